Context: an optimization exercise on an open-source flow, tuned for a short achievable clock period and few clock cycles. The choices shown serve that exercise and are no tape-out recipe.
In this exercise RTL edits were held to simulation tests only and were not proved equivalent to the original.
Order is by start time. A run may have started before the one above it ended, and the first run may already hold edits.
Not every run is shown, and edits may drop behaviour that the tests do not exercise.
Power and IR drop assume default switching activity.

==> flow/design.v <==
module ffd #( parameter WIDTH = 32)
            ( input                  CLK, 
              input                  RESET,
              input                  EN,
              input      [WIDTH-1:0] D,
              output reg [WIDTH-1:0] Q );
always_ff @(posedge CLK)
  if (RESET)  Q <= 0;
  else if(EN) Q <= D;
endmodule
module mux2 #(parameter WIDTH = 32)
             ( input             S,
               input [WIDTH-1:0] D0,
               input [WIDTH-1:0] D1,
               output[WIDTH-1:0] Y);
assign Y = S ? D1 : D0;
endmodule
module mux4 #(parameter WIDTH = 32)
             ( input [1:0] S,
               input [WIDTH-1:0] D0, D1, D2, D3,
               output[WIDTH-1:0] Y);
assign Y = S[1] ? (S[0] ? D3 : D2)
                : (S[0] ? D1 : D0);
endmodule
module mux8 #(parameter WIDTH = 32)
             ( input [2:0]       S,
               input [WIDTH-1:0] D0, D1, D2, D3, D4, D5, D6, D7,
               output[WIDTH-1:0] Y);
assign Y = S[2] ? (S[1] ? (S[0] ? D7 : D6) :
                          (S[0] ? D5 : D4)):
                  (S[1] ? (S[0] ? D3 : D2) :
                          (S[0] ? D1 : D0));
endmodule
module signext( input  [15:0] a,
                output [31:0] y );
assign y = {{16{a[15]}}, a};
endmodule
module immed_extend( input      [1:0] sel,
                     input      [15:0] immed,
                     output reg [31:0] immed_extend );
always@(*)
  case(sel)
  2'b00:   immed_extend = {{16{immed[15]}}, immed};  
  2'b01:   immed_extend = {16'd0, immed};        
  2'b10:   immed_extend = 32'd0;                 
  default: immed_extend = {immed, 16'd0};        
  endcase
endmodule
module sl2 (input  [31:0] a,
            output [31:0] y );
assign y = {a[29:00], 2'b00};
endmodule
module sync (  input  CLK,
               input  IN,
               output OUT );
reg [1:0] v;
always_ff @(posedge CLK)
  v <= {v[0], IN};
assign OUT = v[1];
endmodule
module edetect (  input  CLK,
                  input  IN,
                  output POS,
                  output NEG );
reg [1:0] v;
always@(posedge CLK)
  v <= {v[0], IN};
assign POS = v[0] & (~v[1]); 
assign NEG = v[1] & (~v[0]); 
endmodule
module hystheresis (  input  CLK,
                      input  RESET,
                      input  IN,
                      output OUT );
reg [3:0] sr;
reg       val;
always_ff @(posedge CLK)
  if(RESET)
    begin
    sr <= 4'd0;
    val <= 1'b0;
    end
  else
    begin
    sr <= {sr[2:0], IN};
    if     (sr == '1)       val <= 1'b1;
    else if(sr == '0)       val <= 1'b0;
    else                    val <= val;
    end
assign OUT = val;
endmodule
module counter #(parameter SIZE = 8) (  input             CLK,
                                        input             RESET,
                                        input             EN,
                                        output [SIZE-1:0] OUT );
logic [SIZE-1:0] cnt;
always_ff@ (posedge CLK)
  if(RESET)
    cnt <= '0;
  else if(EN) cnt <= cnt + 1'b1;
assign OUT = cnt;
endmodule
module shift_reg_lf #(parameter SIZE = 8) ( input             CLK,
                                            input             RESET,
                                            input             IN,
                                            input             EN,
                                            output [SIZE-1:0] OUT );
logic [SIZE-1:0] sreg;
always_ff@ (posedge CLK)
  if(RESET)   sreg <= '0;
  else if(EN) sreg <= {IN, sreg[SIZE-1:1]}; 
assign OUT = sreg;
endmodule
module alu( input   [7:0] ctrl,
            input  [31:0] A, 
            input  [31:0] B,
            input   [4:0] SH,
            output [31:0] Y );
wire AE_bit = ctrl[7] ? A[31] : 1'b0;
wire BE_bit = ctrl[7] ? B[31] : 1'b0;
wire [32:0] op_A = {AE_bit, A};
wire [32:0] op_B = {BE_bit, B};
wire Cin = ctrl[3];  
wire [32:0] op_BN = Cin ? ~op_B : op_B;  
wire [32:0] Sum = op_A + op_BN + Cin;
wire [4:0] shamt; 
mux2 #(5) shift_in_mux( .S (ctrl[6]),
                        .D0(SH),
                        .D1(A[4:0]),
                        .Y (shamt));
wire[31:0] sh_out;
shifter shifter_unit( .S(ctrl[5:4]),
                      .N(  shamt  ),
                      .A(    B    ),
                      .Y(  sh_out ) );
wire [31:0] Zero_extend = {31'b0, Sum[32]};
mux8 out_mux( .S (  ctrl[2:0]      ),
              .D0(  A & B          ),
              .D1(  A | B          ),
              .D2(  A ^ B          ),
              .D3(~(A | B)         ),
              .D4(  Sum[31:0]      ),
              .D5(  0              ),  
              .D6(  sh_out         ), 
              .D7(  Zero_extend    ),
              .Y (  Y              ) );
endmodule
module shifter( input         [1:0] S,
                input         [4:0] N,
                input signed [31:0] A,
                output       [31:0] Y );
assign Y = S[1] ? (S[0] ? A >>> N : A <<< N) :
                  (S[0] ?  A >> N : A << N);
endmodule
module controller ( input   [5:0] OPCODE,        
                    input   [5:0] FCODE,         
                    input   [4:0] RS,            
                    input   [4:0] RT,            
                    output        WRITE_REG,     
                    output        WRITE_MEM,     
                    output        MEM_PARTIAL,   
                    output  [1:0] MEM_OPTYPE,    
                    output        ALUORMEM_WR,   
                    output        MULTIPLY,      
                    output        BRANCH_E,      
                    output        BRANCH_NE,     
                    output        BRANCH_LEZ,    
                    output        BRANCH_LTZ,    
                    output        BRANCH_GEZ,    
                    output        BRANCH_GTZ,    
                    output        JUMP,          
                    output        JUMP_R,        
                    output        NOT_IMPLTD,    
                    output        ALU_SRC_B,     
                    output  [7:0] ALU_OP,        
                    output  [1:0] REG_DST,       
                    output  [1:0] IMMED_EXT,
                    output  [1:0] MFCOP_SEL );   
parameter OP_RT    = 6'b000000;  
parameter OP_LW    = 6'b100011;
parameter OP_LH    = 6'b100001;
parameter OP_LHU   = 6'b100101;
parameter OP_LB    = 6'b100000;
parameter OP_LBU   = 6'b100100;
parameter OP_SW    = 6'b101011;
parameter OP_SH    = 6'b101001;
parameter OP_SB    = 6'b101000;
parameter OP_ADDI  = 6'b001000;
parameter OP_ADDIU = 6'b001001;
parameter OP_ANDI  = 6'b001100;
parameter OP_ORI   = 6'b001101;
parameter OP_XORI  = 6'b001110;
parameter OP_LUI   = 6'b001111;
parameter OP_BRT   = 6'b000001;  
parameter OP_BEQ   = 6'b000100;  
parameter OP_BNE   = 6'b000101;  
parameter OP_BLEZ  = 6'b000110;  
parameter OP_BGTZ  = 6'b000111;  
parameter OP_J     = 6'b000010;
parameter OP_JAL   = 6'b000011;
parameter OP_SLTI  = 6'b001010;
parameter OP_SLTIU = 6'b001011;
parameter OP_COP0  = 6'b010000;
logic  [30:0] controls;
assign { WRITE_REG, 
         WRITE_MEM,
         MEM_PARTIAL,
         MEM_OPTYPE,
         ALUORMEM_WR,  
         MULTIPLY,
         REG_DST,      
         MFCOP_SEL,    
         BRANCH_E,
         BRANCH_NE,
         BRANCH_LEZ,
         BRANCH_LTZ,
         BRANCH_GEZ,
         BRANCH_GTZ,
         JUMP,
         JUMP_R,
         NOT_IMPLTD,
         ALU_SRC_B,  
         IMMED_EXT,
         ALU_OP } = controls;
always_comb
  case(OPCODE)              
    OP_RT:
      case(FCODE)              
      6'b100000: controls = 31'b1_0000_00_01_00_000000_000_0_00_10000100;  
      6'b100001: controls = 31'b1_0000_00_01_00_000000_000_0_00_10000100;  
      6'b100010: controls = 31'b1_0000_00_01_00_000000_000_0_00_10001100;  
      6'b100011: controls = 31'b1_0000_00_01_00_000000_000_0_00_10001100;  
      6'b100100: controls = 31'b1_0000_00_01_00_000000_000_0_00_00000000;  
      6'b100101: controls = 31'b1_0000_00_01_00_000000_000_0_00_00000001;  
      6'b100110: controls = 31'b1_0000_00_01_00_000000_000_0_00_00000010;  
      6'b100111: controls = 31'b1_0000_00_01_00_000000_000_0_00_00000011;  
      6'b101010: controls = 31'b1_0000_00_01_00_000000_000_0_00_10001111;  
      6'b101011: controls = 31'b1_0000_00_01_00_000000_000_0_00_00001111;  
      6'b000000: controls = 31'b1_0000_00_01_00_000000_000_0_00_00000110;  
      6'b000010: controls = 31'b1_0000_00_01_00_000000_000_0_00_00010110;  
      6'b000011: controls = 31'b1_0000_00_01_00_000000_000_0_00_00110110;  
      6'b000100: controls = 31'b1_0000_00_01_00_000000_000_0_00_01000110;  
      6'b000110: controls = 31'b1_0000_00_01_00_000000_000_0_00_01010110;  
      6'b000111: controls = 31'b1_0000_00_01_00_000000_000_0_00_01110110;  
      6'b001000: controls = 31'b0_0000_00_01_00_000000_010_0_00_00000100;  
      6'b001001: controls = 31'b1_0000_00_01_00_000000_010_0_00_00000100;  
      6'b010000: controls = 31'b1_0000_00_01_01_000000_000_0_00_00000000;  
      6'b010010: controls = 31'b1_0000_00_01_10_000000_000_0_00_00000000;  
      6'b011000: controls = 31'b0_0000_01_01_00_000000_000_0_00_10000000;  
      6'b011001: controls = 31'b0_0000_01_01_00_000000_000_0_00_00000000;  
      default:   controls = 31'b0_0000_00_00_00_000000_001_0_00_00000000;  
      endcase
    OP_LW:    controls = 31'b1_0000_10_00_00_000000_000_1_00_00000100;
    OP_LH:    controls = 31'b1_0111_10_00_00_000000_000_1_00_00000100; 
    OP_LHU:   controls = 31'b1_0101_10_00_00_000000_000_1_00_00000100; 
    OP_LB:    controls = 31'b1_0110_10_00_00_000000_000_1_00_00000100; 
    OP_LBU:   controls = 31'b1_0100_10_00_00_000000_000_1_00_00000100; 
    OP_SW:    controls = 31'b0_1000_00_00_00_000000_000_1_00_00000100;
    OP_SH:    controls = 31'b0_1101_00_00_00_000000_000_1_00_00000100;
    OP_SB:    controls = 31'b0_1100_00_00_00_000000_000_1_00_00000100;
    OP_ADDI:  controls = 31'b1_0000_00_00_00_000000_000_1_00_10000100;
    OP_ADDIU: controls = 31'b1_0000_00_00_00_000000_000_1_00_00000100;
    OP_ANDI:  controls = 31'b1_0000_00_00_00_000000_000_1_01_00000000;
    OP_ORI:   controls = 31'b1_0000_00_00_00_000000_000_1_01_00000001;
    OP_XORI:  controls = 31'b1_0000_00_00_00_000000_000_1_01_00000010;
    OP_SLTI:  controls = 31'b1_0000_00_00_00_000000_000_1_00_10001111;
    OP_SLTIU: controls = 31'b1_0000_00_00_00_000000_000_1_01_00001111;
    OP_LUI:   controls = 31'b1_0000_00_00_00_000000_000_1_11_00000100; 
    OP_BEQ:   controls = 31'b0_0000_00_00_00_100000_000_0_00_00001100; 
    OP_BNE:   controls = 31'b0_0000_00_00_00_010000_000_0_00_00001100;
    OP_BLEZ:  controls = 31'b0_0000_00_00_00_001000_000_0_00_00000100;  
    OP_BGTZ:  controls = 31'b0_0000_00_00_00_000001_000_0_00_00000100;
    OP_BRT:
      case(RT)                
      5'b00000: controls = 31'b0_0000_00_11_00_000100_000_0_00_00000100; 
      5'b10000: controls = 31'b1_0000_00_11_00_000100_000_0_00_00000100; 
      5'b00001: controls = 31'b0_0000_00_11_00_000010_000_0_00_00000100; 
      5'b10001: controls = 31'b1_0000_00_11_00_000010_000_0_00_00000100; 
      default:  controls = 31'b0_0000_00_00_00_000000_001_0_00_00000000; 
      endcase
    OP_COP0:
      case(RS)                
      5'b00000: controls = 31'b1_0000_00_00_11_000000_000_0_00_00000000; 
      default:  controls = 31'b0_0000_00_00_00_000000_001_0_00_00000000; 
      endcase
    OP_J:     controls = 31'b0_0000_00_11_00_000000_100_0_00_00000100;
    OP_JAL:   controls = 31'b1_0000_00_11_00_000000_100_0_00_00000100;
    default:  controls = 31'b0_0000_00_00_00_000000_001_0_00_00000000;  
  endcase
endmodule
module coprocessor0 ( input         CLK,
                      input         RESET,
                      input  [31:0] DEC_STAGE_ADDR,
                      input         DEC_STAGE_EXCP,
                      input         DELAY_SLOT,
                      input  [31:0] EXE_STAGE_ADDR,
                      input         EXE_STAGE_EXCP,
                      input  [31:0] MEM_STAGE_ADDR,
                      input         MEM_STAGE_EXCP,
                      input   [4:0] CP0_REG_SELECT, 
                      output [31:0] CP0_REG_OUT,
                      output [31:0] EXCP_VECTOR );
wire exception_occured = DEC_STAGE_EXCP | EXE_STAGE_EXCP | MEM_STAGE_EXCP;
wire [31:0] excp_epc  = MEM_STAGE_EXCP ? MEM_STAGE_ADDR :
                        EXE_STAGE_EXCP ? EXE_STAGE_ADDR :
                        DEC_STAGE_EXCP ? DEC_STAGE_ADDR : 32'h00000000;                  
wire [31:0] excp_cause = {DELAY_SLOT, 28'd0, MEM_STAGE_EXCP, EXE_STAGE_EXCP, DEC_STAGE_EXCP};
wire [31:0] cause_q, epc_q;
ffd #(32) cause_reg(CLK, RESET, exception_occured, excp_cause, cause_q); 
ffd #(32) epc_reg  (CLK, RESET, exception_occured, excp_epc,   epc_q);
assign CP0_REG_OUT = (CP0_REG_SELECT == 5'd13) ? cause_q :
                     (CP0_REG_SELECT == 5'd14) ? epc_q   : 32'hECECECEC;  
assign EXCP_VECTOR = 32'h0000DEAD;  
endmodule
module store_reorder( input  [ 1:0] LO_ADDR,
                      input  [31:0] DATA_IN,
                      input         PARTIAL,
                      input  [ 1:0] OP_TYPE,
                      output [ 3:0] BYTE_EN,
                      output [31:0] DATA_OUT );
logic [35:0] out;
always_comb
  if(PARTIAL)
    begin
    if(OP_TYPE[0])  
      begin
      if(LO_ADDR[1])  out = {4'b0011, 16'd0, DATA_IN[15:0]};  
      else            out = {4'b1100, DATA_IN[15:0], 16'd0};
      end
    else            
      begin
      case(LO_ADDR)
        2'd0:  out = {4'b1000, DATA_IN[7:0], 24'd0};
        2'd1:  out = {4'b0100, 8'd0,  DATA_IN[7:0], 16'd0};
        2'd2:  out = {4'b0010, 16'd0, DATA_IN[7:0], 8'd0};
      default: out = {4'b0001, 24'd0, DATA_IN[7:0]};
      endcase
      end
    end
  else out = {4'b1111, DATA_IN};
assign BYTE_EN  = out[35:32];
assign DATA_OUT = out[31:0];
endmodule
module load_reorder(  input  [ 1:0] LO_ADDR,
                      input  [31:0] DATA_IN,
                      input         PARTIAL,
                      input  [ 1:0] OP_TYPE,
                      output [31:0] DATA_OUT );
logic [31:0] out;
always_comb
  if(PARTIAL)
    case(OP_TYPE)
    2'b01:    begin  
                if(LO_ADDR[1])  out = {16'd0, DATA_IN[15:00]};  
                else            out = {16'd0, DATA_IN[31:16]};
              end
    2'b00:    begin  
                case(LO_ADDR)
                2'd0:           out = {24'd0, DATA_IN[31:24]};
                2'd1:           out = {24'd0, DATA_IN[23:16]};
                2'd2:           out = {24'd0, DATA_IN[15:08]};
                default:        out = {24'd0, DATA_IN[07:00]};
                endcase
              end
    2'b11:    begin  
                if(LO_ADDR[1])  out = {{16{DATA_IN[15]}}, DATA_IN[15:00]};  
                else            out = {{16{DATA_IN[31]}}, DATA_IN[31:16]};
              end
    default:  begin  
                case(LO_ADDR)
                2'd0:           out = {{24{DATA_IN[31]}}, DATA_IN[31:24]};
                2'd1:           out = {{24{DATA_IN[23]}}, DATA_IN[23:16]};
                2'd2:           out = {{24{DATA_IN[15]}}, DATA_IN[15:08]};
                default:        out = {{24{DATA_IN[07]}}, DATA_IN[07:00]};
                endcase
              end
    endcase
  else out = DATA_IN;
assign DATA_OUT = out;
endmodule
module regfile(   input           CLK,
                  input   [4:0]   RD_ADDR_1, 
                  input   [4:0]   RD_ADDR_2, 
                  input   [4:0]   WR_ADDR_3,
                  input   [31:0]  W_DATA,
                  input           WE,
                  output  [31:0]  R_DATA_1,
                  output  [31:0]  R_DATA_2);
logic [31:0] rf[31:0];
logic [31:0] rd1, rd2, rd_reg1, rd_reg2;
always_ff@ (posedge CLK)
   begin
   if(WE) rf[WR_ADDR_3] <= W_DATA;
   end
assign rd_reg1 = rf[RD_ADDR_1];
assign rd_reg2 = rf[RD_ADDR_2];
always_comb
  begin
  if(WE)
    begin
      if      (RD_ADDR_1 == 0)          rd1 = 0;
      else if (RD_ADDR_1 == WR_ADDR_3)  rd1 = W_DATA;
      else                              rd1 = rd_reg1;
    end
  else
    begin
      if      (RD_ADDR_1 == 0)          rd1 = 0;
      else                              rd1 = rd_reg1;
    end
  end
always_comb
  begin
  if(WE)
    begin
      if      (RD_ADDR_2 == 0)          rd2 = 0;
      else if (RD_ADDR_2 == WR_ADDR_3)  rd2 = W_DATA;
      else                              rd2 = rd_reg2;
    end
  else
    begin
      if      (RD_ADDR_2 == 0)          rd2 = 0;
      else                              rd2 = rd_reg2;
    end
  end
assign R_DATA_1 = rd1;
assign R_DATA_2 = rd2;
endmodule
module datapath ( input CLK,
                  input RESET,
                  input        WRITE_REG,     
                  input        WRITE_MEM,     
                  input        ALUORMEM_WR,   
                  input        MEM_PARTIAL,   
                  input  [1:0] MEM_OPTYPE,    
                  input        MULTIPLY,      
                  input        BRANCH_E,      
                  input        BRANCH_NE,     
                  input        BRANCH_LEZ,    
                  input        BRANCH_LTZ,    
                  input        BRANCH_GEZ,    
                  input        BRANCH_GTZ,    
                  input        JUMP,          
                  input        JUMP_R,        
                  input        NOT_IMPLTD,    
                  input        ALU_SRC_B,     
                  input  [7:0] ALU_OP,        
                  input  [1:0] REG_DST,       
                  input  [1:0] IMMED_EXT,     
                  input  [1:0] MFCOP_SEL,     
                  output [5:0] OPCODE,        
                  output [5:0] FCODE,         
                  output [4:0] RS,            
                  output [4:0] RT,            
                  output [31:0] DEC_STAGE_ADDR,
                  output        DEC_STAGE_EXCP,
                  output        DELAY_SLOT,   
                  output [31:0] EXE_STAGE_ADDR,
                  output        EXE_STAGE_EXCP,
                  output [31:0] MEM_STAGE_ADDR,
                  output        MEM_STAGE_EXCP,
                  output  [4:0] CP0_REG_SELECT, 
                  input  [31:0] CP0_REG_OUT,
                  input  [31:0] EXCP_VECTOR,
                  output [29:0] inst_mem_addr,
                  input  [31:0] inst_mem_data,
                  output        data_mem_we,
                  output [ 3:0] data_mem_be,
                  output [29:0] data_mem_addr,
                  output [31:0] data_mem_wdata,
                  input  [31:0] data_mem_rdata );
wire [31:0] branch_target, jump_target, jumpr_target, next_pc_reg, pc, pc_plus_4;
wire [31:0] inst_d, pc_plus_4_d, rd1, rd2, regfile_wdata, immed_extend_d, immed_extend_sl2_d,
            rd1_fwd, rd2_fwd;
wire  [4:0] reg_dst_addr_w, rs_d, rt_d;
wire        link_d, do_branch, stall, lw_stall, br_stall;
wire [31:0] pc_plus_4_e, immed_extend_e, src_a_e, src_b_e, 
            src_a_fwd_e, src_b_fwd_e, src_a, src_b, hi_e,
            lo_e, aluout_e, aluout_mux_e;
wire  [7:0] alu_op_e;
wire  [4:0] reg_dst_addr_e, rs_e, rt_e, rd_e, shamt_e;
wire  [1:0] reg_dst_e, mfcop_sel_e, mem_optype_e;
wire        write_reg_e, write_mem_e, aluormem_e, multiply_e, 
            alu_src_b_e, link_e, mem_partial_e,
            br_inst_e;
wire [31:0] aluout_m, src_b_m, mem_reordered_m;
wire  [4:0] reg_dst_addr_m;
wire  [1:0] mem_optype_m;
wire        write_reg_m, write_mem_m, aluormem_m, mem_partial_m;
wire [31:0] aluout_w, mem_reordered_w;
wire        write_reg_w, aluormem_w;
assign pc_plus_4 = pc + 4;
assign stall = lw_stall | br_stall;
assign inst_mem_addr = pc[31:2];
wire [2:0] next_pc_select = NOT_IMPLTD ? 3'b100 :
                            JUMP       ? 3'b011 :
                            JUMP_R     ? 3'b010 :
                            do_branch  ? 3'b001 :
                                         3'b000 ;
mux8  pc_src_mux( next_pc_select,
                  pc_plus_4,         
                  branch_target,     
                  jumpr_target,      
                  jump_target,       
                  32'h00000100,      
                  32'h00000100,
                  32'h00000100,
                  32'h00000100,
                  next_pc_reg );
ffd   pc_reg(CLK, RESET, ~stall | NOT_IMPLTD, next_pc_reg, pc );
ffd #(64) pipe_reg_D(CLK, RESET | NOT_IMPLTD, ~stall, 
                              {  inst_mem_data, 
                                 pc_plus_4 }, 
                              {  inst_d, 
                                 pc_plus_4_d }); 
assign OPCODE = inst_d[31:26];
assign FCODE  = inst_d [5:0];
assign RS     = inst_d[25:21];
assign RT     = inst_d[20:16];
assign rs_d = RS;
assign rt_d = RT;
assign DEC_STAGE_ADDR = pc_plus_4_d;
assign DEC_STAGE_EXCP = NOT_IMPLTD;
regfile rf_unit(.CLK        (CLK            ), 
                .WE         (write_reg_w    ), 
                .RD_ADDR_1  (rs_d           ),   
                .RD_ADDR_2  (rt_d           ),   
                .WR_ADDR_3  (reg_dst_addr_w ),   
                .W_DATA     (regfile_wdata  ),   
                .R_DATA_1   (rd1            ),   
                .R_DATA_2   (rd2            ));  
immed_extend immed_ext_unit(IMMED_EXT, inst_d[15:0], immed_extend_d);
sl2 shl2_unit(immed_extend_d, immed_extend_sl2_d);
wire fwd_br_a = (rs_d != 0) && (rs_d == reg_dst_addr_m) && write_reg_m;
wire fwd_br_b = (rt_d != 0) && (rt_d == reg_dst_addr_m) && write_reg_m;
mux2 fwd_br_a_mux(fwd_br_a, rd1,             
                            aluout_m,        
                            rd1_fwd );
mux2 fwd_br_b_mux(fwd_br_b, rd2,             
                            aluout_m,        
                            rd2_fwd );
wire br_inst =  BRANCH_E   | BRANCH_NE  | BRANCH_LEZ |
                BRANCH_LTZ | BRANCH_GEZ | BRANCH_GTZ |
                JUMP | JUMP_R;
assign br_stall =  ((rs_d != 0) | (rt_d != 0)) & br_inst &
                  ((write_reg_e & ((reg_dst_addr_e == rs_d)    |    
                                   (reg_dst_addr_e == rt_d) )) |
                   (aluormem_m  & ((reg_dst_addr_m == rs_d)    |     
                                   (reg_dst_addr_m == rt_d) )));
assign branch_target = immed_extend_sl2_d + pc_plus_4_d;
assign jump_target   = {pc_plus_4_d[31:28], inst_d[25:0], 2'b00};
assign jumpr_target  = rd1_fwd; 
wire regs_equal = (rd1_fwd == rd2_fwd);
wire reg_zero   = (rd1_fwd == 0);
assign do_branch = ( (BRANCH_E   &  regs_equal)    |
                     (BRANCH_NE  & ~regs_equal)    |
                     (BRANCH_LEZ & ( rd1_fwd[31]   |  reg_zero)) |   
                     (BRANCH_LTZ &   rd1_fwd[31] ) |   
                     (BRANCH_GEZ &  ~rd1_fwd[31] ) |   
                     (BRANCH_GTZ & (~rd1_fwd[31] & ~reg_zero)) );  
assign link_d = JUMP | JUMP_R | BRANCH_GEZ | BRANCH_LTZ;
ffd #(170) pipe_reg_E(CLK, RESET | stall, 1'b1,
                  {  WRITE_REG,          
                     WRITE_MEM,          
                     MEM_PARTIAL,        
                     MEM_OPTYPE,         
                     ALUORMEM_WR,        
                     MULTIPLY,           
                     link_d,             
                     br_inst,            
                     ALU_SRC_B,          
                     ALU_OP,             
                     REG_DST,            
                     MFCOP_SEL,          
                     rd1,                
                     rd2,                
                     rs_d,               
                     rt_d,               
                     inst_d[15:11],      
                     inst_d[10:06],      
                     immed_extend_d,     
                     pc_plus_4_d  },     
                  {  write_reg_e,        
                     write_mem_e,        
                     mem_partial_e,      
                     mem_optype_e,       
                     aluormem_e,         
                     multiply_e,         
                     link_e,             
                     br_inst_e,          
                     alu_src_b_e,        
                     alu_op_e,           
                     reg_dst_e,          
                     mfcop_sel_e,        
                     src_a_e,
                     src_b_e,
                     rs_e,
                     rt_e,
                     rd_e,
                     shamt_e,
                     immed_extend_e, 
                     pc_plus_4_e  }); 
assign EXE_STAGE_ADDR = pc_plus_4_e;
assign EXE_STAGE_EXCP = 1'b0;
assign CP0_REG_SELECT = rd_e;
assign DELAY_SLOT = br_inst_e;
mux4 #(5) regfile_wr_addr_mux( reg_dst_e, 
                               rt_e, 
                               rd_e,
                               5'd31,  
                               5'd31,  
                               reg_dst_addr_e);
wire [1:0] fwd_a = ((rs_e != 0) && (rs_e == reg_dst_addr_m) && write_reg_m) ? 2'b10 :
                   ((rs_e != 0) && (rs_e == reg_dst_addr_w) && write_reg_w) ? 2'b01 :
                                                                              2'b00;
wire [1:0] fwd_b = ((rt_e != 0) && (rt_e == reg_dst_addr_m) && write_reg_m) ? 2'b10 :
                   ((rt_e != 0) && (rt_e == reg_dst_addr_w) && write_reg_w) ? 2'b01 :
                                                                              2'b00;
assign lw_stall = aluormem_e & ((rs_d == rt_e) | 
                                (rt_d == rt_e) );
mux4 fwd_src_a(fwd_a, src_a_e,         
                      regfile_wdata,   
                      aluout_m,        
                      src_a_e,         
                      src_a_fwd_e );
mux4 fwd_src_b(fwd_b, src_b_e,         
                      regfile_wdata,   
                      aluout_m,        
                      src_b_e,         
                      src_b_fwd_e );
mux2 alu_src_a_mux( link_e,
                    src_a_fwd_e,
                    pc_plus_4_e,
                    src_a );
mux4 alu_src_b_mux( {link_e, alu_src_b_e}, 
                    src_b_fwd_e,     
                    immed_extend_e,  
                    32'd4,           
                    32'd4,           
                    src_b );
alu alu(alu_op_e, src_a, src_b, shamt_e, aluout_e);
wire [63:0] product_e = src_a_fwd_e * src_b_fwd_e;
ffd #( 64) hi_lo_reg(CLK, RESET, multiply_e, product_e, {hi_e, lo_e});
mux4 aluout_mux(  mfcop_sel_e,
                  aluout_e,
                  hi_e,            
                  lo_e,            
                  CP0_REG_OUT,     
                  aluout_mux_e ); 
ffd #( 75) pipe_reg_M(CLK, RESET, 1'b1,
                  {  write_reg_e,        
                     write_mem_e,        
                     mem_partial_e,      
                     mem_optype_e,       
                     aluormem_e,         
                     aluout_mux_e,       
                     src_b_fwd_e,        
                     reg_dst_addr_e },   
                  {  write_reg_m,
                     write_mem_m,
                     mem_partial_m,         
                     mem_optype_m,
                     aluormem_m,
                     aluout_m,
                     src_b_m,
                     reg_dst_addr_m });
assign data_mem_we = write_mem_m;
assign data_mem_addr = aluout_m[31:2];
assign MEM_STAGE_ADDR = 32'hEEEE8888;
assign MEM_STAGE_EXCP = 1'b0;
store_reorder st_reorder_unit( .LO_ADDR ( aluout_m[1:0]  ),
                               .DATA_IN ( src_b_m        ),
                               .PARTIAL ( mem_partial_m  ),
                               .OP_TYPE ( mem_optype_m   ),
                               .BYTE_EN ( data_mem_be    ),
                               .DATA_OUT( data_mem_wdata ));
load_reorder ld_reorder_unit( .LO_ADDR ( aluout_m[1:0]  ),
                              .DATA_IN ( data_mem_rdata ),
                              .PARTIAL ( mem_partial_m  ),
                              .OP_TYPE ( mem_optype_m   ),
                              .DATA_OUT( mem_reordered_m)); 
ffd #( 71) pipe_reg_W(CLK, RESET, 1'b1,
                  {  write_reg_m,         
                     aluormem_m,          
                     aluout_m,            
                     mem_reordered_m,     
                     reg_dst_addr_m},     
                  {  write_reg_w,         
                     aluormem_w,          
                     aluout_w,            
                     mem_reordered_w,     
                     reg_dst_addr_w} );   
mux2 regfile_wr_data_mux( aluormem_w, 
                          aluout_w,         
                          mem_reordered_w,  
                          regfile_wdata);
endmodule
module mcpu(  input CLK,
              input RESET,
              output [29:0] INST_ADDR,
              input  [31:0] INST_RD,
              output        DATA_WE,
              output [3:0]  DATA_BE,
              output [29:0] DATA_ADDR,
              output [31:0] DATA_WD,
              input  [31:0] DATA_RD );
wire  WRITE_REG, WRITE_MEM, ALUORMEM_WR, MULTIPLY, 
      ALU_SRC_B, BRANCH_E, BRANCH_NE, JUMP, JUMP_R,
      BRANCH_LEZ, BRANCH_LTZ, BRANCH_GEZ, BRANCH_GTZ,
      MEM_PARTIAL, NOT_IMPLTD, DEC_STAGE_EXCP, 
      EXE_STAGE_EXCP, MEM_STAGE_EXCP, DELAY_SLOT;
wire [1:0] IMMED_EXT, REG_DST, MFCOP_SEL, MEM_OPTYPE;     
wire [7:0] ALU_OP;
wire [5:0] OPCODE;
wire [5:0] FCODE;
wire [4:0] RT, RS, CP0_REG_SELECT;
wire [31:0] DEC_STAGE_ADDR, EXE_STAGE_ADDR, MEM_STAGE_ADDR, 
            CP0_REG_OUT, EXCP_VECTOR;
controller the_controller ( .OPCODE     (OPCODE     ),   
                            .FCODE      (FCODE      ),   
                            .RS         (RS         ),   
                            .RT         (RT         ),   
                            .WRITE_REG  (WRITE_REG  ),   
                            .WRITE_MEM  (WRITE_MEM  ),   
                            .MEM_PARTIAL(MEM_PARTIAL),   
                            .MEM_OPTYPE (MEM_OPTYPE ),   
                            .ALUORMEM_WR(ALUORMEM_WR),   
                            .MULTIPLY   (MULTIPLY   ),   
                            .BRANCH_E   (BRANCH_E   ),   
                            .BRANCH_NE  (BRANCH_NE  ),   
                            .BRANCH_LEZ (BRANCH_LEZ ),   
                            .BRANCH_LTZ (BRANCH_LTZ ),   
                            .BRANCH_GEZ (BRANCH_GEZ ),   
                            .BRANCH_GTZ (BRANCH_GTZ ),   
                            .JUMP       (JUMP       ),   
                            .JUMP_R     (JUMP_R     ),   
                            .NOT_IMPLTD (NOT_IMPLTD ),   
                            .ALU_SRC_B  (ALU_SRC_B  ),   
                            .ALU_OP     (ALU_OP     ),   
                            .REG_DST    (REG_DST    ),   
                            .IMMED_EXT  (IMMED_EXT  ),   
                            .MFCOP_SEL  (MFCOP_SEL  ));  
datapath the_datapath (     .CLK            (CLK        ),
                            .RESET          (RESET      ),
                            .OPCODE         (OPCODE     ),  
                            .FCODE          (FCODE      ),  
                            .RS             (RS         ),  
                            .RT             (RT         ),  
                            .WRITE_REG      (WRITE_REG  ),  
                            .WRITE_MEM      (WRITE_MEM  ),  
                            .MEM_PARTIAL    (MEM_PARTIAL),  
                            .MEM_OPTYPE     (MEM_OPTYPE ),  
                            .ALUORMEM_WR    (ALUORMEM_WR),  
                            .MULTIPLY       (MULTIPLY   ),  
                            .BRANCH_E       (BRANCH_E   ),  
                            .BRANCH_NE      (BRANCH_NE  ),  
                            .BRANCH_LEZ     (BRANCH_LEZ ),  
                            .BRANCH_LTZ     (BRANCH_LTZ ),  
                            .BRANCH_GEZ     (BRANCH_GEZ ),  
                            .BRANCH_GTZ     (BRANCH_GTZ ),  
                            .JUMP           (JUMP       ),  
                            .JUMP_R         (JUMP_R     ),  
                            .NOT_IMPLTD     (NOT_IMPLTD ),   
                            .ALU_SRC_B      (ALU_SRC_B  ),  
                            .ALU_OP         (ALU_OP     ),  
                            .REG_DST        (REG_DST    ),  
                            .IMMED_EXT      (IMMED_EXT  ),  
                            .MFCOP_SEL      (MFCOP_SEL  ),  
                            .DEC_STAGE_ADDR ( DEC_STAGE_ADDR ),
                            .DEC_STAGE_EXCP ( DEC_STAGE_EXCP ),
                            .DELAY_SLOT     ( DELAY_SLOT     ),
                            .EXE_STAGE_ADDR ( EXE_STAGE_ADDR ),
                            .EXE_STAGE_EXCP ( EXE_STAGE_EXCP ),
                            .MEM_STAGE_ADDR ( MEM_STAGE_ADDR ),
                            .MEM_STAGE_EXCP ( MEM_STAGE_EXCP ),
                            .CP0_REG_SELECT ( CP0_REG_SELECT ), 
                            .CP0_REG_OUT    ( CP0_REG_OUT    ),
                            .EXCP_VECTOR    ( EXCP_VECTOR    ),        
                            .inst_mem_addr  (INST_ADDR),
                            .inst_mem_data  (INST_RD  ),
                            .data_mem_we    (DATA_WE  ),
                            .data_mem_be    (DATA_BE  ),
                            .data_mem_addr  (DATA_ADDR),
                            .data_mem_wdata (DATA_WD  ),
                            .data_mem_rdata (DATA_RD  ) );
 coprocessor0 cop0( .CLK            ( CLK            ),
                    .RESET          ( RESET          ),
                    .DEC_STAGE_ADDR ( DEC_STAGE_ADDR ),
                    .DEC_STAGE_EXCP ( DEC_STAGE_EXCP ),
                    .DELAY_SLOT     ( DELAY_SLOT     ),
                    .EXE_STAGE_ADDR ( EXE_STAGE_ADDR ),
                    .EXE_STAGE_EXCP ( EXE_STAGE_EXCP ),
                    .MEM_STAGE_ADDR ( MEM_STAGE_ADDR ),
                    .MEM_STAGE_EXCP ( MEM_STAGE_EXCP ),
                    .CP0_REG_SELECT ( CP0_REG_SELECT ),
                    .CP0_REG_OUT    ( CP0_REG_OUT    ),
                    .EXCP_VECTOR    ( EXCP_VECTOR    ) );           
endmodule
==> flow/run.sh <==
#!/bin/bash
# synth_recipe.tcl (not shown) runs the flow's synth.tcl, then flattens the netlist and writes it again
# the make line also repeats each setting of config.mk as NAME=value (left out here)
make -C /OpenROAD-flow-scripts/flow DESIGN_CONFIG=/design/flow/config.mk WORK_HOME=/design/flow/orfs CLKGATE_MAP_FILE= SYNTH_SCRIPT=/design/flow/synth_recipe.tcl finish
==> flow/config.mk <==
export PLATFORM = sky130hd
export DESIGN_NAME = mcpu
export DESIGN_NICKNAME = mcpu
export VERILOG_FILES = /design/flow/design.v
export SDC_FILE = /design/flow/constraint.sdc
export NUM_CORES = 4
export LEC_CHECK = 0
export CAP_MARGIN = 20
export CORE_MARGIN = 2
export CORE_UTILIZATION = 40
export SLEW_MARGIN = 20
==> flow/constraint.sdc <==
create_clock -name core_clock -period 10.5 [get_ports {CLK}]
set_input_delay 2.1000 -clock core_clock [delete_from_list [all_inputs] [get_ports {CLK}]]
set_output_delay 2.1000 -clock core_clock [all_outputs]
set_load 0.01 [all_outputs]
==> results of run 1 <==
[registers in the layout, indices dropped and copies added (netlist names), named ones only]
register / cells
cop0.cause_reg.Q: 2
cop0.epc_reg.Q: 32
the_datapath.hi_lo_reg.Q: 64
the_datapath.pc_reg.Q: 32
the_datapath.pipe_reg_D.Q: 64
the_datapath.pipe_reg_E.Q: 170
the_datapath.pipe_reg_M.Q: 75
the_datapath.pipe_reg_W.Q: 71
the_datapath.rf_unit.rf: 1024
[per-stage QoR]
step	std cells	worst slack (ns)	power (mW)	hold WS [ns]	setup TNS, ns
3_3_place_gp	14934	-0.181	37.0	0.436	-0.336
6_report	15331	0.209	44.4	0.438	0
2_1_floorplan	11094	0.429	23.6	0.414	0
5_1_grt	15307	-0.0474	46.3	0.450	-0.0720
4_1_cts	15259	0.0289	43.7	0.423	0
3_5_place_dp	14934	-0.167	37.1	0.451	-0.429
[metal layers]
metal  wire (µm)  track usage [%]  vias up  share of wire (%)
met5          71                0        -              0.013
met4       49300             26.6       12                9.3
met3       54600             8.27     1617                 10
met2      231000             54.3     6088                 43
met1      197000             44.0    47828                 37
li1            -                -    39211                  -
[worst reg2reg max path, delay by kind of cell (launching register included)]
| kind | cells | cell delay, ns |
|---|---|---|
| AO/OA/AOI/OAI | 10 | 1.62 |
| buffers and inverters | 7 | 1.31 |
| AND/OR/NAND/NOR | 9 | 2.19 |
| XOR/XNOR | 1 | 0.16 |
| adder cells (fa/ha/maj) | 9 | 4.52 |
| flip-flops | 1 | 0.33 |
[final cells by class]
type	instances	area, µm²	share of cell area (%)
diodes	61	153	0.117
multi-input cells	7684	66600	50.8
flip-flops and latches	1559	41500	31.7
clock buffers	223	4740	3.62
inverters	1023	3840	2.93
repair buffers	924	8240	6.30
well taps	3762	4710	3.60
clock inverters	95	1180	0.905
[kinds of logic (layout without fill, tap and decap cells)]
logic type,count (synthesis),after routing,share of synthesized area (%)
flops,1559,1559,36.0
compound gates,1838,1838,10.8
buf+inv,1852,2265,6.86
fa+ha+maj,1287,1287,19.8
xor+xnor,277,277,2.11
mux,1207,1207,12.5
simple gates,3074,3075,12.0
other cells,0,61,0
[worst paths after layout]
check | endpoint
worst max-delay path | the_datapath.hi_lo_reg.Q[60]
worst min-delay path | the_datapath.pipe_reg_M.Q[73]
worst max register to register | the_datapath.hi_lo_reg.Q[60]
worst min register to register | the_datapath.pipe_reg_M.Q[73]
[cell usage after synthesis (172+ instances only)]
library cell | number | area [µm²]
nand2_1 | 906 | 3400
nand3_1 | 181 | 906
a21oi_1 | 335 | 1680
fa_1 | 898 | 18000
mux4_2 | 172 | 3870
inv_1 | 1015 | 3810
mux2i_1 | 967 | 9680
clkbuf_1 | 462 | 1730
a22oi_1 | 219 | 1640
edfxtp_1 | 1024 | 30700
nor2_1 | 1243 | 4670
o21ai_0 | 318 | 1590
xnor2_1 | 201 | 1760
dfxtp_1 | 535 | 10700
ha_1 | 388 | 4850
o22ai_1 | 187 | 1170
[what timing repair did]
action | 4_1_cts | 5_1_grt
gates cloned | 1 | 0
setup endpoints to repair | 9 | 18
pin swaps | 4 | 18
hold buffers | 0 | 0
buffers inserted | 6 | 7
gates resized for setup | 12 | 58
[power by group through the flow]
stage                     Combinational [mW]  Clock (mW)  Sequential [mW]
after global routing                    31.4        6.70             8.19
final                                   29.7        6.43             8.22
after floorplan                         16.1           0             7.57
after CTS                               29.1        6.46             8.15
after detailed placement                28.9           0             8.27
after global placement                  28.8           0             8.27
==> run_results.csv, run 1 <==
group,metric,value,unit
power,power.density,339,nW/µm²
global_route,antenna_found_initial,41,
clocking,numCtsBuffers,175,
sta,period_share,98.0,%
yosys,synthesis.nets,12446,
drt,initialDrtViolationCount,12945,
critical_path,cp_data_required_time,11.21,ns
critical_path,critical_path_depth,36,
final_layout,fin_util,45.8,%
power,p_int,21.9,mW
power,leakage,52.2,nW
clocking,cts_tree,"done",
final_layout,final_cell_mix,"nor2_1 (1,199), edfxtp_1 (1,024), inv_1 (1,011)",
sta,slew_headroom,8.86,%
die,die_w,541,µm
critical_path,cp-start-kind,"register",
yosys,synthArstFlopShare,0,%
min_path,hold-path-cell-count,1,
global_route,grt_max_degree,129,
place,gp_congestion,1.06,
sta,hold_viol_final,0,
yosys,avgSynthCellArea,10.4,µm²
clocking,clk_pin_slew,0.06,ns
critical_path,r2r_cells,36,
die,die_area,292000,µm²
clocking,h-tree-depth,4,
critical_path,critPathTopFamily,"adder cells",
sta,worst_slew_pin_slew,1.35,ns
global_route,grt_usage,35.6,%
place,placed_cell_area,124000,µm²
drt,drc_errors,0,
power,vdd_ir_drop_max,0.471,mV
power,pwr-share-seq,18.5,%
critical_path,worstSetupStartpoint,"the_datapath.pipe_reg_E.Q[74]",
power,switching_share,50.7,%
yosys,synth-seq-cells,1559,
clocking,clkSinkCount,1559,
drt,postRouteAntennaNets,0,
drt,post_drt_wl_per_cell,34.7,µm
yosys,synth_cell_types,118,
die,start_util,40.3,%
critical_path,end_kind,"register",
drt,dr.pass1.iters,7,
power,power_frac_comb,67.0,%
sta,max_freq,0.0972,GHz
power,p_clk_share,14.5,%
critical_path,timing.rr.start,"the_datapath.pipe_reg_E.Q[74]",
final_layout,fin_nets,12719,
critical_path,cp_data_arrival_time,11.00,ns
power,switchingPower,22.5,mW
die,core_area,286000,µm²
min_path,hold_path_class,"reg2reg",
min_path,hp-start,"the_datapath.pipe_reg_E.Q[168]",
final_layout,nFillCells,26344,
drt,via_count,94756,
final_layout,drive_gt1_share,13.1,%
clocking,root_buffer,"clkbuf_16",
critical_path,crit_path_max_fanout,8,
sta,period_needed,10.29,ns
drt,vias_per_cell,6.18,
sta,maxSlewViolCount,0,
place,port_buffers,162,
critical_path,cpMaxStageDelayCell,"fa_1",
sta,clock-skew-final,0.132,ns
global_route,overflow,0,
run_status,status,"timing/DRC/antenna clean",
clocking,clock_path_buffers,4,
sta,finalSetupViolations,0,
yosys,netlist_instances,11094,
clocking,clock_latency,0.95,ns
job,cap_violations,0,
die,io_pins,163,
yosys,synth_seq_area_share,36.0,%
yosys,synth_flop_cell,"edfxtp_1",
yosys,yosysWarnings,11,
critical_path,critPathBufInv,7,
drt,finalWirelength,532,mm
critical_path,crit_type,"reg2reg",
global_route,grt_pass1_wl,733,mm
yosys,syn_area,115000,µm²
die,die_y,541,µm
place,hpwl,392,mm
critical_path,slowest_delay,0.74,ns
final_layout,final_common_cell,"nor2_1",
global_route,grt_pass1_vias,94032,
critical_path,rrSetupSlack,0.21,ns
final_layout,syn_to_final_growth,13.7,%
yosys,synth-edff-count,1024,
die,rows,196,
final_layout,fin_area,131000,µm²
Testbench counts, summed over its fixed seeds: cycles 274,921.
--- run 2: outline of the changes from run 1 ---
flow/design.v: 797 -> 2711 lines; modules unchanged: 4
  mul_stage1: new, 1755 lines, shown in part
  mul_stage2: new, 461 lines, not shown
  alu: edited, 34 -> 25 lines
  coprocessor0: edited, 24 -> 19 lines
  regfile: edited, 47 -> 14 lines
  datapath: edited, 269 -> 209 lines
  mcpu: edited, 101 -> 19 lines
  removed: ffd, mux2, mux4, mux8, signext, immed_extend, sl2, sync, edetect, hystheresis, counter, shift_reg_lf
==> module mul_stage1 as of run 2, first 29 of 1755 lines <==
module mul_stage1(input [31:0] a, input [31:0] b, output [348:0] rows);
wire s0 = (a[28]&b[0])^(a[27]&b[1]);
wire c0 = (a[28]&b[0])&(a[27]&b[1]);
wire s1 = (a[29]&b[0])^(a[28]&b[1])^(a[27]&b[2]);
wire c1 = ((a[29]&b[0])&(a[28]&b[1]))|((a[29]&b[0])&(a[27]&b[2]))|((a[28]&b[1])&(a[27]&b[2]));
wire s2 = (a[26]&b[3])^(a[25]&b[4]);
wire c2 = (a[26]&b[3])&(a[25]&b[4]);
wire s3 = (a[30]&b[0])^(a[29]&b[1])^(a[28]&b[2]);
wire c3 = ((a[30]&b[0])&(a[29]&b[1]))|((a[30]&b[0])&(a[28]&b[2]))|((a[29]&b[1])&(a[28]&b[2]));
wire s4 = (a[27]&b[3])^(a[26]&b[4])^(a[25]&b[5]);
wire c4 = ((a[27]&b[3])&(a[26]&b[4]))|((a[27]&b[3])&(a[25]&b[5]))|((a[26]&b[4])&(a[25]&b[5]));
wire s5 = (a[24]&b[6])^(a[23]&b[7]);
wire c5 = (a[24]&b[6])&(a[23]&b[7]);
wire s6 = (a[31]&b[0])^(a[30]&b[1])^(a[29]&b[2]);
wire c6 = ((a[31]&b[0])&(a[30]&b[1]))|((a[31]&b[0])&(a[29]&b[2]))|((a[30]&b[1])&(a[29]&b[2]));
wire s7 = (a[28]&b[3])^(a[27]&b[4])^(a[26]&b[5]);
wire c7 = ((a[28]&b[3])&(a[27]&b[4]))|((a[28]&b[3])&(a[26]&b[5]))|((a[27]&b[4])&(a[26]&b[5]));
wire s8 = (a[25]&b[6])^(a[24]&b[7])^(a[23]&b[8]);
wire c8 = ((a[25]&b[6])&(a[24]&b[7]))|((a[25]&b[6])&(a[23]&b[8]))|((a[24]&b[7])&(a[23]&b[8]));
wire s9 = (a[22]&b[9])^(a[21]&b[10]);
wire c9 = (a[22]&b[9])&(a[21]&b[10]);
wire s10 = (a[31]&b[1])^(a[30]&b[2])^(a[29]&b[3]);
wire c10 = ((a[31]&b[1])&(a[30]&b[2]))|((a[31]&b[1])&(a[29]&b[3]))|((a[30]&b[2])&(a[29]&b[3]));
wire s11 = (a[28]&b[4])^(a[27]&b[5])^(a[26]&b[6]);
wire c11 = ((a[28]&b[4])&(a[27]&b[5]))|((a[28]&b[4])&(a[26]&b[6]))|((a[27]&b[5])&(a[26]&b[6]));
wire s12 = (a[25]&b[7])^(a[24]&b[8])^(a[23]&b[9]);
wire c12 = ((a[25]&b[7])&(a[24]&b[8]))|((a[25]&b[7])&(a[23]&b[9]))|((a[24]&b[8])&(a[23]&b[9]));
wire s13 = (a[22]&b[10])^(a[21]&b[11]);
wire c13 = (a[22]&b[10])&(a[21]&b[11]);
==> module alu as of run 2 <==
module alu( input   [3:0] ctrl,      
            input         sh_var,    
            input  [31:0] A,
            input  [31:0] B,
            input   [4:0] SH,
            input   [6:0] sel,       
            output [31:0] Y,
            output  [1:0] SUM_LO );
wire AE_bit = ctrl[3] & A[31];
wire BE_bit = ctrl[3] & B[31];
wire Cin    = ctrl[2];
wire [32:0] op_BN = Cin ? ~{BE_bit, B} : {BE_bit, B};
wire [32:0] Sum   = {AE_bit, A} + op_BN + Cin;
wire [4:0] shamt = sh_var ? A[4:0] : SH;
wire [31:0] sh_out;
shifter shifter_unit( .S(ctrl[1:0]), .N(shamt), .A(B), .Y(sh_out) );
assign Y = ({32{sel[0]}} & (A & B))
         | ({32{sel[1]}} & (A | B))
         | ({32{sel[2]}} & (A ^ B))
         | ({32{sel[3]}} & ~(A | B))
         | ({32{sel[4]}} & Sum[31:0])
         | ({32{sel[5]}} & sh_out)
         | {31'd0, sel[6] & Sum[32]};
assign SUM_LO = Sum[1:0];
endmodule
==> module coprocessor0 as of run 2 <==
module coprocessor0 ( input         CLK,
                      input         RESET,
                      input  [31:0] DEC_STAGE_ADDR,
                      input         DEC_STAGE_EXCP,
                      input         DELAY_SLOT,
                      output [31:0] CAUSE,
                      output [31:0] EPC );
reg [31:0] cause_q, epc_q;
always_ff @(posedge CLK)
  if (RESET) begin
    cause_q <= 32'd0;
    epc_q   <= 32'd0;
  end else if (DEC_STAGE_EXCP) begin
    cause_q <= {DELAY_SLOT, 28'd0, 3'b001};
    epc_q   <= DEC_STAGE_ADDR;
  end
assign CAUSE = cause_q;
assign EPC   = epc_q;
endmodule
==> module regfile as of run 2 <==
module regfile(   input           CLK,
                  input   [4:0]   RD_ADDR_1,
                  input   [4:0]   RD_ADDR_2,
                  input   [4:0]   WR_ADDR_3,
                  input   [31:0]  W_DATA,
                  input           WE,
                  output  [31:0]  R_DATA_1,
                  output  [31:0]  R_DATA_2);
logic [31:0] rf[31:0];
always_ff@ (posedge CLK)
  if(WE) rf[WR_ADDR_3] <= W_DATA;
assign R_DATA_1 = (RD_ADDR_1 == 5'd0) ? 32'd0 : rf[RD_ADDR_1];
assign R_DATA_2 = (RD_ADDR_2 == 5'd0) ? 32'd0 : rf[RD_ADDR_2];
endmodule
==> module datapath as of run 2 <==
module datapath ( input         CLK,
                  input         RESET,
                  output [29:0] inst_mem_addr,
                  input  [31:0] inst_mem_data,
                  output        data_mem_we,
                  output [ 3:0] data_mem_be,
                  output [29:0] data_mem_addr,
                  output [31:0] data_mem_wdata,
                  input  [31:0] data_mem_rdata );
reg  [31:0] pc;
reg  [31:0] inst_d, pc4_d;
reg         wreg_e, load_e, wmem_e, partial_e, mult_e, br_inst_e;
reg   [1:0] optype_e;
reg   [4:0] dst_e;
reg   [3:0] aluctl_e;
reg         shvar_e;
reg   [6:0] alusel_e;        
reg   [5:0] ressel_e;        
reg   [4:0] shamt_e;
reg  [31:0] a_e, b_e, rt_e;
reg         sa_m_e, sa_w_e, sb_m_e, sb_w_e, st_m_e, st_w_e;
reg         wreg_m, load_m, we_m, partial_m;
reg   [1:0] optype_m;
reg   [4:0] dst_m;
reg  [31:0] res_m;
reg   [3:0] be_m;
reg  [31:0] wd_m;
reg         mv_m;
reg         wreg_w;
reg   [4:0] dst_w;
reg  [31:0] res_w;
reg  [31:0] hi, lo;
wire        WRITE_REG, WRITE_MEM, MEM_PARTIAL, ALUORMEM_WR, MULTIPLY,
            BRANCH_E, BRANCH_NE, BRANCH_LEZ, BRANCH_LTZ, BRANCH_GEZ, BRANCH_GTZ,
            JUMP, JUMP_R, NOT_IMPLTD, ALU_SRC_B;
wire  [1:0] MEM_OPTYPE, REG_DST, IMMED_EXT, MFCOP_SEL;
wire  [7:0] ALU_OP;
wire  [5:0] opcode = inst_d[31:26];
wire  [4:0] rs_d   = inst_d[25:21];
wire  [4:0] rt_d   = inst_d[20:16];
wire  [4:0] rd_d   = inst_d[15:11];
controller the_controller ( .OPCODE(opcode), .FCODE(inst_d[5:0]), .RS(rs_d), .RT(rt_d),
                            .WRITE_REG(WRITE_REG), .WRITE_MEM(WRITE_MEM),
                            .MEM_PARTIAL(MEM_PARTIAL), .MEM_OPTYPE(MEM_OPTYPE),
                            .ALUORMEM_WR(ALUORMEM_WR), .MULTIPLY(MULTIPLY),
                            .BRANCH_E(BRANCH_E), .BRANCH_NE(BRANCH_NE),
                            .BRANCH_LEZ(BRANCH_LEZ), .BRANCH_LTZ(BRANCH_LTZ),
                            .BRANCH_GEZ(BRANCH_GEZ), .BRANCH_GTZ(BRANCH_GTZ),
                            .JUMP(JUMP), .JUMP_R(JUMP_R), .NOT_IMPLTD(NOT_IMPLTD),
                            .ALU_SRC_B(ALU_SRC_B), .ALU_OP(ALU_OP), .REG_DST(REG_DST),
                            .IMMED_EXT(IMMED_EXT), .MFCOP_SEL(MFCOP_SEL));
wire  [4:0] dst_d  = REG_DST[1] ? 5'd31 : (REG_DST[0] ? rd_d : rt_d);
wire        wreg_d = WRITE_REG & (dst_d != 5'd0);
wire        link_d = JUMP | JUMP_R | BRANCH_GEZ | BRANCH_LTZ;
wire        br_inst = BRANCH_E | BRANCH_NE | BRANCH_LEZ | BRANCH_LTZ |
                      BRANCH_GEZ | BRANCH_GTZ | JUMP | JUMP_R;
wire        uses_rs = ~(opcode == 6'b000010 || opcode == 6'b000011);
wire        uses_rt = (opcode == 6'b000000) | (opcode == 6'b000100) | (opcode == 6'b000101) |
                      (opcode[5:3] == 3'b101);
wire        is_mf_d = (MFCOP_SEL == 2'b01) | (MFCOP_SEL == 2'b10);
wire [31:0] rf_a, rf_b;
regfile rf_unit(.CLK(CLK), .WE(wreg_w), .RD_ADDR_1(rs_d), .RD_ADDR_2(rt_d),
                .WR_ADDR_3(dst_w), .W_DATA(res_w), .R_DATA_1(rf_a), .R_DATA_2(rf_b));
wire ma_e = wreg_e & (dst_e == rs_d);
wire mb_e = wreg_e & (dst_e == rt_d);
wire ma_m = wreg_m & (dst_m == rs_d);
wire mb_m = wreg_m & (dst_m == rt_d);
wire ma_w = wreg_w & (dst_w == rs_d);
wire mb_w = wreg_w & (dst_w == rt_d);
wire [31:0] va_d = ma_w ? res_w : rf_a;
wire [31:0] vb_d = mb_w ? res_w : rf_b;
wire [31:0] ra_br = ma_m ? res_m : va_d;
wire [31:0] rb_br = mb_m ? res_m : vb_d;
wire regs_equal = (ra_br == rb_br);
wire reg_zero   = (ra_br == 32'd0);
wire do_branch  = (BRANCH_E   &  regs_equal) |
                  (BRANCH_NE  & ~regs_equal) |
                  (BRANCH_LEZ & ( ra_br[31] |  reg_zero)) |
                  (BRANCH_LTZ &   ra_br[31]) |
                  (BRANCH_GEZ &  ~ra_br[31]) |
                  (BRANCH_GTZ & (~ra_br[31] & ~reg_zero));
wire lw_stall  = load_e & ((ma_e & uses_rs) | (mb_e & uses_rt));
wire br_stall  = br_inst & (((ma_e & uses_rs) | (mb_e & uses_rt)) |
                            (load_m & ((ma_m & uses_rs) | (mb_m & uses_rt))));
wire mul_stall = is_mf_d & mult_e;
wire stall     = (lw_stall | br_stall | mul_stall) & ~NOT_IMPLTD;
reg [31:0] imm_d;
always @(*)
  case (IMMED_EXT)
  2'b00:   imm_d = {{16{inst_d[15]}}, inst_d[15:0]};
  2'b01:   imm_d = {16'd0, inst_d[15:0]};
  2'b10:   imm_d = 32'd0;
  default: imm_d = {inst_d[15:0], 16'd0};
  endcase
wire [31:0] pc_plus_4     = pc + 32'd4;
wire [31:0] branch_target = pc4_d + {{14{inst_d[15]}}, inst_d[15:0], 2'b00};
wire [31:0] jump_target   = {pc4_d[31:28], inst_d[25:0], 2'b00};
wire [31:0] next_pc = NOT_IMPLTD ? 32'h00000100 :
                      JUMP       ? jump_target  :
                      JUMP_R     ? ra_br        :
                      do_branch  ? branch_target :
                                   pc_plus_4;
assign inst_mem_addr = pc[31:2];
always @(posedge CLK)
  if (RESET)       pc <= 32'd0;
  else if (~stall) pc <= next_pc;
always @(posedge CLK)
  if (RESET | NOT_IMPLTD) begin
    inst_d <= 32'd0;
    pc4_d  <= 32'd0;
  end else if (~stall) begin
    inst_d <= inst_mem_data;
    pc4_d  <= pc_plus_4;
  end
wire [31:0] cause_q, epc_q;
coprocessor0 cop0( .CLK(CLK), .RESET(RESET),
                   .DEC_STAGE_ADDR(pc4_d), .DEC_STAGE_EXCP(NOT_IMPLTD),
                   .DELAY_SLOT(br_inst_e), .CAUSE(cause_q), .EPC(epc_q));
wire [6:0] alusel_d = (MFCOP_SEL != 2'b00) ? 7'd0 :
                      {ALU_OP[2:0] == 3'd7, ALU_OP[2:0] == 3'd6, ALU_OP[2:0] == 3'd4,
                       ALU_OP[2:0] == 3'd3, ALU_OP[2:0] == 3'd2, ALU_OP[2:0] == 3'd1,
                       ALU_OP[2:0] == 3'd0};
wire [5:0] ressel_d = {MFCOP_SEL == 2'b11 && rd_d != 5'd13 && rd_d != 5'd14,
                       MFCOP_SEL == 2'b11 && rd_d == 5'd14,
                       MFCOP_SEL == 2'b11 && rd_d == 5'd13,
                       MFCOP_SEL == 2'b10,
                       MFCOP_SEL == 2'b01,
                       MFCOP_SEL == 2'b00};
always @(posedge CLK)
  if (RESET | stall) begin
    wreg_e <= 1'b0; load_e <= 1'b0; wmem_e <= 1'b0; mult_e <= 1'b0; br_inst_e <= 1'b0;
  end else begin
    wreg_e <= wreg_d; load_e <= ALUORMEM_WR; wmem_e <= WRITE_MEM; mult_e <= MULTIPLY;
    br_inst_e <= br_inst;
  end
always @(posedge CLK) begin
  partial_e <= MEM_PARTIAL;
  optype_e  <= MEM_OPTYPE;
  dst_e     <= dst_d;
  aluctl_e  <= {ALU_OP[7], ALU_OP[3], ALU_OP[5:4]};
  shvar_e   <= ALU_OP[6];
  alusel_e  <= alusel_d;
  ressel_e  <= ressel_d;
  shamt_e   <= inst_d[10:6];
  a_e       <= link_d ? pc4_d : va_d;
  b_e       <= link_d ? 32'd4 : (ALU_SRC_B ? imm_d : vb_d);
  rt_e      <= vb_d;
  sa_m_e    <= ma_e & ~link_d;
  sa_w_e    <= ma_m & ~ma_e & ~link_d;
  sb_m_e    <= mb_e & ~link_d & ~ALU_SRC_B;
  sb_w_e    <= mb_m & ~mb_e & ~link_d & ~ALU_SRC_B;
  st_m_e    <= mb_e;
  st_w_e    <= mb_m & ~mb_e;
end
wire [31:0] src_a  = sa_m_e ? res_m : (sa_w_e ? res_w : a_e);
wire [31:0] src_b  = sb_m_e ? res_m : (sb_w_e ? res_w : b_e);
wire [31:0] src_rt = st_m_e ? res_m : (st_w_e ? res_w : rt_e);
wire [31:0] alu_y;
wire  [1:0] sum_lo;
alu alu(.ctrl(aluctl_e), .sh_var(shvar_e), .A(src_a), .B(src_b), .SH(shamt_e),
        .sel(alusel_e), .Y(alu_y), .SUM_LO(sum_lo));
wire [31:0] res_e = ({32{ressel_e[0]}} & alu_y)
                  | ({32{ressel_e[1]}} & hi)
                  | ({32{ressel_e[2]}} & lo)
                  | ({32{ressel_e[3]}} & cause_q)
                  | ({32{ressel_e[4]}} & epc_q)
                  | ({32{ressel_e[5]}} & 32'hECECECEC);
wire  [3:0] be_e;
wire [31:0] wd_e;
store_reorder st_reorder_unit( .LO_ADDR(sum_lo), .DATA_IN(src_rt), .PARTIAL(partial_e),
                               .OP_TYPE(optype_e), .BYTE_EN(be_e), .DATA_OUT(wd_e));
wire [348:0] rows_e;
reg  [348:0] rows_m;
mul_stage1 mul1(.a(src_a), .b(src_rt), .rows(rows_e));
always @(posedge CLK)
  if (RESET) begin
    wreg_m <= 1'b0; load_m <= 1'b0; we_m <= 1'b0; mv_m <= 1'b0;
  end else begin
    wreg_m <= wreg_e; load_m <= load_e; we_m <= wmem_e; mv_m <= mult_e;
  end
always @(posedge CLK) begin
  partial_m <= partial_e;
  optype_m  <= optype_e;
  dst_m     <= dst_e;
  res_m     <= res_e;
  be_m      <= be_e;
  wd_m      <= wd_e;
  rows_m    <= rows_e;
end
assign data_mem_we    = we_m;
assign data_mem_addr  = res_m[31:2];
assign data_mem_be    = be_m;
assign data_mem_wdata = wd_m;
wire [31:0] load_data;
load_reorder ld_reorder_unit( .LO_ADDR(res_m[1:0]), .DATA_IN(data_mem_rdata),
                              .PARTIAL(partial_m), .OP_TYPE(optype_m), .DATA_OUT(load_data));
wire [63:0] product_m;
mul_stage2 mul2(.rows(rows_m), .p(product_m));
always @(posedge CLK)
  if (RESET)     {hi, lo} <= 64'd0;
  else if (mv_m) {hi, lo} <= product_m;
always @(posedge CLK)
  if (RESET) wreg_w <= 1'b0;
  else       wreg_w <= wreg_m;
always @(posedge CLK) begin
  dst_w <= dst_m;
  res_w <= load_m ? load_data : res_m;
end
endmodule
==> module mcpu as of run 2 <==
module mcpu(  input CLK,
              input RESET,
              output [29:0] INST_ADDR,
              input  [31:0] INST_RD,
              output        DATA_WE,
              output [3:0]  DATA_BE,
              output [29:0] DATA_ADDR,
              output [31:0] DATA_WD,
              input  [31:0] DATA_RD );
datapath the_datapath ( .CLK            (CLK      ),
                        .RESET          (RESET    ),
                        .inst_mem_addr  (INST_ADDR),
                        .inst_mem_data  (INST_RD  ),
                        .data_mem_we    (DATA_WE  ),
                        .data_mem_be    (DATA_BE  ),
                        .data_mem_addr  (DATA_ADDR),
                        .data_mem_wdata (DATA_WD  ),
                        .data_mem_rdata (DATA_RD  ) );
endmodule
--- a/flow/config.mk
+++ b/flow/config.mk
@@ -5,7 +5,9 @@
 export SDC_FILE = /design/flow/constraint.sdc
 export NUM_CORES = 4
 export LEC_CHECK = 0
+export ABC_CLOCK_PERIOD_IN_PS = 3000
 export CAP_MARGIN = 20
 export CORE_MARGIN = 2
 export CORE_UTILIZATION = 40
+export SETUP_SLACK_MARGIN = 5
 export SLEW_MARGIN = 20
==> run 2 against run 1 <==
Design area grew 0.61%. Highest routed layer unchanged. Utilization shrank 0.50 points. Cell count shrank 4.1%.
==> run_results.csv, run 2 <==
group,metric,value,unit
power,power.density,343,nW/µm²
sta,slew_headroom,17.6,%
sta,worst_slew_pin_slew,1.22,ns
min_path,hold_path_class,"reg2reg",
critical_path,cp_data_required_time,11.25,ns
sta,clock-skew-final,0.126,ns
yosys,synth_top_area_share,26.4,%
power,p_clk_share,16.5,%
critical_path,rrSetupSlack,4.88,ns
critical_path,slowest_delay,0.64,ns
clocking,numCtsBuffers,206,
clocking,root_buffer,"clkbuf_16",
final_layout,largest_reg_flops,1024,
yosys,avgSynthCellArea,11.0,µm²
yosys,synthesis.nets,11785,
clocking,cts-hold-fix-buffers,0,
yosys,synth_flop_cell,"edfxtp_1",
clocking,cts_tree,"done",
die,rows,198,
yosys,netlist_top_cells_count,"inv_1 (1,377), nor2_1 (1,217), edfxtp_1 (1,024)",
drt,via_count,91695,
yosys,yosysMostFrequentCell,"inv_1",
power,leakage,50.9,nW
final_layout,drive_gt1_share,13.7,%
final_layout,largestRegisters,"the_datapath.rf_unit.rf x1024, the_datapath.rows_m x349",
sta,hold_viol_final,0,
power,switching_share,50.5,%
job,cap_violations,0,
place,placed_cell_area,123000,µm²
clocking,clock_latency,0.96,ns
min_path,hp-start,"the_datapath.optype_e[1]",
sta,maxSlewViolCount,0,
critical_path,cp-start-kind,"register",
clocking,h-tree-depth,4,
yosys,synth_cell_types,100,
final_layout,syn_to_final_growth,12.9,%
critical_path,crit_type,"reg2reg",
sta,finalSetupViolations,0,
yosys,synthArstFlopShare,0,%
critical_path,cpMaxStageDelayCell,"dfxtp_4",
die,die_w,544,µm
critical_path,cp_data_arrival_time,6.37,ns
clocking,clock_path_buffers,4,
final_layout,fin_nets,11811,
power,power_frac_comb,61.5,%
yosys,synth-edff-count,1024,
sta,rsz0062_at_grt,"true",
die,die_y,544,µm
yosys,netlist_instances,10595,
drt,vias_per_cell,6.24,
place,hpwl,332,mm
global_route,grt_usage,33.4,%
power,p_int,22.4,mW
sta,period_share,53.5,%
final_layout,final_common_cell,"inv_1",
sta,period_needed,5.62,ns
yosys,synth_seq_area_share,40.5,%
clocking,clkSinkCount,1848,
place,port_buffers,162,
global_route,grt_pass1_vias,91487,
min_path,holdPathEnd,"the_datapath.optype_m[1]",
critical_path,critPathTopFamily,"compound AO/OA/AOI/OAI gates",
final_layout,final_cell_mix,"inv_1 (1,375), nor2_1 (1,173), edfxtp_1 (1,024)",
critical_path,critPathBufInv,3,
drt,initialDrtViolationCount,13348,
drt,finalWirelength,503,mm
die,io_pins,163,
power,vdd_ir_drop_max,0.380,mV
yosys,synth-seq-cells,1848,
min_path,hold-path-cell-count,0,
sta,max_freq,0.178,GHz
critical_path,r2r_cells,17,
yosys,yosysTopAreaCell,"edfxtp_1",
global_route,overflow,0,
clocking,clk_pin_slew,0.06,ns
die,die_area,296000,µm²
critical_path,crit_chain,"buf_6, mux4_2, a22o_1, a221oi_1, o2bb2ai_1, or4_1, o2111a_1, a31oi_1, o221ai_1, nor4_2, o2bb2ai_1, nor4_4, buf_6, o21ai_4, buf_12, mux2_1, o221ai_1",
global_route,antenna_found_initial,29,
power,pwr-share-seq,22.0,%
power,switchingPower,22.8,mW
final_layout,fin_area,132000,µm²
drt,postRouteAntennaNets,0,
final_layout,regMostFlops,"the_datapath.rf_unit.rf",
critical_path,rr_endpoint,"the_datapath.pc[6]",
place,gp_congestion,1.01,
critical_path,end_kind,"register",
drt,post_drt_wl_per_cell,34.2,µm
critical_path,crit_path_max_fanout,32,
yosys,syn_area,117000,µm²
die,core_area,291000,µm²
yosys,yosysWarnings,6,
global_route,grt_max_degree,66,
run_status,status,"timing/DRC/antenna clean",
drt,dr.pass1.iters,8,
yosys,ys_top_cells_by_area,"edfxtp_1 (26%), fa_1 (15%), dfxtp_1 (14%)",
global_route,grt_pass1_wl,696,mm
drt,drc_errors,0,
die,start_util,40.1,%
sta,tns,0,ns
run 2: cell count changes after synthesis, moves of 103 or more:
cell / before / now
mux2i_1: 967 / 380
inv_1: 1015 / 1377
ha_1: 388 / 222
buf_2: 136 / 33
mux4_2: 172 / 479
o22ai_1: 187 / 72
dfxtp_1: 535 / 824
run 2: power groups by stage:
stage	clock (mW)	combinational [mW]	sequential (mW)
after floorplan	0	15.5	9.84
after global placement	0	25.7	10.1
after detailed placement	0	26.0	10.1
after CTS	7.49	26.6	9.91
after global routing	7.76	29.3	9.97
final	7.46	27.8	9.94
run 2: cell type report:
cell class                 instances  area (µm²)
fill                           26582      159000
multi-input combinational       6619       62100
sequential                      1848       47300
clock buffer                     264        5610
timing repair buffer             552        5350
inverter                        1394        5240
tap                             3900        4880
clock inverter                   112        1180
antenna                           15        37.5
run 2: per-stage QoR:
stage	util, %	cells	hold slack, ns	power [mW]	setup WS (ns)
2_1_floorplan	-	10595	0.310	25.3	5.46
3_3_place_gp	42.3	14244	0.319	35.7	3.88
3_5_place_dp	42.3	14246	0.314	36.0	3.78
4_1_cts	45.1	14664	0.344	44.0	4.97
5_1_grt	45.3	14692	0.345	47.0	4.76
6_report	45.3	14704	0.348	45.2	4.88
run 2: worst register-to-register path: stages (launching register included):
cell	delay, ns
dfxtp_4	0.64
buf_6	0.44
mux4_2	0.43
a22o_1	0.26
a221oi_1	0.34
o2bb2ai_1	0.19
or4_1	0.49
o2111a_1	0.15
a31oi_1	0.21
o221ai_1	0.21
nor4_2	0.48
o2bb2ai_1	0.17
nor4_4	0.38
buf_6	0.25
o21ai_4	0.10
buf_12	0.20
mux2_1	0.30
o221ai_1	0.20
run 2: worst max path at each step:
| stage | to | slack [ns] | cells after the start |
|---|---|---|---|
| floorplan | the_datapath.rows_m[182] | 5.46 | 15 |
| global placement | the_datapath.pc[0] | 3.88 | 16 |
| detailed placement | the_datapath.pc[0] | 3.78 | 16 |
| CTS | the_datapath.pc[6] | 4.97 | 15 |
| global route | the_datapath.res_m[30] | 4.76 | 22 |
| finish | the_datapath.pc[6] | 4.88 | 17 |
run 2: repair_timing:
action                                 in CTS  in global routing
endpoints found under the hold margin       0                  0
gates cloned                               11                  1
pin swaps                                   7                 23
gates resized for setup                   104                 94
setup endpoints to repair                  84                 71
setup buffers                              31                 24
run 2: logic make-up after synthesis:
| logic type | synth area share, % |
|---|---|
| xor+xnor | 1.70 |
| buf+inv | 7.27 |
| compound gates | 10.4 |
| fa+ha+maj | 17.9 |
| mux | 12.9 |
| simple gates | 9.42 |
| flops | 40.5 |
run 2: routing by layer:
layer / GRT usage [%] / vias to the layer above / wire, µm
li1: - / 36656 / -
met4: 25.0 / 10 / 45400
met2: 51.1 / 6797 / 222000
met5: 0.114 / - / 103
met3: 8.91 / 1819 / 57700
met1: 40.5 / 46413 / 178000
Testbench counts for the RTL of run 2, summed over its fixed seeds: cycles 274,703.
## Run 3: large edit since run 2, in outline
flow/design.v: 2711 -> 2937 lines; modules unchanged: 6
  mul_stage1: edited, 1755 -> 1602 lines, not shown
  mul_stage2: edited, 461 -> 761 lines, shown in part
  alu: edited, 25 -> 26 lines
  ks_add: new, 27 lines
  regfile: edited, 14 -> 23 lines
  datapath: edited, 209 -> 251 lines
==> module mul_stage2, changes in run 3, first 34 of 769 lines <==
@@ -1,224 +1,524 @@
-module mul_stage2(input [348:0] rows, output [63:0] p);
+module mul_stage2(input [495:0] rows, output [127:0] p);
+wire s552 = rows[21]^rows[22];
+wire c552 = rows[21]&rows[22];
+wire s553 = rows[28]^rows[29]^rows[30];
+wire c553 = (rows[28]&rows[29])|(rows[28]&rows[30])|(rows[29]&rows[30]);
+wire s554 = rows[31]^rows[32];
+wire c554 = rows[31]&rows[32];
+wire s555 = rows[36]^rows[37]^rows[38];
+wire c555 = (rows[36]&rows[37])|(rows[36]&rows[38])|(rows[37]&rows[38]);
+wire s556 = rows[39]^rows[40]^rows[41];
+wire c556 = (rows[39]&rows[40])|(rows[39]&rows[41])|(rows[40]&rows[41]);
+wire s557 = rows[42]^rows[43];
+wire c557 = rows[42]&rows[43];
+wire s558 = rows[45]^rows[46]^rows[47];
+wire c558 = (rows[45]&rows[46])|(rows[45]&rows[47])|(rows[46]&rows[47]);
+wire s559 = rows[48]^rows[49]^rows[50];
+wire c559 = (rows[48]&rows[49])|(rows[48]&rows[50])|(rows[49]&rows[50]);
+wire s560 = rows[51]^rows[52]^rows[53];
+wire c560 = (rows[51]&rows[52])|(rows[51]&rows[53])|(rows[52]&rows[53]);
+wire s561 = rows[54]^rows[55]^rows[56];
+wire c561 = (rows[54]&rows[55])|(rows[54]&rows[56])|(rows[55]&rows[56]);
+wire s562 = rows[57]^rows[58]^rows[59];
+wire c562 = (rows[57]&rows[58])|(rows[57]&rows[59])|(rows[58]&rows[59]);
+wire s563 = rows[60]^rows[61]^rows[62];
+wire c563 = (rows[60]&rows[61])|(rows[60]&rows[62])|(rows[61]&rows[62]);
+wire s564 = rows[63]^rows[64]^rows[65];
+wire c564 = (rows[63]&rows[64])|(rows[63]&rows[65])|(rows[64]&rows[65]);
+wire s565 = rows[66]^rows[67]^rows[68];
+wire c565 = (rows[66]&rows[67])|(rows[66]&rows[68])|(rows[67]&rows[68]);
+wire s566 = rows[69]^rows[70]^rows[71];
+wire c566 = (rows[69]&rows[70])|(rows[69]&rows[71])|(rows[70]&rows[71]);
+wire s567 = rows[72]^rows[73]^rows[74];
==> module alu, changes in run 3 <==
@@ -10,7 +10,8 @@
 wire BE_bit = ctrl[3] & B[31];
 wire Cin    = ctrl[2];
 wire [32:0] op_BN = Cin ? ~{BE_bit, B} : {BE_bit, B};
-wire [32:0] Sum   = {AE_bit, A} + op_BN + Cin;
+wire [32:0] Sum;
+ks_add #(33) adder(.A({AE_bit, A}), .B(op_BN), .CI(Cin), .S(Sum));
 wire [4:0] shamt = sh_var ? A[4:0] : SH;
 wire [31:0] sh_out;
 shifter shifter_unit( .S(ctrl[1:0]), .N(shamt), .A(B), .Y(sh_out) );
==> module ks_add as of run 3 <==
module ks_add #(parameter N = 32)
              ( input  [N-1:0] A,
                input  [N-1:0] B,
                input          CI,
                output [N-1:0] S );
localparam L = (N > 64) ? 7 : (N > 32) ? 6 : (N > 16) ? 5 : (N > 8) ? 4 : (N > 4) ? 3 : 2;
wire [N-1:0] p0 = A ^ B;
wire [N-1:0] g [0:L];
wire [N-1:0] p [0:L];
assign g[0] = (A & B) | {{(N-1){1'b0}}, p0[0] & CI};
assign p[0] = p0;
genvar l, i;
generate
  for (l = 0; l < L; l = l + 1) begin : lvl
    for (i = 0; i < N; i = i + 1) begin : bt
      if (i >= (1 << l)) begin : comb
        assign g[l+1][i] = g[l][i] | (p[l][i] & g[l][i - (1 << l)]);
        assign p[l+1][i] = p[l][i] & p[l][i - (1 << l)];
      end else begin : pass
        assign g[l+1][i] = g[l][i];
        assign p[l+1][i] = p[l][i];
      end
    end
  end
endgenerate
assign S = p0 ^ {g[L][N-2:0], CI};
endmodule
==> module regfile as of run 3 <==
module regfile(   input           CLK,
                  input   [31:1]  RD_SEL_1,
                  input   [31:1]  RD_SEL_2,
                  input   [4:0]   WR_ADDR_3,
                  input   [31:0]  W_DATA,
                  input           WE,
                  output  [31:0]  R_DATA_1,
                  output  [31:0]  R_DATA_2);
logic [31:0] rf[31:1];
always_ff@ (posedge CLK)
  if(WE && WR_ADDR_3 != 5'd0) rf[WR_ADDR_3] <= W_DATA;
logic [31:0] rd1, rd2;
always_comb begin
  rd1 = 32'd0;
  rd2 = 32'd0;
  for (int k = 1; k < 32; k++) begin
    rd1 = rd1 | ({32{RD_SEL_1[k]}} & rf[k]);
    rd2 = rd2 | ({32{RD_SEL_2[k]}} & rf[k]);
  end
end
assign R_DATA_1 = rd1;
assign R_DATA_2 = rd2;
endmodule
==> module datapath, changes in run 3 <==
@@ -9,6 +9,7 @@
                   input  [31:0] data_mem_rdata );
 reg  [31:0] pc;
 reg  [31:0] inst_d, pc4_d;
+reg  [31:1] rs_oh_d, rt_oh_d;    
 reg         wreg_e, load_e, wmem_e, partial_e, mult_e, br_inst_e;
 reg   [1:0] optype_e;
 reg   [4:0] dst_e;
@@ -19,13 +20,16 @@
 reg   [4:0] shamt_e;
 reg  [31:0] a_e, b_e, rt_e;
 reg         sa_m_e, sa_w_e, sb_m_e, sb_w_e, st_m_e, st_w_e;
+reg  [31:0] ma_e_q, mb_e_q;      
+reg         sma_m_e, sma_w_e, smb_m_e, smb_w_e;
 reg         wreg_m, load_m, we_m, partial_m;
 reg   [1:0] optype_m;
 reg   [4:0] dst_m;
 reg  [31:0] res_m;
 reg   [3:0] be_m;
 reg  [31:0] wd_m;
-reg         mv_m;
+reg         mv_m, mv_w;
+reg [127:0] prod_w;
 reg         wreg_w;
 reg   [4:0] dst_w;
 reg  [31:0] res_w;
@@ -59,7 +63,7 @@
                       (opcode[5:3] == 3'b101);
 wire        is_mf_d = (MFCOP_SEL == 2'b01) | (MFCOP_SEL == 2'b10);
 wire [31:0] rf_a, rf_b;
-regfile rf_unit(.CLK(CLK), .WE(wreg_w), .RD_ADDR_1(rs_d), .RD_ADDR_2(rt_d),
+regfile rf_unit(.CLK(CLK), .WE(wreg_w), .RD_SEL_1(rs_oh_d), .RD_SEL_2(rt_oh_d),
                 .WR_ADDR_3(dst_w), .W_DATA(res_w), .R_DATA_1(rf_a), .R_DATA_2(rf_b));
 wire ma_e = wreg_e & (dst_e == rs_d);
 wire mb_e = wreg_e & (dst_e == rt_d);
@@ -71,8 +75,18 @@
 wire [31:0] vb_d = mb_w ? res_w : rf_b;
 wire [31:0] ra_br = ma_m ? res_m : va_d;
 wire [31:0] rb_br = mb_m ? res_m : vb_d;
-wire regs_equal = (ra_br == rb_br);
-wire reg_zero   = (ra_br == 32'd0);
+wire a_rf = ~ma_m & ~ma_w, a_w = ~ma_m & ma_w;
+wire b_rf = ~mb_m & ~mb_w, b_w = ~mb_m & mb_w;
+wire eq_rr = (rf_a == rf_b);
+wire eq_rw = (rf_a == res_w);
+wire eq_rm = (rf_a == res_m);
+wire eq_wr = (res_w == rf_b);
+wire eq_mr = (res_m == rf_b);
+wire eq_wm = (res_w == res_m);
+wire regs_equal = a_rf ? (b_rf ? eq_rr : (b_w ? eq_rw : eq_rm)) :
+                  a_w  ? (b_rf ? eq_wr : (b_w ? 1'b1  : eq_wm)) :
+                         (b_rf ? eq_mr : (b_w ? eq_wm : 1'b1 ));
+wire reg_zero   = a_rf ? (rf_a == 32'd0) : (a_w ? (res_w == 32'd0) : (res_m == 32'd0));
 wire do_branch  = (BRANCH_E   &  regs_equal) |
                   (BRANCH_NE  & ~regs_equal) |
                   (BRANCH_LEZ & ( ra_br[31] |  reg_zero)) |
@@ -82,7 +96,7 @@
 wire lw_stall  = load_e & ((ma_e & uses_rs) | (mb_e & uses_rt));
 wire br_stall  = br_inst & (((ma_e & uses_rs) | (mb_e & uses_rt)) |
                             (load_m & ((ma_m & uses_rs) | (mb_m & uses_rt))));
-wire mul_stall = is_mf_d & mult_e;
+wire mul_stall = is_mf_d & (mult_e | mv_m);
 wire stall     = (lw_stall | br_stall | mul_stall) & ~NOT_IMPLTD;
 reg [31:0] imm_d;
 always @(*)
@@ -92,26 +106,37 @@
   2'b10:   imm_d = 32'd0;
   default: imm_d = {inst_d[15:0], 16'd0};
   endcase
-wire [31:0] pc_plus_4     = pc + 32'd4;
-wire [31:0] branch_target = pc4_d + {{14{inst_d[15]}}, inst_d[15:0], 2'b00};
+wire [31:0] pc_plus_4;
+ks_add #(32) pc_inc(.A(pc), .B(32'd4), .CI(1'b0), .S(pc_plus_4));
+wire [31:0] branch_target;
+ks_add #(32) br_add(.A(pc4_d), .B({{14{inst_d[15]}}, inst_d[15:0], 2'b00}), .CI(1'b0), .S(branch_target));
 wire [31:0] jump_target   = {pc4_d[31:28], inst_d[25:0], 2'b00};
-wire [31:0] next_pc = NOT_IMPLTD ? 32'h00000100 :
-                      JUMP       ? jump_target  :
-                      JUMP_R     ? ra_br        :
-                      do_branch  ? branch_target :
-                                   pc_plus_4;
+wire [31:0] pc_other = NOT_IMPLTD ? 32'h00000100 :
+                       JUMP       ? jump_target  :
+                       JUMP_R     ? ra_br        :
+                                    pc_plus_4;
+wire take_branch = do_branch & ~NOT_IMPLTD;
+wire [31:0] next_pc = take_branch ? branch_target : pc_other;
 assign inst_mem_addr = pc[31:2];
 always @(posedge CLK)
   if (RESET)       pc <= 32'd0;
   else if (~stall) pc <= next_pc;
 always @(posedge CLK)
   if (RESET | NOT_IMPLTD) begin
-    inst_d <= 32'd0;
-    pc4_d  <= 32'd0;
+    inst_d  <= 32'd0;
+    pc4_d   <= 32'd0;
+    rs_oh_d <= 31'd0;
+    rt_oh_d <= 31'd0;
   end else if (~stall) begin
-    inst_d <= inst_mem_data;
-    pc4_d  <= pc_plus_4;
-  end
+    inst_d  <= inst_mem_data;
+    pc4_d   <= pc_plus_4;
+    rs_oh_d <= onehot(inst_mem_data[25:21]);
+    rt_oh_d <= onehot(inst_mem_data[20:16]);
+  end
+function [31:1] onehot(input [4:0] r);
+  integer k;
+  for (k = 1; k < 32; k = k + 1) onehot[k] = (r == k);
+endfunction
 wire [31:0] cause_q, epc_q;
 coprocessor0 cop0( .CLK(CLK), .RESET(RESET),
                    .DEC_STAGE_ADDR(pc4_d), .DEC_STAGE_EXCP(NOT_IMPLTD),
@@ -151,6 +176,14 @@
   sb_w_e    <= mb_m & ~mb_e & ~link_d & ~ALU_SRC_B;
   st_m_e    <= mb_e;
   st_w_e    <= mb_m & ~mb_e;
+  sma_m_e   <= ma_e & MULTIPLY;
+  sma_w_e   <= ma_m & ~ma_e & MULTIPLY;
+  smb_m_e   <= mb_e & MULTIPLY;
+  smb_w_e   <= mb_m & ~mb_e & MULTIPLY;
+  if (MULTIPLY) begin
+    ma_e_q  <= va_d;
+    mb_e_q  <= vb_d;
+  end
 end
 wire [31:0] src_a  = sa_m_e ? res_m : (sa_w_e ? res_w : a_e);
 wire [31:0] src_b  = sb_m_e ? res_m : (sb_w_e ? res_w : b_e);
@@ -169,9 +202,11 @@
 wire [31:0] wd_e;
 store_reorder st_reorder_unit( .LO_ADDR(sum_lo), .DATA_IN(src_rt), .PARTIAL(partial_e),
                                .OP_TYPE(optype_e), .BYTE_EN(be_e), .DATA_OUT(wd_e));
-wire [348:0] rows_e;
-reg  [348:0] rows_m;
-mul_stage1 mul1(.a(src_a), .b(src_rt), .rows(rows_e));
+wire [495:0] rows_e;
+reg  [495:0] rows_m;
+wire [31:0] mul_a = sma_m_e ? res_m : (sma_w_e ? res_w : ma_e_q);
+wire [31:0] mul_b = smb_m_e ? res_m : (smb_w_e ? res_w : mb_e_q);
+mul_stage1 mul1(.a(mul_a), .b(mul_b), .rows(rows_e));
 always @(posedge CLK)
   if (RESET) begin
     wreg_m <= 1'b0; load_m <= 1'b0; we_m <= 1'b0; mv_m <= 1'b0;
@@ -194,11 +229,18 @@
 wire [31:0] load_data;
 load_reorder ld_reorder_unit( .LO_ADDR(res_m[1:0]), .DATA_IN(data_mem_rdata),
                               .PARTIAL(partial_m), .OP_TYPE(optype_m), .DATA_OUT(load_data));
-wire [63:0] product_m;
-mul_stage2 mul2(.rows(rows_m), .p(product_m));
+wire [127:0] prod_m;
+mul_stage2 mul2(.rows(rows_m), .p(prod_m));
+always @(posedge CLK) begin
+  prod_w <= prod_m;
+  if (RESET) mv_w <= 1'b0;
+  else       mv_w <= mv_m;
+end
+wire [63:0] product_w;
+ks_add #(64) mul_cpa(.A(prod_w[63:0]), .B(prod_w[127:64]), .CI(1'b0), .S(product_w));
 always @(posedge CLK)
   if (RESET)     {hi, lo} <= 64'd0;
-  else if (mv_m) {hi, lo} <= product_m;
+  else if (mv_w) {hi, lo} <= product_w;
 always @(posedge CLK)
   if (RESET) wreg_w <= 1'b0;
   else       wreg_w <= wreg_m;
removed: flow/run.sh
==> flow/flow/run.sh (new file) <==
#!/bin/bash
set -euo pipefail
export SETUP_SLACK_MARGIN=6.5
bash standard.sh > standard_flow.log 2>&1
==> flow/standard.sh (new file) <==
#!/bin/bash
# synth_recipe.tcl (not shown) runs the flow's synth.tcl, then flattens the netlist and writes it again
# the make line also repeats each setting of config.mk as NAME=value (left out here)
make -C /OpenROAD-flow-scripts/flow DESIGN_CONFIG=/design/flow/config.mk WORK_HOME=/design/flow/orfs CLKGATE_MAP_FILE= SYNTH_SCRIPT=/design/flow/synth_recipe.tcl "${@:-finish}"
--- a/flow/config.mk
+++ b/flow/config.mk
@@ -9,5 +9,4 @@
 export CAP_MARGIN = 20
 export CORE_MARGIN = 2
 export CORE_UTILIZATION = 40
-export SETUP_SLACK_MARGIN = 5
 export SLEW_MARGIN = 20
==> run 3 against run 2 <==
Still clean on timing, DRC and antenna. Cell count is 6.1% higher. Sequential cell count is 361 higher. Sequential share of layout area is 3.1 points higher. Routed wire length is 19% higher. Critical path depth shrank 1. Area after synthesis is 2.5% higher. Die area grew 2.5%. Worst hold slack lost 0.020 ns. Design area rose by 7.4%. Combinational power decreased by 47%. Register-to-register slack improved by 1.1 ns. Global-route usage is 4.5 points higher. Critical endpoint is now the_datapath.pc[11]. Largest cell class unchanged.
==> run_results.csv, run 3 <==
group,metric,value,unit
global_route,grt_pass1_vias,100781,
drt,post_drt_wl_per_cell,38.3,µm
sta,worst_slew_pin_slew,1.32,ns
final_layout,fin_nets,12624,
global_route,grt_usage,37.9,%
global_route,grt_max_degree,97,
clocking,clock_path_buffers,4,
min_path,hold_path_class,"reg2reg",
clocking,clkSinkCount,2209,
global_route,antenna_found_initial,34,
power,leakage,55.6,nW
clocking,clock_latency,0.97,ns
yosys,ys_top_cells_by_area,"edfxtp_1 (27%), dfxtp_1 (19%), fa_1 (15%)",
yosys,netlist_top_cells_count,"nor2_1 (1,284), dfxtp_1 (1,153), edfxtp_1 (1,056)",
final_layout,regMostFlops,"the_datapath.rf_unit.rf",
place,gp_congestion,1.01,
yosys,yosysTopAreaCell,"edfxtp_1",
clocking,h-tree-depth,4,
drt,drc_errors,0,
yosys,synth_cell_types,78,
final_layout,final_cell_mix,"nor2_1 (1,228), edfxtp_1 (1,056), dfxtp_1 (984)",
run_status,status,"timing/DRC/antenna clean",
critical_path,crit_path_max_fanout,25,
power,power.density,244,nW/µm²
drt,via_count,104424,
yosys,synthArstFlopShare,0,%
drt,postRouteAntennaNets,0,
die,core_area,297000,µm²
drt,vias_per_cell,6.69,
critical_path,cp_data_arrival_time,5.33,ns
die,start_util,40.2,%
sta,rsz0062_at_grt,"true",
clocking,clk_pin_slew,0.06,ns
place,hpwl,364,mm
drt,dr.pass1.iters,15,
yosys,synth-edff-count,1056,
clocking,numCtsBuffers,239,
final_layout,largest_reg_flops,992,
die,die_w,551,µm
die,io_pins,163,
clocking,cts_tree,"done",
final_layout,drive_gt1_share,14.4,%
yosys,synth-seq-cells,2209,
yosys,yosysWarnings,9,
sta,maxSlewViolCount,0,
yosys,synth_top_area_share,26.5,%
critical_path,cp_data_required_time,11.31,ns
die,rows,200,
critical_path,cp-start-kind,"register",
drt,initialDrtViolationCount,19889,
sta,clock-skew-final,0.0607,ns
sta,max_freq,0.221,GHz
drt,finalWirelength,598,mm
die,die_area,303000,µm²
power,vdd_ir_drop_max,0.155,mV
final_layout,finalNonFillerCells,15605,
sta,period_needed,4.52,ns
critical_path,crit_type,"reg2reg",
final_layout,syn_to_final_growth,18.3,%
clocking,cts-hold-fix-buffers,0,
global_route,overflow,0,
sta,slew_headroom,11.3,%
sta,hold_ws,0.329,ns
job,cap_violations,0,
clocking,root_buffer,"clkbuf_16",
die,die_y,551,µm
yosys,synth_flop_cell,"dfxtp_1",
critical_path,end_kind,"register",
sta,tns,0,ns
final_layout,final_common_cell,"nor2_1",
yosys,synthesis.nets,12388,
final_layout,fin_util,47.6,%
sta,hold_viol_final,0,
place,dpl.cell_count,14851,
yosys,synth_seq_area_share,45.8,%
yosys,avgSynthCellArea,10.7,µm²
global_route,grt_pass1_wl,801,mm
place,port_buffers,162,
yosys,netlist_instances,11198,
yosys,syn_area,120000,µm²
sta,finalSetupViolations,0,
yosys,yosysMostFrequentCell,"nor2_1",
final_layout,largestRegisters,"the_datapath.rf_unit.rf x992, the_datapath.rows_m x496, the_datapath.prod_w x125",
power,p_total,34.6,mW
sta,period_share,43.1,%
==> run 3: cell types whose count changed after synthesis, sizes merged, moves of 78 or more <==
cell / previous run / this run
a22oi: 127 / 673
inv: 1380 / 842
mux4: 481 / 4
dfxtp: 824 / 1153
a22o: 26 / 155
nand4: 22 / 142
clkbuf: 506 / 623
nor3: 72 / 163
nand2: 829 / 908
xor2: 79 / 157
==> run 3: layer usage <==
layer  global-route usage [%]  up-vias  wire length [µm]
li1                         -    39975                 -
met2                     54.9     9851            245000
met5                    0.750        -               998
met3                     15.7     3196             91400
met4                     28.6       32             59200
met1                     44.9    51370            201000
==> run 3: power breakdown <==
group	total, mW	switching [mW]	leakage [nW]	internal (mW)
Sequential	11.1	0.815	19.3	10.3
Clock	8.87	3.78	3.95	5.09
Combinational	14.6	9.69	32.3	4.87
Total	34.6	14.3	55.6	20.3
==> run 3: per-stage QoR <==
stage	worst slack [ns]	area [µm²]
4_1_cts	6.24	139000
3_5_place_dp	4.72	126000
2_1_floorplan	6.51	120000
5_1_grt	5.91	141000
3_3_place_gp	4.66	126000
6_report	5.98	141000
==> run 3: worst paths after layout <==
| path | from | endpoint | slack (ns) | cells past startpoint |
|---|---|---|---|---|
| setup / recovery | the_datapath.rt_oh_d[30] | the_datapath.pc[11] | 5.98 | 16 |
| hold reg to reg | the_datapath.rows_m[2] | the_datapath.prod_w[65] | 0.33 | 0 |
| setup reg to reg | the_datapath.rt_oh_d[30] | the_datapath.pc[11] | 5.98 | 16 |
| hold / removal | the_datapath.rows_m[2] | the_datapath.prod_w[65] | 0.33 | 0 |
==> run 3: worst max-delay path, stage by stage (launching register included) <==
cell	delay, ns
dfxtp_4	0.42
buf_12	0.23
a22oi_1	0.31
nand4_1	0.17
nor3_1	0.48
a31oi_2	0.36
mux2i_1	0.26
xnor2_1	0.21
nor4_1	0.23
nand4_1	0.19
o21ai_4	0.30
mux2i_4	0.34
or2_4	0.27
buf_12	0.13
buf_16	0.12
nor3_4	0.04
a221o_1	0.30
==> run 3: layout make-up <==
cell class	instances	area, µm²
inverters	843	3160
clock inverters	128	1500
diodes	30	75.1
flip-flops and latches	2209	55200
fillers	26548	156000
clock buffers	315	6600
well taps	3939	4930
repair buffers	796	8790
multi-input cells	7345	61200
==> run 3: cell families after synthesis <==
kind of cell	after synthesis	share of synthesized area (%)
adder cells (fa/ha/maj)	1124	17.4
flip-flops	2209	45.8
buffers and inverters	1646	5.32
AO/OA/AOI/OAI	2463	14.5
multiplexers	407	3.49
AND/OR/NAND/NOR	3018	11.0
XOR/XNOR	331	2.43
==> run 3: timing repair <==
| action | 4_1_cts | 5_1_grt |
|---|---|---|
| pin swaps | 76 | 92 |
| gates resized for setup | 738 | 260 |
| setup buffers | 137 | 107 |
| gates cloned | 23 | 13 |
| endpoints found under the setup margin | 355 | 207 |
Testbench counts for the RTL of run 3, summed over its fixed seeds: cycles 275,480.

-- separate check: timing with driven ports --
In the flow no input, the clock included, has a driving cell. The finished layouts below were timed again as built, in two steps.
Step 1, drivers: a clkbuf_16 drives CLK and a buf_2 each remaining input, both assumed.
Step 2 adds t to the input delays and takes it off the output delays; t is the mean of the earliest and latest rising clock arrival at the registers after step 1. Input paths then give back, and output paths get back, about the clock's delay inside the block.
Three values: ideal, step 1, step 2; two values: the first two.
run	t, ns	slack for setup (ns)	worst setup path at the end	pins driven straight from the clock port
run 1	0.980	0.209 / 0.209 / 0.209	register to register	1
run 2	0.994	4.879 / 4.879 / 4.834	input to register	1
run 3	1.046	5.977 / 5.977 / 5.685	input to register	1
After both steps every run listed still meets setup and hold. For run 3, which loses most, drivers alone change the setup slack by 0.000 ns; drivers and shift together by -0.292 ns.
